Background: an optimization exercise with open tools, aiming at small area. Do not read the settings as production practice.
RTL that was checked went through simulation tests only; none was proved equivalent to the original.
Runs are listed by start time; runs that overlapped did not see each other's results, and the first one shown may already differ from the original design.
Some runs may be left out. An edit can pass the tests and still lose a function that they never use.
Function not checked in runs 3 to 6 and 9: the RTL went through the layout flow alone.
The flow treats the clock pin as an ideal source, which a real chip does not have.
Power and IR drop assume default switching activity.

==> flow/design.v <==
module bcd_to_led7seg(
    input       [3:0] bcd,           
    output reg  [7:0] led7seg_ca     
    );
    always @(bcd) begin
        case (bcd)
            4'd0:   led7seg_ca = 8'b11000000;
            4'd1:   led7seg_ca = 8'b11111001;
            4'd2:   led7seg_ca = 8'b10100100;
            4'd3:   led7seg_ca = 8'b10110000;
            4'd4:   led7seg_ca = 8'b10011001;
            4'd5:   led7seg_ca = 8'b10010010;
            4'd6:   led7seg_ca = 8'b10000010;
            4'd7:   led7seg_ca = 8'b11111000;
            4'd8:   led7seg_ca = 8'b10000000;
            4'd9:   led7seg_ca = 8'b10010000;
            default:led7seg_ca = 8'b11111111;
        endcase
    end 
endmodule
module clk_divider #(
    parameter   input_clk_freq  = 100_000_000,       
    parameter   output_clk_freq = 10                 
)(
    input       clk,
    input       rst_n,                               
    output      clk_10Hz,                            
    output      tick                                 
);
    reg         clk_10Hz_temp;
    integer     count;
    localparam  integer half_cycle = input_clk_freq / output_clk_freq / 2 - 1;
    always @(posedge clk) begin
        if (~rst_n) begin
            clk_10Hz_temp <= 0;
            count <= 0;
        end else if (count == half_cycle) begin
            clk_10Hz_temp <= ~clk_10Hz_temp;
            count <= 0;
        end else
            count <= count + 1;
    end
    assign clk_10Hz = clk_10Hz_temp;
    assign tick     = (count == half_cycle) && ~clk_10Hz_temp;
endmodule
module digits(
    input               clk,
    input               rst_n,         
    input               en,            
    output reg [3:0]    dig_0,
    output reg [3:0]    dig_1,
    output reg [3:0]    dig_2,
    output reg [3:0]    dig_3
);
    always @(posedge clk)
        if (~rst_n)
            dig_0 <= 0;
        else if (en) begin
            if (dig_0 == 9)
                dig_0 <= 0;
            else
                dig_0 <= dig_0 + 1;
        end
    always @(posedge clk)
        if (~rst_n)
            dig_1 <= 0;
        else if (en && dig_0 == 9) begin
            if (dig_1 == 9)
                dig_1 <= 0;
            else
                dig_1 <= dig_1 + 1;
        end
    always @(posedge clk)
        if (~rst_n)
            dig_2 <= 0;
        else if (en && dig_1 == 9 && dig_0 == 9) begin
            if (dig_2 == 9)
                dig_2 <= 0;
            else
                dig_2 <= dig_2 + 1;
        end
    always @(posedge clk)
        if (~rst_n)
            dig_3 <= 0;
        else if (en && dig_2 == 9 && dig_1 == 9 && dig_0 == 9) begin
            if (dig_3 == 9)
                dig_3 <= 0;
            else
                dig_3 <= dig_3 + 1;
        end
endmodule
module gen_eninput_pulse #(
    parameter   input_clk_freq  = 100_000_000,       
    parameter   output_clk_freq = 10,                
    parameter   en_on_count     = 1000,              
    parameter   en_off_count    = 1500               
)(
    input       clk,
    input       rst_n,                               
    input       clk_10Hz,                            
    output      en_input                             
);
    reg         en_input_r;
    integer     count;
    always @(posedge clk)
        if (~rst_n) begin
            count <= 0;
            en_input_r <= 0;
        end else if (clk_10Hz) begin
            count <= count + 1;
            if (count == en_on_count)
                en_input_r <= 1;
            else if (count == en_off_count)
                en_input_r <= 0;
        end else begin
            count <= 0;
            en_input_r <= 0;
        end
    assign en_input = en_input_r;
endmodule
module gen_pulse #(
    parameter   setup_time      = 200,       
    parameter   pulse_duration  = 200        
)(
    input wire  clk,                         
    input wire  rst_n,                       
    input wire  toggle,
    output wire pulse
);
    localparam  [1:0]   IDLE    = 2'b00,
                        LOW     = 2'b01,
                        HIGH    = 2'b10,
                        WAIT    = 2'b11;
    reg [1:0]   state;
    integer     count;
    reg         pulse_r;
    assign pulse = pulse_r;
    always @(posedge clk) begin
        if (~rst_n) begin
            state       <= IDLE;
            count       <= 0;
            pulse_r     <= 0;
        end else
        case (state)
            IDLE: begin                              
                if (toggle) begin
                    state       <= LOW;
                    pulse_r     <= 0;
                    count       <= 0;
                end
            end
            LOW: begin                               
                if (count == setup_time - 3) begin   
                    state       <= HIGH;
                    pulse_r     <= 1;
                    count       <= 0;
                end else begin
                    count       <= count + 1;
                end
            end
            HIGH: begin                              
                if (count == pulse_duration - 1) begin
                    state       <= WAIT;
                    pulse_r     <= 0;
                    count       <= 0;
                end else begin
                    count       <= count + 1;
                end
            end
            WAIT: begin                              
                if (~toggle) begin
                    state   <= IDLE;
                end
            end
        endcase
    end
endmodule
module hc595_driver #(
    parameter   N = 8,                       
    parameter   setup_time      = 200,       
    parameter   pulse_duration  = 200        
)(
    input wire  clk,                         
    input wire  rst_n,                       
    input wire  en_input,                    
    input wire  [N-1:0] data_in,             
    output wire RDY,                         
    output wire SRCLK,                       
    output wire RCLK,                        
    output wire SER                          
);
    localparam  [1:0]   IDLE    = 2'b00,     
                        SHIFT   = 2'b01,
                        LATCH   = 2'b10;
    localparam  [1:0]   PUSH    = 2'b00,     
                        TGL_ON  = 2'b01,
                        TGL_OFF = 2'b10,
                        CHECK   = 2'b11;
    reg [1:0]   state;
    reg [1:0]   sub_state;
    reg [4:0]   count;
    reg [N:0]   shift;
    reg         SRCLK_toggle_r;
    reg         RCLK_toggle_r;
    reg         RDY_r;
    wire        SRCLK_toggle;
    wire        RCLK_toggle;
    assign SRCLK_toggle = SRCLK_toggle_r;
    assign RCLK_toggle  = RCLK_toggle_r;
    assign RDY          = RDY_r;
    assign SER          = shift[N];
    gen_pulse #(.setup_time(setup_time), .pulse_duration(pulse_duration)) SRCLK_gen (
        .clk            (clk),
        .rst_n          (rst_n),
        .toggle         (SRCLK_toggle),
        .pulse          (SRCLK)
    );
    gen_pulse #(.setup_time(setup_time), .pulse_duration(pulse_duration)) RCLK_gen (
        .clk            (clk),
        .rst_n          (rst_n),
        .toggle         (RCLK_toggle),
        .pulse          (RCLK)
    );
    always @(posedge clk) begin
        if (~rst_n) begin
            state           <= IDLE;
            sub_state       <= PUSH;
            count           <= 0;
            shift           <= 0;
            SRCLK_toggle_r  <= 0;
            RCLK_toggle_r   <= 0;
            RDY_r           <= 1;
        end else
        case (state)
            IDLE: begin                                  
                if (en_input) begin
                    state           <= SHIFT;
                    sub_state       <= PUSH;
                    shift[N-1:0]    <= data_in;
                    count           <= 0;
                    RDY_r           <= 0;
                    SRCLK_toggle_r  <= 0;
                    RCLK_toggle_r   <= 0;
                end else begin
                    state           <= IDLE;
                    sub_state       <= PUSH;
                    count           <= 0;
                    RDY_r           <= 1;
                    SRCLK_toggle_r  <= 0;
                    RCLK_toggle_r   <= 0;
                end
            end
            SHIFT: begin                                 
                case (sub_state)
                    PUSH: begin                          
                        sub_state           <= TGL_ON;
                        shift               <= {shift[N-1:0], 1'b0};
                    end
                    TGL_ON: begin                        
                        sub_state           <= TGL_OFF;
                        SRCLK_toggle_r      <= 1;
                    end
                    TGL_OFF: begin                       
                        if (SRCLK == 1) begin
                            sub_state       <= CHECK;
                            SRCLK_toggle_r  <= 0;
                        end
                    end
                    CHECK: begin                         
                        if (SRCLK == 0) begin
                            if (count == N-1) begin
                                state       <= LATCH;
                                sub_state   <= TGL_ON;
                                count       <= 0;
                            end else begin
                                sub_state   <= PUSH;
                                count       <= count + 1;
                            end
                        end
                    end
                endcase
            end
            LATCH: begin                                 
                case (sub_state)
                    TGL_ON: begin                        
                        sub_state           <= TGL_OFF;
                        RCLK_toggle_r       <= 1;
                    end
                    TGL_OFF: begin                       
                        if (RCLK == 1) begin
                            sub_state       <= CHECK;
                            RCLK_toggle_r   <= 0;
                        end
                    end
                    CHECK: begin                         
                        if (RCLK == 0) begin
                            state           <= IDLE;
                            sub_state       <= PUSH;
                            RDY_r           <= 1;
                        end
                    end
                endcase
            end
            default: begin
                state           <= IDLE;
                sub_state       <= PUSH;
                RDY_r           <= 1;
            end
        endcase
    end
endmodule
module top #(
    parameter   input_clk_freq  = 100_000_000,       
    parameter   output_clk_freq = 100_000,           
    parameter   en_on_count     = 100,               
    parameter   en_off_count    = 150,               
    parameter   hc595_setup     = 8,                 
    parameter   hc595_pulse     = 8                  
)(
    input   clk,
    input   rst_n,                                   
    output  SRCLK,
    output  RCLK,
    output  SER
);
    wire        clk_10Hz;
    wire        tick_10Hz;
    wire        en_input;
    wire [3:0]  dig_0_bcd;
    wire [3:0]  dig_1_bcd;
    wire [3:0]  dig_2_bcd;
    wire [3:0]  dig_3_bcd;
    wire [7:0]  dig_0_7seg;
    wire [7:0]  dig_1_7seg;
    wire [7:0]  dig_2_7seg;
    wire [7:0]  dig_3_7seg;
    clk_divider #(
        .input_clk_freq (input_clk_freq),
        .output_clk_freq(output_clk_freq)
    ) clk_10Hz_gen(
        .clk        (clk),
        .rst_n      (rst_n),
        .clk_10Hz   (clk_10Hz),
        .tick       (tick_10Hz)
    );
    gen_eninput_pulse #(
        .input_clk_freq (input_clk_freq),
        .output_clk_freq(output_clk_freq),
        .en_on_count    (en_on_count),
        .en_off_count   (en_off_count)
    ) eninput_pulse_gen(
        .clk        (clk),
        .rst_n      (rst_n),
        .clk_10Hz   (clk_10Hz),
        .en_input   (en_input)
    );
    digits digs(
        .clk        (clk),
        .rst_n      (rst_n),
        .en         (tick_10Hz),
        .dig_0      (dig_0_bcd),
        .dig_1      (dig_1_bcd),
        .dig_2      (dig_2_bcd),
        .dig_3      (dig_3_bcd)
    );
    bcd_to_led7seg DIGIT_0(
        .bcd        (dig_0_bcd),
        .led7seg_ca (dig_0_7seg)
    );
    bcd_to_led7seg DIGIT_1(
        .bcd        (dig_1_bcd),
        .led7seg_ca (dig_1_7seg)
    );
    bcd_to_led7seg DIGIT_2(
        .bcd        (dig_2_bcd),
        .led7seg_ca (dig_2_7seg)
    );
    bcd_to_led7seg DIGIT_3(
        .bcd        (dig_3_bcd),
        .led7seg_ca (dig_3_7seg)
    );
    hc595_driver #(
        .N              (32),
        .setup_time     (hc595_setup),
        .pulse_duration (hc595_pulse)
    ) hc595_controller(
        .clk        (clk),
        .rst_n      (rst_n),
        .en_input   (en_input),
        .data_in    ({dig_0_7seg, dig_1_7seg, dig_2_7seg, dig_3_7seg}),
        .RDY        (),
        .SRCLK      (SRCLK),
        .RCLK       (RCLK),
        .SER        (SER)
    );
endmodule
==> flow/run.sh <==
#!/bin/bash
# synth_recipe.tcl (not shown) runs the flow's synth.tcl, then flattens the netlist and writes it again
# the make line also repeats each setting of config.mk as NAME=value (left out here)
make -C /OpenROAD-flow-scripts/flow DESIGN_CONFIG=/design/flow/config.mk WORK_HOME=/design/flow/orfs CLKGATE_MAP_FILE= SYNTH_SCRIPT=/design/flow/synth_recipe.tcl finish
==> flow/config.mk <==
export PLATFORM = sky130hd
export DESIGN_NAME = top
export DESIGN_NICKNAME = top
export VERILOG_FILES = /design/flow/design.v
export SDC_FILE = /design/flow/constraint.sdc
export NUM_CORES = 4
export LEC_CHECK = 0
export CAP_MARGIN = 20
export CORE_MARGIN = 2
export CORE_UTILIZATION = 40
export SLEW_MARGIN = 20
==> flow/constraint.sdc <==
create_clock -name core_clock -period 10.0 [get_ports {clk}]
set_input_delay 2.0000 -clock core_clock [delete_from_list [all_inputs] [get_ports {clk}]]
set_output_delay 2.0000 -clock core_clock [all_outputs]
set_load 0.01 [all_outputs]
==> flow_metrics.tcl, run 1 <==
set metrics [dict create \
    r2r-start "digs.dig_1[3]" \
    antennaDiodeCount 0 \
    worst_r2r_endpoint "DIGIT_2.led7seg_ca[3]" \
    cp.arrival_ns 4.21 \
    rsz0062_at_grt "false" \
    cp_slowest_cell "nor3_1" \
    layout_common_cells "224 x dfxtp_1, 210 x nor2_1, 123 x nand2_1" \
    cts_resized 0 \
    worst_pin_slew_ns 1.086 \
    ir_drop_uv 150.1 \
    root_buffer "clkbuf_16" \
    routed_wl_um 23680 \
    max_stage_delay_ns 0.79 \
    rrSetupSlack_ns 6.19 \
    yosysSeqAreaShare 0.3880 \
    crit_chain "nor2b_1, nand4_1, nor3_1, mux2i_1, nor2_1, inv_1, ha_1, nor3_1, a21oi_1, nand2b_1, o221ai_1, a21oi_1" \
    ys_async_sr_fraction 0 \
    grt_pass1_vias 8981 \
    synth_fp_nets 1439 \
    hold_buffers 0 \
    post_drt_wl_per_cell_um 13.32 \
    ys_types 73 \
    period_share 0.3810 \
    first_pass_iters 5 \
    gp_congestion 0.8315 \
    fmax_mhz 262.4 \
    grt_use_total 0.1592 \
    final_common_cell "dfxtp_1" \
    boundaryPins 5 \
    synth_top_area_cell "dfxtp_1" \
    static-leakage-power_nw 4.340 \
    overflow 0 \
    cp.required_ns 10.40 \
    cp_max_fo 16 \
    ys_ff_latch 224 \
    setup-tns-final_ns 0 \
    layout-drive-gt1-share 0.07251 \
    grt_pass1_wl_um 42210 \
    min_from "clk_10Hz_gen.count[0]" \
    start_util 0.4049 \
    holdPathEnd "clk_10Hz_gen.count[0]" \
    whs_path_depth 1 \
    startpoint "digs.dig_1[3]" \
    clock_latency_ns 0.53 \
    die_h_um 174.0 \
    fin_crit_ns 3.810 \
    power_per_cell_area_nw_per_um2 154.8 \
    route.vias.total 9410 \
    syn2layout_area_growth_pct 12.04 \
    portBuffers 4 \
    start_kind "register" \
    grt_max_degree 54 \
    numCtsBuffers 26 \
    synth_area_leaders "dfxtp_1 39%, nor2_1 6.9%, ha_1 5.2%" \
    min_path_type "reg2reg" \
    nNetsFinal 1423 \
    synth.top_cell.area_share 0.3880 \
    drc_errors 0 \
    yosysWarnings 6 \
    critical_path_class "reg2reg" \
    synthesis.area_um2 11560 \
    synth_cells 1389 \
    fp.coreArea_um2 28550 \
    clk_pin_slew_ns 0.06 \
    synth_ff_type "dfxtp_1" \
    synth_edf_count 0 \
    drtIter0Drc 587 \
    drv_cap 0 \
    dpl.hpwl_um 16030 \
    htreeDepth 1 \
    ant_nets 0 \
    max_slew_margin 0.2748 \
    rows 62 \
    fp.dieArea_um2 30270 \
    clk_path_buf_depth 3 \
    rr_worst_depth 12 \
    status "timing/DRC/antenna clean" \
    fin_skew_ns 0.009618 \
    vias_per_cell 5.295 \
    drv_slew 0 \
    fin_hold_ws_ns 0.4382 \
    setup_viol 0 \
    die_x_um 174.0 \
    avgSynthCellArea_um2 8.322 \
    hold_viol_final 0 \
    post_cts_buffers 0 \
    setup.worst_path.end_class "register" \
    cts.sinks 224 \
    antenna_found_initial 0 \
    cts_tree "yes" \
]
area by class of cell:
type	instances	area [um2]
Multi-Input combinational cell	1051	6681
Inverter	57	214.0
Clock buffer	29	703.2
Tap cell	384	480.5
Fill cell	2837	15600
Timing Repair Buffer	13	122.6
Clock inverter	19	264.0
Sequential cell	224	4484
where the power goes:
part	switching, W	total (W)	internal [W]	leakage (nW)
combinational	0.0000379	0.0000546	0.0000167	2.06
sequential	0.00000276	0.000898	0.000895	1.80
clock	0.000390	0.00105	0.000663	0.473
total	0.000430	0.00201	0.00157	4.34
layer usage:
metal / vias up / global-route usage / wire length (um)
li1: 4875 / - / -
met3: 30 / 0.02253 / 880
met5: - / 0 / 0
met1: 4376 / 0.2207 / 11920
met4: 0 / 0.04132 / 470
met2: 129 / 0.2603 / 10400
cell usage after synthesis, drive strengths merged, types with 9 or more instances:
cell type	n
a211oi	35
a21oi	60
a31oi	14
and3	16
and4	10
buf	14
clkbuf	43
dfxtp	224
ha	48
inv	56
mux2i	51
nand2	124
nand2b	13
nand3	73
nand4	31
nor2	211
nor2b	12
nor3	34
nor4	43
o21a	9
o21ai	46
or3	15
xnor2	46
xor2	59
worst max-delay path by stage:
stage	cells past startpoint	to	slack [ns]
3_5_place_dp	11	DIGIT_2.led7seg_ca[3]	5.74
4_1_cts	12	DIGIT_2.led7seg_ca[3]	6.25
6_report	12	DIGIT_2.led7seg_ca[3]	6.19
3_3_place_gp	11	DIGIT_2.led7seg_ca[0]	5.75
5_1_grt	12	DIGIT_2.led7seg_ca[0]	5.91
2_1_floorplan	9	DIGIT_0.led7seg_ca[5]	6.20
metrics by stage:
stage	utilization	std cells	cell area (um2)	setup WS, ns	power, W
after global routing	0.4536	1777	12950	5.910	0.002081
after CTS	0.4531	1777	12930	6.249	0.002035
final	0.4536	1777	12950	6.190	0.002005
after floorplan	-	1389	11560	6.199	0.0009574
after detailed placement	0.4192	1729	11970	5.738	0.0009704
after global placement	0.4183	1728	11940	5.748	0.0009705
sequential cells by signal, summed over array words and instances, names as in the netlist, 5 cells and up:
name                              count
hc595_controller.count                5
hc595_controller.SRCLK_gen.count     32
hc595_controller.shift               33
DIGIT_3.led7seg_ca                    7
hc595_controller.RCLK_gen.count      32
DIGIT_1.led7seg_ca                    7
DIGIT_0.led7seg_ca                    7
eninput_pulse_gen.count              32
clk_10Hz_gen.count                   32
DIGIT_2.led7seg_ca                    7
logic make-up after synthesis:
kind of cell	count (synthesis)	synth area share
buffers and inverters	114	0.03778
AND/OR/NAND/NOR	619	0.2667
AO/OA/AOI/OAI	226	0.1288
adder cells (fa/ha/maj)	48	0.05196
multiplexers	53	0.04720
flip-flops	224	0.3880
XOR/XNOR	105	0.07956
worst max-delay path, delay by kind of cell (launching register included):
| kind | cells | cell delay [ns] |
|---|---|---|
| and+or+nand+nor | 6 | 2.19 |
| muxes | 1 | 0.21 |
| AOI/OAI and AO/OA | 3 | 0.27 |
| buffers and inverters | 1 | 0.11 |
| DFF | 1 | 0.64 |
| adders and majority gates | 1 | 0.25 |
==> inputs of run 2 (changes only) <==
==> flow/design.v (replaced) <==
module top (
    input   clk,
    input   rst_n,
    output  SRCLK,
    output  RCLK,
    output  SER
);
    reg [4:0]  p;
    reg [5:0]  q;
    reg        first;
    reg [3:0]  r0, r1, r2, r3;
    reg        c;
    reg        ser_r;
    wire jump = (q == 6'd55) && (p == 5'd9);       
    wire wrap = (p == 5'd17) || jump;              
    always @(posedge clk) begin
        if (~rst_n) begin
            p     <= 5'd1;
            q     <= 6'd22;
            first <= 1'b1;
        end else begin
            p     <= wrap ? 5'd0 : p + 5'd1;
            if (wrap) q <= jump ? 6'd0 : q + 6'd1;
            if (jump) first <= 1'b0;
        end
    end
    wire [1:0] ph  = {p[1] ^ q[0], p[0]};          
    wire       h9  = r0[3] & r0[0];                
    reg [3:0] inc;
    always @(*)
        if (first)     inc = 4'd0;
        else if (!c)   inc = r0;
        else if (h9)   inc = 4'd0;
        else           inc = r0 + 4'd1;
    always @(posedge clk) begin
        r0 <= r1;
        r1 <= r2;
        r2 <= r3;
        r3 <= inc;
        c  <= jump | (c & h9 & (ph != 2'd3));
    end
    localparam [127:0] SEGBIT = 128'hffffffffffff09011f4149990d259f03;
    always @(posedge clk)
        if (ph == q[4:3]) ser_r <= SEGBIT[{r0, q[2:0]}];
    assign SER   = ser_r;
    assign SRCLK = ~first & ~q[5] & ~p[4] & p[3];
    assign RCLK  = ~first & (q == 6'd32) & (p >= 5'd7) & (p <= 5'd14);
endmodule
==> run 2 against run 1 <==
  * Still clean
  * Via count fell by 90%
  * Setup slack got worse by 0.47 ns
  * Worst hold slack got worse by 0.11 ns
  * Power fell by 90%
  * Register-to-register slack improved by 1.9 ns
  * Sequential share of layout area rose by 8.3 points
  * Synthesized cell count fell by 90%
  * Non-clock buffer count fell by 9
  * Core utilization rose by 1.2 points
  * Critical endpoint is now RCLK
  * Largest cell class unchanged
  * Largest power group is now sequential cells
==> flow_metrics.tcl, run 2 <==
set metrics [dict create \
    cts.sinks 30 \
    cp_slowest_cell "clkdlybuf4s50_1" \
    synth_fp_nets 143 \
    route.vias.total 916 \
    die_x_um 60.76 \
    cp_max_fo 8 \
    grt_pass1_vias 877 \
    post_cts_buffers 0 \
    synth.top_cell.area_share 0.4505 \
    fp.coreArea_um2 3053 \
    layout-drive-gt1-share 0.08571 \
    start_util 0.4221 \
    grt_max_degree 16 \
    rr_worst_depth 6 \
    cp.required_ns 8.00 \
    portBuffers 4 \
    rsz0062_at_grt "false" \
    numCtsBuffers 5 \
    setup-tns-final_ns 0 \
    min_path_type "reg2reg" \
    clk_path_buf_depth 2 \
    drc_errors 0 \
    fin_skew_ns 0.01034 \
    max_stage_delay_ns 0.55 \
    largest-register "q" \
    critical_path_class "reg2out" \
    largest_registers "q (6), p (5)" \
    ys_types 32 \
    status "timing/DRC/antenna clean" \
    largest_reg_flops 6 \
    rows 20 \
    fill_cells 307 \
    avgSynthCellArea_um2 9.763 \
    holdPathEnd "r0[3]" \
    setup.worst_path.end_class "output pin" \
    dpl.hpwl_um 1560 \
    cts_resized 0 \
    power_per_cell_area_nw_per_um2 146.7 \
    cp.arrival_ns 2.28 \
    r2r-start "q[0]" \
    dpl.cell_count 176 \
    post_drt_wl_per_cell_um 12.34 \
    worst_pin_slew_ns 0.5467 \
    fmax_mhz 233.6 \
    yosysSeqAreaShare 0.4738 \
    startpoint "p[0]" \
    synth.top_cells.by_count "29 x dfxtp_1, 15 x nor2_1, 9 x a21oi_1, 9 x ha_1, 9 x xor2_1" \
    synth.most_common_cell "dfxtp_1" \
    antenna_found_initial 0 \
    syn2layout_area_growth_pct 10.29 \
    drv_slew 0 \
    regArea_um2 610.6 \
    ys_ff_latch 30 \
    static-leakage-power_nw 0.5368 \
    synth_top_area_cell "dfxtp_1" \
    vias_per_cell 4.978 \
    fp.dieArea_um2 3692 \
    clock_latency_ns 0.33 \
    root_buffer "clkbuf_4" \
    synth_area_leaders "dfxtp_1 45%, ha_1 8.7%, xor2_1 6.1%" \
    cp_common_cell "a21oi_1" \
    cts_tree "yes" \
    die_h_um 60.76 \
    worst_r2r_endpoint "ser_r" \
    yosysWarnings 1 \
    antennaDiodeCount 0 \
    gp_congestion 0.7963 \
    fin_crit_ns 4.281 \
    crit_chain "ha_1, a21oi_1, or3b_2, a21oi_1, clkdlybuf4s50_1" \
    boundaryPins 5 \
    rrSetupSlack_ns 8.11 \
    ir_drop_uv 80.89 \
    ant_nets 0 \
    final_common_cell "dfxtp_1" \
    routed_wl_um 2270 \
    hold_viol_final 0 \
    multi_input_area_um2 629.4 \
    setup_viol 0 \
    start_kind "register" \
    period_share 0.4281 \
    synth_ff_type "dfxtp_1" \
    nNetsFinal 150 \
    whs_path_depth 0 \
    synthesis.area_um2 1289 \
    ys_async_sr_fraction 0 \
    final_cells 184 \
    hold_buffers 0 \
    grt_use_total 0.1479 \
    synth_edf_count 1 \
    drv_cap 0 \
    synth_cells 132 \
    max_slew_margin 0.6351 \
    clk_pin_slew_ns 0.10 \
    drtIter0Drc 38 \
    overflow 0 \
    min_from "r1[3]" \
    grt_pass1_wl_um 3822 \
    first_pass_iters 4 \
    htreeDepth 2 \
    layout_common_cells "29 x dfxtp_1, 15 x nor2_1, 9 x a21oi_1, 9 x xor2_1, 9 x ha_1" \
]
[run 2: changes by cell type in the layout (fill, tap and decap cells not counted), moves of 36 or more]
| cell | delta |
|---|---|
| dfxtp_1 | -195 |
| nor2_1 | -195 |
| nand2_1 | -115 |
| nand3_1 | -68 |
| a21oi_1 | -51 |
| xor2_1 | -50 |
| inv_1 | -49 |
| mux2i_1 | -49 |
| xnor2_1 | -43 |
| ha_1 | -38 |
| nor4_1 | -36 |
[run 2: power by group]
| part | total (W) | internal [W] | switching [W] |
|---|---|---|---|
| logic | 0.00000867 | 0.00000467 | 0.00000400 |
| clock network | 0.0000749 | 0.0000337 | 0.0000411 |
| registers | 0.000125 | 0.000122 | 0.00000318 |
[run 2: cell families after synthesis]
logic type / synth area share
buffers and inverters: 0.03786
AND/OR/NAND/NOR: 0.2019
XOR/XNOR: 0.08156
flip-flops: 0.4738
multiplexers: 0.01650
adder cells (fa/ha/maj): 0.08738
AO/OA/AOI/OAI: 0.1010
[run 2: per-stage QoR]
stage / total power (W) / hold slack, ns / setup slack (ns) / area [um2] / util
floorplan: 0.0001336 / 0.3096 / 6.634 / 1289 / -
global placement: 0.0001361 / 0.3106 / 6.144 / 1358 / 0.4447
detailed placement: 0.0001363 / 0.3121 / 6.099 / 1358 / 0.4447
CTS: 0.0002123 / 0.3316 / 5.689 / 1421 / 0.4656
global route: 0.0002202 / 0.3396 / 5.591 / 1421 / 0.4656
finish: 0.0002085 / 0.3293 / 5.719 / 1421 / 0.4656
[run 2: critical path: cells and delay by family (launching register included)]
family / cells / cell delay [ns]
fa+ha+maj: 1 / 0.26
simple gates: 1 / 0.45
compound gates: 2 / 0.22
flops: 1 / 0.49
buf+inv: 1 / 0.55
[run 2: metal layers]
layer | track usage | wire [um] | up-vias
met5 | 0 | 0 | -
met4 | 0.07453 | 41 | 0
met3 | 0.07676 | 96 | 4
met2 | 0.2243 | 1003 | 13
met1 | 0.1711 | 1129 | 419
li1 | - | - | 480
[run 2: area by class of cell]
cell class                      instances  share of cell area
Multi-Input combinational cell         92              0.4428
Sequential cell                        30              0.4296
Tap cell                               44             0.03873
Clock buffer                            6             0.03609
Timing Repair Buffer                    4             0.02817
Inverter                                6             0.01585
Clock inverter                          2            0.008803
[run 2: worst max-delay path by stage]
stage | slack (ns) | to | cells after the start
finish | 5.72 | RCLK | 5
detailed placement | 6.10 | RCLK | 5
CTS | 5.69 | RCLK | 5
global route | 5.59 | RCLK | 5
floorplan | 6.63 | RCLK | 4
global placement | 6.14 | RCLK | 5
==> inputs of run 3 (changes only) <==
--- a/flow/design.v
+++ b/flow/design.v
@@ -11,8 +11,9 @@
     reg [3:0]  r0, r1, r2, r3;
     reg        c;
     reg        ser_r;
-    wire jump = (q == 6'd55) && (p == 5'd9);       
-    wire wrap = (p == 5'd17) || jump;              
+    wire jump = q[5] & q[4] & q[2] & q[1] & q[0]   
+              & p[3] & ~p[2] & ~p[1] & p[0];
+    wire wrap = (p[4] & p[0]) | jump;              
     always @(posedge clk) begin
         if (~rst_n) begin
             p     <= 5'd1;
@@ -44,5 +45,5 @@
         if (ph == q[4:3]) ser_r <= SEGBIT[{r0, q[2:0]}];
     assign SER   = ser_r;
     assign SRCLK = ~first & ~q[5] & ~p[4] & p[3];
-    assign RCLK  = ~first & (q == 6'd32) & (p >= 5'd7) & (p <= 5'd14);
+    assign RCLK  = ~first & (q == 6'd32) & ~p[4] & (p[3] ^ (p[2] & p[1] & p[0]));
 endmodule
--- a/flow/config.mk
+++ b/flow/config.mk
@@ -5,7 +5,10 @@
 export SDC_FILE = /design/flow/constraint.sdc
 export NUM_CORES = 4
 export LEC_CHECK = 0
+export ABC_AREA = 1
 export CAP_MARGIN = 20
 export CORE_MARGIN = 2
 export CORE_UTILIZATION = 40
+export CTS_CLUSTER_DIAMETER = 500
+export CTS_CLUSTER_SIZE = 50
 export SLEW_MARGIN = 20
==> run 3 against run 2 <==
  * Count of clock-buffer cells in the layout shrank 1
  * Largest power group unchanged
  * Fmax grew 4.5%
  * Register-to-register slack improved by 0.25 ns
  * Setup slack improved by 0.19 ns
  * Design area grew 1.3%
  * Power increased by 7.6%
  * Global-route usage down 0.062 points
==> flow_metrics.tcl, run 3 <==
set metrics [dict create \
    synth.most_common_cell "nand2_1" \
    rows 20 \
    setup.worst_path.end_class "output pin" \
    die_x_um 60.54 \
    numCtsBuffers 5 \
    ys_types 22 \
    hold_buffers 0 \
    die_h_um 60.54 \
    startpoint "q[0]" \
    cts.sinks 30 \
    post_cts_buffers 0 \
    fin_skew_ns 0.01352 \
    nNetsFinal 175 \
    status "timing/DRC/antenna clean" \
    start_kind "register" \
    multi_input_area_um2 570.5 \
    grt_use_total 0.1473 \
    fin_crit_ns 4.096 \
    post_drt_wl_per_cell_um 10.92 \
    antennaDiodeCount 0 \
    root_buffer "clkbuf_4" \
    fmax_mhz 244.1 \
    ys_async_sr_fraction 0 \
    ir_drop_uv 84.30 \
    largest_reg_flops 6 \
    yosysWarnings 1 \
    overflow 0 \
    vias_per_cell 4.627 \
    synthesis.area_um2 1279 \
    ys_ff_latch 30 \
    antenna_found_initial 0 \
    largest_registers "q (6), p (5)" \
    routed_wl_um 2316 \
    dpl.hpwl_um 1689 \
    min_from "r3[3]" \
    fin_hold_ws_ns 0.3164 \
    fp.dieArea_um2 3665 \
    synth_top_area_cell "dfxtp_1" \
    r2r-start "q[0]" \
    htreeDepth 2 \
    layout-drive-gt1-share 0.08333 \
    rsz0062_at_grt "false" \
    start_util 0.4189 \
    drv_cap 0 \
    synth_edf_count 1 \
    cp_max_fo 6 \
    syn2layout_area_growth_pct 12.62 \
    drc_errors 0 \
    critical_path_class "reg2out" \
    boundaryPins 5 \
    synth.top_cell.area_share 0.4540 \
    max_slew_margin 0.7595 \
    grt_pass1_wl_um 3898 \
    fill_cells 314 \
    min_path_type "reg2reg" \
    setup-tns-final_ns 0 \
    layout_common_cells "32 x nand2_1, 29 x dfxtp_1, 23 x inv_1" \
    period_share 0.4096 \
    grt_pass1_vias 927 \
    fp.coreArea_um2 3053 \
    first_pass_iters 4 \
    cp.required_ns 8.00 \
    cp.arrival_ns 2.10 \
    avgSynthCellArea_um2 8.145 \
    cts_resized 0 \
    largest-register "q" \
    clk_pin_slew_ns 0.10 \
    synth_ff_type "dfxtp_1" \
    synth.top_cells.by_count "32 x nand2_1, 29 x dfxtp_1, 23 x inv_1" \
    cts_tree "yes" \
    route.vias.total 981 \
    yosysSeqAreaShare 0.4775 \
    regArea_um2 610.6 \
    setup_viol 0 \
    static-leakage-power_nw 0.6560 \
    grt_max_degree 11 \
    clk_path_buf_depth 2 \
    portBuffers 4 \
    power_per_cell_area_nw_per_um2 155.8 \
    drv_slew 0 \
    drtIter0Drc 52 \
    synth_area_leaders "dfxtp_1 45%, nand2_1 9.4%, inv_1 6.8%" \
    synth_fp_nets 165 \
    hold_viol_final 0 \
    final_common_cell "nand2_1" \
    synth_cells 157 \
    worst_pin_slew_ns 0.3569 \
    clock_latency_ns 0.32 \
    ant_nets 0 \
    gp_congestion 0.8874 \
]
run 3: cell count changes in the layout (fill, tap and decap cells not counted), sizes merged, moves of 3 or more:
cell and change:
inv +17, o211ai +4, o21ai -3, ha -3
a21oi -3, nand4b -4, nor2 +6, xor2 -3
nand3 +8, nand2 +26
run 3: path summary, 6_finish.rpt:
check / end / slack [ns] / cells past startpoint
hold reg to reg: r2[3] / 0.32 / 0
setup reg to reg: ser_r / 8.36 / 7
setup / recovery: RCLK / 5.90 / 7
hold / removal: r2[3] / 0.32 / 0
run 3: final cells by class:
type                       instances  share of cell area
sequential                        30              0.4240
multi-input combinational        103              0.3962
inverter                          23             0.05995
tap                               44             0.03823
clock inverter                     3             0.02780
timing repair buffer               4             0.02780
clock buffer                       5             0.02606
run 3: cell families (layout without fill, tap and decap cells):
group | after synthesis | after routing | synth area share
compound gates | 16 | 16 | 0.07730
fa+ha+maj | 6 | 6 | 0.05871
simple gates | 73 | 73 | 0.2554
xor+xnor | 8 | 8 | 0.05480
flops | 30 | 30 | 0.4775
buf+inv | 24 | 35 | 0.07632
run 3: where the power goes:
part / leakage, nW / total [W] / internal [W] / switching [W]
Sequential: 0.244 / 0.000124 / 0.000122 / 0.00000208
Clock: 0.0450 / 0.0000926 / 0.0000518 / 0.0000408
Combinational: 0.367 / 0.00000802 / 0.00000370 / 0.00000432
run 3: metrics by stage:
stage	cell area, um2	util	std cells	setup slack (ns)	power, W
5_1_grt	1440	0.4717	212	5.721	0.0002359
4_1_cts	1440	0.4717	212	5.927	0.0002277
3_5_place_dp	1363	0.4463	204	6.315	0.0001346
6_report	1440	0.4717	212	5.904	0.0002244
3_3_place_gp	1363	0.4463	204	6.364	0.0001346
2_1_floorplan	1279	-	157	6.895	0.0001322
run 3: worst max-delay path, cell delays in order (launching register included):
cell	delay, ns
dfxtp_1	0.39
inv_1	0.14
ha_1	0.15
inv_1	0.07
nor3_1	0.17
nand4_1	0.11
nor3_1	0.18
clkdlybuf4s50_1	0.57
run 3: metal layers:
layer  up-vias  track usage  wire length (um)
met5         -            0                 0
met4         0      0.07143                19
met3         2      0.05117                95
met2        21       0.2283              1051
met1       440       0.1835              1150
li1        518            -                 -
==> inputs of run 4 (changes only) <==
--- a/flow/config.mk
+++ b/flow/config.mk
@@ -5,7 +5,6 @@
 export SDC_FILE = /design/flow/constraint.sdc
 export NUM_CORES = 4
 export LEC_CHECK = 0
-export ABC_AREA = 1
 export CAP_MARGIN = 20
 export CORE_MARGIN = 2
 export CORE_UTILIZATION = 40
==> run 4 against run 3 <==
  * Highest routed layer unchanged
  * Fmax grew 0.58%
  * Still clean
  * Largest power group unchanged
  * Clock skew is 0.0069 ns lower
  * Final cell count down 14%
  * Synthesized cell count decreased by 17%
  * Worst hold slack gained 0.015 ns
  * First-iteration DRC count is 71% lower
  * Sequential share of layout area grew 0.98 points
  * Setup slack improved by 0.024 ns
  * Die area down 0.46%
  * Critical endpoint unchanged
==> flow_metrics.tcl, run 4 <==
set metrics [dict create \
    setup.worst_path.end_class "output pin" \
    static-leakage-power_nw 0.5622 \
    rows 20 \
    post_drt_wl_per_cell_um 11.77 \
    ant_nets 0 \
    root_buffer "clkbuf_4" \
    ys_async_sr_fraction 0 \
    largest-register "q" \
    synth_edf_count 1 \
    synth_area_leaders "dfxtp_1 46%, ha_1 5.9%, xor2_1 4.8%" \
    utilization 0.4649 \
    vias_per_cell 4.896 \
    synthesis.area_um2 1272 \
    rsz0062_at_grt "false" \
    ys_ff_latch 30 \
    period_share 0.4073 \
    syn2layout_area_growth_pct 10.62 \
    synth.most_common_cell "dfxtp_1" \
    antenna_found_initial 0 \
    fin_hold_ws_ns 0.3315 \
    critical_path_class "reg2out" \
    ir_drop_uv 73.89 \
    drv_slew 0 \
    start_kind "register" \
    drtIter0Drc 15 \
    cp.required_ns 8.00 \
    min_path_type "reg2reg" \
    yosysWarnings 1 \
    die_x_um 60.40 \
    grt_pass1_wl_um 3815 \
    clk_path_buf_depth 2 \
    layout_common_cells "29 x dfxtp_1, 12 x nand2_1, 8 x o21ai_0" \
    cts_tree "yes" \
    grt_pass1_vias 834 \
    yosysSeqAreaShare 0.4798 \
    cts.sinks 30 \
    cp_max_fo 11 \
    numCtsBuffers 5 \
    largest_reg_flops 6 \
    setup-tns-final_ns 0 \
    routed_wl_um 2143 \
    drc_errors 0 \
    fin_crit_ns 4.073 \
    layout-drive-gt1-share 0.07246 \
    fp.dieArea_um2 3648 \
    htreeDepth 2 \
    final_common_cell "dfxtp_1" \
    cts_resized 0 \
    fin_skew_ns 0.006577 \
    finish.instance_area_um2 1408 \
    clock_latency_ns 0.32 \
    boundaryPins 5 \
    synth_top_area_cell "dfxtp_1" \
    fmax_mhz 245.5 \
    nNetsFinal 145 \
    synth_ff_type "dfxtp_1" \
    synth.top_cells.by_count "29 x dfxtp_1, 12 x nand2_1, 8 x o21ai_0" \
    largest_registers "q (6), p (5)" \
    clk_pin_slew_ns 0.09 \
    hold_buffers 0 \
    drv_cap 0 \
    first_pass_iters 4 \
    ys_types 40 \
    setup_viol 0 \
    max_slew_margin 0.6857 \
    synth_fp_nets 139 \
    avgSynthCellArea_um2 9.714 \
    grt_use_total 0.1444 \
    portBuffers 4 \
    route.vias.total 891 \
    power_per_cell_area_nw_per_um2 150.8 \
    worst_pin_slew_ns 0.4708 \
    overflow 0 \
    grt_max_degree 16 \
    antennaDiodeCount 0 \
    die_h_um 60.40 \
    synth.top_cell.area_share 0.4562 \
    cp.arrival_ns 2.07 \
    dpl.hpwl_um 1471 \
    placed_area_um2 1338 \
    hold_viol_final 0 \
    synth_cells 131 \
    start_util 0.4202 \
    status "timing/DRC/antenna clean" \
    fp.coreArea_um2 3028 \
    post_cts_buffers 0 \
    gp_congestion 0.8173 \
]
==> run 4: cell types whose count changed after synthesis, moves of 3 or more <==
cell,previous run,this run
inv_1,23,4
mux2i_1,0,3
nand2_1,32,12
nand2b_1,0,4
nand3_1,10,5
nor2_1,19,7
nor2b_1,0,3
nor3_1,5,1
o211ai_1,4,0
o21ai_0,4,8
==> run 4: stage by stage <==
step | setup slack [ns] | total power [W] | std cells
2_1_floorplan | 6.696 | 0.0001312 | 131
3_3_place_gp | 6.284 | 0.0001336 | 174
3_5_place_dp | 6.265 | 0.0001335 | 174
4_1_cts | 5.908 | 0.0002152 | 182
5_1_grt | 5.810 | 0.0002225 | 182
6_report | 5.927 | 0.0002122 | 182
==> run 4: path summary, 6_finish.rpt <==
path	from	to	slack, ns	depth (start not counted)
worst min-delay path	r1[1]	r0[1]	0.33	0
worst max register to register	q[0]	ser_r	8.05	6
worst max-delay path	q[2]	RCLK	5.93	3
worst min register to register	r1[1]	r0[1]	0.33	0
==> run 4: layout make-up <==
cell class	instances	area, um2
Sequential cell	30	610.6
Timing Repair Buffer	4	40.04
Clock buffer	8	70.07
Fill cell	298	1620
Inverter	4	15.01
Tap cell	44	55.05
Multi-Input combinational cell	92	616.8
==> run 4: cell families (layout without fill, tap and decap cells) <==
logic type	count (synthesis)	in the layout	synth area share
AO/OA/AOI/OAI	23	23	0.1121
XOR/XNOR	9	9	0.06195
adder cells (fa/ha/maj)	6	6	0.05900
buffers and inverters	9	16	0.03539
flip-flops	30	30	0.4798
multiplexers	4	4	0.03245
AND/OR/NAND/NOR	50	50	0.2193
==> run 4: report_power, final <==
group,total [W],switching [W],internal (W)
Clock,0.0000814,0.0000384,0.0000430
Combinational,0.00000695,0.00000344,0.00000351
Sequential,0.000124,0.00000215,0.000122
==> run 4: critical path: stages (launching register included) <==
cell	delay, ns
dfxtp_1	0.41
or4_1	0.54
nor4_1	0.21
clkdlybuf4s50_1	0.59
==> run 4: metal layers <==
layer	share of wire	vias to the layer above	GRT usage
met2	0.42	21	0.1925
met3	0.048	2	0.05757
met4	0.0070	0	0.05714
met1	0.53	399	0.2072
met5	0	-	0
li1	-	469	-
==> inputs of run 5 (changes only) <==
--- a/flow/design.v
+++ b/flow/design.v
@@ -26,13 +26,14 @@
         end
     end
     wire [1:0] ph  = {p[1] ^ q[0], p[0]};          
-    wire       h9  = r0[3] & r0[0];                
-    reg [3:0] inc;
-    always @(*)
-        if (first)     inc = 4'd0;
-        else if (!c)   inc = r0;
-        else if (h9)   inc = 4'd0;
-        else           inc = r0 + 4'd1;
+    wire       h9  = (r0[0] & r0[3]);    
+    wire [3:0] nxt;                               
+    assign nxt[0] = (~r0[0]);
+    assign nxt[1] = (r0[0] & ~r0[1] & ~r0[3]) | (~r0[0] & r0[1]);
+    assign nxt[2] = (r0[0] & r0[1] & ~r0[2]) | (~r0[1] & r0[2]) | (~r0[0] & r0[2]);
+    assign nxt[3] = (~r0[0] & r0[3]) | (r0[0] & r0[1] & r0[2]);
+    wire [3:0] inc = first ? 4'd0 : (c ? nxt : r0);
+    wire       segbit = (~q[1] & ~q[2] & ~r0[1] & ~r0[2] & ~r0[3]) | (~q[0] & ~q[1] & r0[0] & ~r0[1] & ~r0[2] & ~r0[3]) | (q[0] & q[1] & r0[0] & ~r0[1] & ~r0[2] & ~r0[3]) | (~q[0] & ~q[2] & r0[1] & ~r0[2]) | (q[0] & ~q[1] & q[2] & ~r0[0] & r0[1] & ~r0[2]) | (~q[0] & ~q[1] & ~r0[0] & ~r0[1] & r0[2]) | (~q[0] & ~q[1] & ~q[2]) | (q[0] & q[1] & ~r0[0] & ~r0[1] & r0[2]) | (q[0] & q[1] & ~q[2] & r0[0]) | (~q[0] & q[1] & q[2] & r0[0] & ~r0[1] & r0[2]) | (~q[0] & q[1] & q[2] & ~r0[0] & r0[1] & r0[2]) | (~q[2] & r0[0] & r0[1] & r0[2]) | (~q[0] & ~q[1] & r0[0] & r0[1] & r0[2]) | (q[1] & ~q[2] & r0[0] & ~r0[2] & ~r0[3]);
     always @(posedge clk) begin
         r0 <= r1;
         r1 <= r2;
@@ -40,9 +41,8 @@
         r3 <= inc;
         c  <= jump | (c & h9 & (ph != 2'd3));
     end
-    localparam [127:0] SEGBIT = 128'hffffffffffff09011f4149990d259f03;
     always @(posedge clk)
-        if (ph == q[4:3]) ser_r <= SEGBIT[{r0, q[2:0]}];
+        if (ph == q[4:3]) ser_r <= segbit;
     assign SER   = ser_r;
     assign SRCLK = ~first & ~q[5] & ~p[4] & p[3];
     assign RCLK  = ~first & (q == 6'd32) & ~p[4] & (p[3] ^ (p[2] & p[1] & p[0]));
--- a/flow/config.mk
+++ b/flow/config.mk
@@ -8,6 +8,4 @@
 export CAP_MARGIN = 20
 export CORE_MARGIN = 2
 export CORE_UTILIZATION = 40
-export CTS_CLUSTER_DIAMETER = 500
-export CTS_CLUSTER_SIZE = 50
 export SLEW_MARGIN = 20
==> run 5 against run 4 <==
  * Via count fell by 2.8%
  * Routed wire length up 1.4%
  * Setup slack improved by 0.026 ns
  * Largest cell class is now sequential cells
==> flow_metrics.tcl, run 5 <==
set metrics [dict create \
    start_util 0.4133 \
    fp.coreArea_um2 3003 \
    grt_use_total 0.1425 \
    die_x_um 59.71 \
    p_total_w 0.0002111 \
    boundaryPins 5 \
    fp.dieArea_um2 3565 \
    wl_met3_um 71 \
    routed_wl_um 2174 \
    power_per_cell_area_nw_per_um2 155.9 \
    cp.arrival_ns 2.05 \
    portBuffers 4 \
    largest_registers "q (6), p (5)" \
    holdPathEnd "r1[3]" \
    start_kind "register" \
    overflow 0 \
    synth_area_leaders "dfxtp_1 47%, ha_1 6.0%, xor2_1 4.9%" \
    clock_latency_ns 0.32 \
    top_layer_used "met4" \
    yosysWarnings 1 \
    clk_path_buf_depth 2 \
    fill_cells 295 \
    layout_common_cells "29 x dfxtp_1, 10 x nor2_1, 8 x nand2_1" \
    drc_errors 0 \
    ys_types 34 \
    synth_edf_count 1 \
    drv_slew 0 \
    htreeDepth 2 \
    period_share 0.4047 \
    synth_fp_nets 134 \
    cp.required_ns 8.00 \
    avgSynthCellArea_um2 9.851 \
    critical_path_class "reg2out" \
    crit_cells 6 \
    rows 20 \
    ys_ff_latch 30 \
    post_drt_wl_per_cell_um 13.18 \
    root_buffer "clkbuf_4" \
    first_pass_iters 4 \
    setup_viol 0 \
    hold_buffers 0 \
    fin_skew_ns 0.004078 \
    finish.instance_area_um2 1354 \
    route.vias.total 866 \
    gp_congestion 0.7463 \
    r2r-start "q[0]" \
    antennaDiodeCount 0 \
    largest-register "q" \
    cts_resized 0 \
    min_from "r2[3]" \
    largest_reg_flops 6 \
    drv_cap 0 \
    ant_nets 0 \
    setup-tns-final_ns 0 \
    max_slew_margin 0.7139 \
    cp_slowest_cell "clkdlybuf4s50_1" \
    fin_hold_ws_ns 0.3340 \
    fin_crit_ns 4.047 \
    ir_drop_uv 80.61 \
    dpl.hpwl_um 1507 \
    synthesis.area_um2 1241 \
    drtIter0Drc 22 \
    worst_r2r_endpoint "ser_r" \
    syn2layout_area_growth_pct 9.073 \
    vias_per_cell 5.248 \
    antenna_found_initial 0 \
    synth_cells 126 \
    rsz0062_at_grt "false" \
    grt_pass1_wl_um 3712 \
    placed_area_um2 1290 \
    wl_met1_um 1087 \
    nNetsFinal 139 \
    cts_tree "yes" \
    cp.buffers_inverters 2 \
    whs_path_depth 0 \
    grt_max_degree 13 \
    rrSetupSlack_ns 8.20 \
    wl_met2_um 994 \
    min_path_type "reg2reg" \
    rr_worst_depth 6 \
    hold_viol_final 0 \
    cp_max_fo 6 \
    max_stage_delay_ns 0.54 \
    post_cts_buffers 0 \
    layout-drive-gt1-share 0.1061 \
    fmax_mhz 247.1 \
    numCtsBuffers 5 \
    synth.top_cell.area_share 0.4677 \
    final_common_cell "dfxtp_1" \
    status "timing/DRC/antenna clean" \
    ys_async_sr_fraction 0 \
    die_h_um 59.71 \
    regArea_um2 610.6 \
    cp_top_family "buffers and inverters" \
    synth_ff_type "dfxtp_1" \
    static-leakage-power_nw 0.5318 \
    setup.worst_path.end_class "output pin" \
    synth_top_area_cell "dfxtp_1" \
    worst_pin_slew_ns 0.4273 \
    clk_pin_slew_ns 0.10 \
    utilization 0.4508 \
    multi_input_area_um2 571.8 \
    grt_pass1_vias 812 \
    synth.top_cells.by_count "29 x dfxtp_1, 10 x nor2_1, 8 x nand2_1" \
    crit_chain "inv_1, ha_1, nor2b_1, nand3_1, nor2_1, clkdlybuf4s50_1" \
    yosysSeqAreaShare 0.4919 \
    synth.most_common_cell "dfxtp_1" \
    cts.sinks 30 \
]
-- run 5: changes by cell type in the layout (fill, tap and decap cells not counted), sizes merged, moves of 3 or more --
| cell | before | now |
|---|---|---|
| nand2 | 12 | 8 |
| nand3 | 5 | 8 |
| nand2b | 4 | 0 |
| inv | 4 | 7 |
| nor2 | 7 | 10 |
-- run 5: how the worst max path moves through the flow --
stage               from  endpoint  slack, ns
global placement    q[0]      RCLK       6.39
floorplan           q[0]      RCLK       6.94
detailed placement  q[0]      RCLK       6.34
finish              q[0]      RCLK       5.95
global route        q[0]      RCLK       5.78
CTS                 q[0]      RCLK       5.96
-- run 5: per-stage QoR --
step,instances,worst slack [ns]
6_report,165,5.953
5_1_grt,165,5.783
4_1_cts,165,5.960
3_5_place_dp,157,6.339
3_3_place_gp,157,6.387
2_1_floorplan,126,6.943
-- run 5: kinds of logic (layout without fill, tap and decap cells) --
group,count (synthesis),count (layout),share of synthesized area
xor+xnor,11,11,0.07762
fa+ha+maj,6,6,0.06048
flops,30,30,0.4919
compound gates,20,20,0.1008
mux,1,1,0.008065
buf+inv,13,19,0.04738
simple gates,45,45,0.2137
-- run 5: final cells by class --
| type | instances | area share |
|---|---|---|
| Multi-Input combinational cell | 83 | 0.4224 |
| Timing Repair Buffer | 4 | 0.02957 |
| Tap cell | 33 | 0.03050 |
| Sequential cell | 30 | 0.4510 |
| Inverter | 7 | 0.01941 |
| Clock buffer | 6 | 0.03789 |
| Clock inverter | 2 | 0.009242 |
-- run 5: per-layer routing --
layer  track usage  vias to the layer above
li1              -                      444
met1        0.1889                      409
met2        0.2081                       11
met3       0.05195                        2
met4       0.06032                        0
met5             0                        -
-- run 5: report_power, final --
part / internal [W] / switching (W) / leakage, nW / total [W]
registers: 0.000123 / 0.00000386 / 0.244 / 0.000126
logic: 0.00000492 / 0.00000452 / 0.253 / 0.00000944
clock network: 0.0000338 / 0.0000414 / 0.0343 / 0.0000752
total: 0.000161 / 0.0000498 / 0.532 / 0.000211
==> inputs of run 6 (changes only) <==
==> flow/design.v (replaced) <==
module top (
    input   clk,
    input   rst_n,
    output  SRCLK,
    output  RCLK,
    output  SER
);
    reg [4:0]  p;
    reg [5:0]  q;
    reg        first;
    reg [3:0]  r0, r1, r2, r3;
    reg        c;
    reg        ser_r;
    wire jump = q[5] & q[4] & q[2] & q[1] & q[0]   
              & p[3] & ~p[2] & ~p[1] & p[0];
    wire wrap = (p[4] & p[0]) | jump;              
    always @(posedge clk) begin
        if (~rst_n) begin
            p     <= 5'd1;
            q     <= 6'd22;
            first <= 1'b1;
        end else begin
            p     <= wrap ? 5'd0 : p + 5'd1;
            if (wrap) q <= jump ? 6'd0 : q + 6'd1;
            if (jump) first <= 1'b0;
        end
    end
    wire [1:0] ph  = {p[1] ^ q[0], p[0]};          
    wire       h9  = (r0[0] & ~r0[1] & r0[2]);    
    wire [3:0] nxt;                               
    assign nxt[0] = (r0[0] & r0[2]) | (~r0[1] & r0[3]) | (r0[0] & r0[1]);
    assign nxt[1] = (~r0[1]);
    assign nxt[2] = (~r0[1] & r0[2]) | (~r0[0] & ~r0[3]) | (r0[2] & r0[3]);
    assign nxt[3] = (r0[0] & ~r0[1] & ~r0[2] & ~r0[3]) | (r0[1] & r0[2] & ~r0[3]) | (~r0[0] & r0[2]);
    wire [3:0] inc = first ? 4'd7 : (c ? nxt : r0);
    wire       segbit = (~q[0] & ~q[1] & ~q[2]) | (q[0] & q[1] & ~q[2] & ~r0[1]) | (~q[1] & ~q[2] & r0[0] & r0[1] & r0[2] & ~r0[3]) | (~q[2] & ~r0[1] & r0[3]) | (q[0] & q[1] & ~r0[2] & r0[3]) | (~q[0] & ~q[1] & ~r0[2] & r0[3]) | (~q[0] & ~q[2] & r0[0] & ~r0[2]) | (~q[0] & q[1] & q[2] & ~r0[0] & ~r0[3]) | (~q[0] & ~q[1] & ~r0[0] & r0[3]) | (q[0] & ~q[1] & q[2] & r0[0] & r0[1] & ~r0[2]);
    always @(posedge clk) begin
        r0 <= r1;
        r1 <= r2;
        r2 <= r3;
        r3 <= inc;
        c  <= jump | (c & h9 & (ph != 2'd3));
    end
    always @(posedge clk)
        if (ph == q[4:3]) ser_r <= segbit;
    assign SER   = ser_r;
    assign SRCLK = ~first & ~q[5] & ~p[4] & p[3];
    assign RCLK  = ~first & (q == 6'd32) & ~p[4] & (p[3] ^ (p[2] & p[1] & p[0]));
endmodule
==> flow/flow/run.sh (new file) <==
#!/bin/bash
# Own layout flow: the standard ORFS flow (standard.sh) with three changes:
#  - synthesis maps logic with an area-oriented ABC script and without the
#    adder extraction step (registers and their names are unchanged);
#  - port buffers use the smallest buffer cell;
#  - the clock tree is one clkbuf_16 that drives every register (pre_cts.tcl).
# Runs in the standard flow's work folder; each tool's output is kept in orfs/logs and
# the make output in flow_make.log.
set -euo pipefail
W=$(pwd)
bash standard.sh \
  SYNTH_SCRIPT="$W/flow/synth.tcl" \
  MY_ABC_SCRIPT="$W/flow/area.abc" \
  ADDER_MAP_FILE= \
  BUFFER_PORTS_ARGS="-buffer_cell sky130_fd_sc_hd__buf_1" \
  PRE_CTS_TCL="$W/flow/pre_cts.tcl" \
  finish 2>&1 | tee "$W/flow_make.log"
==> flow/flow/area.abc (new file) <==
strash
&get -n
&fraig -x
&put
scorr
dc2
dretime
strash
&get -n
&dch -f
&nf
&put
==> flow/flow/pre_cts.tcl (new file) <==
# Clock tree: a single clkbuf_16, placed at the centroid of the registers,
# drives every register; clock_tree_synthesis then finds no net to buffer.
set block [ord::get_db_block]
set sx 0.0; set sy 0.0; set n 0
foreach inst [$block getInsts] {
  if {![string match "*__*df*" [[$inst getMaster] getName]]} continue
  set bb [$inst getBBox]
  set sx [expr {$sx + ([$bb xMin] + [$bb xMax]) / 2.0}]
  set sy [expr {$sy + ([$bb yMin] + [$bb yMax]) / 2.0}]
  incr n
}
set dbu [[ord::get_db_tech] getDbUnitsPerMicron]
set cx [expr {$sx / $n / $dbu}]
set cy [expr {$sy / $n / $dbu}]
set clk_port [lindex [get_property [lindex [all_clocks] 0] sources] 0]
set clk_net [get_nets -of_objects $clk_port]
puts "pre_cts: clkbuf_16 for [get_full_name $clk_net] at $cx $cy ($n registers)"
insert_buffer -net $clk_net -buffer_cell sky130_fd_sc_hd__clkbuf_16 \
  -location [list $cx $cy] -buffer_name clkbuf_root -net_name clknet_root
==> flow/flow/synth.tcl (new file) <==
# The standard flow's synthesis script (synth_recipe.tcl) with ABC's mapping script
# replaced by flow/area.abc
proc abc {args} {
  set i [lsearch -exact $args -script]
  if {$i >= 0} {
    set args [lreplace $args $i [expr {$i + 1}] -script $::env(MY_ABC_SCRIPT)]
  }
  yosys abc {*}$args
}
source [file join [file dirname [info script]] .. synth_recipe.tcl]
==> flow/standard.sh (new file) <==
#!/bin/bash
# synth_recipe.tcl (not shown) runs the flow's synth.tcl, then flattens the netlist and writes it again
# the make line also repeats each setting of config.mk as NAME=value (left out here)
make -C /OpenROAD-flow-scripts/flow DESIGN_CONFIG=/design/flow/config.mk WORK_HOME=/design/flow/orfs CLKGATE_MAP_FILE= SYNTH_SCRIPT=/design/flow/synth_recipe.tcl "${@:-finish}"
removed: flow/run.sh
==> run 6 against run 5 <==
  * Synthesized cell count down 11%
  * Synthesized area fell by 13%
  * The flow now stops in 4_1_cts
==> flow_metrics.tcl, run 6 <==
set metrics [dict create \
    boundaryPins 5 \
    die_x_um 56.08 \
    synth_cells 112 \
    synth_area_leaders "dfxtp_1 54%, nor2_1 4.5%, nand2_1 4.2%" \
    gp_congestion 0.7956 \
    ys_ff_latch 30 \
    portBuffers 4 \
    firstError "[ERROR STA-2204] get_property NULL is not an object." \
    dpl.hpwl_um 1348 \
    synth_edf_count 1 \
    yosysWarnings 1 \
    synth.top_cell.area_share 0.5352 \
    yosysSeqAreaShare 0.5629 \
    start_util 0.4301 \
    ys_async_sr_fraction 0 \
    synth.top_cells.by_count "29 x dfxtp_1, 13 x nor2_1, 12 x nand2_1" \
    synth_fp_nets 114 \
    dp_slack_ns 6.856 \
    haltStage "4_1_cts" \
    synth.most_common_cell "dfxtp_1" \
    rows 18 \
    avgSynthCellArea_um2 9.686 \
    ys_types 30 \
    dpl.cell_count 146 \
    synthesis.area_um2 1085 \
    die_h_um 56.08 \
    status "did not finish" \
    synth_ff_type "dfxtp_1" \
    synth_top_area_cell "dfxtp_1" \
]
==> run 6: cell types whose count changed after synthesis, sizes merged, moves of 3 or more <==
cell | before | now
inv | 7 | 0
buf | 3 | 0
nor2 | 10 | 13
clkbuf | 3 | 0
ha | 6 | 0
nand2 | 8 | 12
nand3 | 8 | 4
xor2 | 7 | 4
clkinv | 0 | 3
o31ai | 0 | 3
==> run 6: logic make-up after synthesis <==
| kind of cell | count (synthesis) | synth area share |
|---|---|---|
| compound gates | 32 | 0.1949 |
| flops | 30 | 0.5629 |
| buf+inv | 3 | 0.01038 |
| xor+xnor | 7 | 0.05652 |
| simple gates | 40 | 0.1753 |
==> run 6: worst max path at each step <==
stage | end | depth (start not counted) | slack (ns)
3_5_place_dp | RCLK | 4 | 6.86
3_3_place_gp | RCLK | 4 | 6.90
2_1_floorplan | RCLK | 3 | 7.05
==> run 6: power groups by stage <==
stage | sequential, W | clock, W | combinational (W)
2_1_floorplan | 0.000126 | 0 | 0.00000414
3_3_place_gp | 0.000126 | 0 | 0.00000539
3_5_place_dp | 0.000126 | 0 | 0.00000540
==> run 6: metrics by stage <==
stage / utilization / total power (W) / cell area [um2]
detailed placement: 0.4509 / 0.0001316 / 1137
global placement: 0.4509 / 0.0001316 / 1137
floorplan: - / 0.0001301 / 1085
==> inputs of run 7 (changes only) <==
==> flow/design.v (replaced) <==
module top (
    input   clk,
    input   rst_n,
    output  SRCLK,
    output  RCLK,
    output  SER
);
    reg [4:0]  p;
    reg [5:0]  q;
    reg [3:0]  r0, r1, r2, r3;
    reg        x;                                  
    reg        ser_r;
    wire jump = q[5] & q[4] & q[2] & q[1] & q[0]   
              & p[3] & ~p[2] & p[1] & ~p[0];
    wire q31  = ~q[5] & q[4] & q[3] & q[2] & q[1] & q[0];
    wire wrap = (p[4] & (p[0] | q31)) | jump;      
    always @(posedge clk) begin
        if (~rst_n) begin
            p     <= 5'd1;
            q     <= 6'd22;
        end else begin
            p     <= wrap ? 5'd0 : p + 5'd1;
            if (wrap) q <= jump ? 6'd0 : q + 6'd1;
        end
    end
    wire [1:0] ph  = {p[1] ^ q[0], p[0]};          
    wire       pre = q[5] | q[4];                  
    wire       first = x & pre;
    wire       c = x;
    wire       h9  = (r0[1] & ~r0[2] & ~r0[3]);    
    wire [3:0] nxt;                               
    assign nxt[0] = (r0[2]) | (r0[0] & r0[3]);
    assign nxt[1] = (~r0[1] & ~r0[2]) | (r0[0] & r0[1] & r0[2]) | (~r0[0] & ~r0[1]);
    assign nxt[2] = (r0[0] & r0[3]) | (r0[0] & r0[1] & ~r0[2]) | (~r0[0] & ~r0[2] & ~r0[3]);
    assign nxt[3] = (r0[0] & ~r0[2] & ~r0[3]) | (~r0[0] & r0[2]);
    wire [3:0] inc = first ? 4'd12 : (c ? nxt : r0);
    wire       segbit = (~q[0] & ~q[1] & ~q[2]) | (q[0] & q[1] & ~q[2] & ~r0[2]) | (~q[2] & r0[0] & r0[3]) | (q[0] & q[1] & r0[1] & r0[3]) | (~q[0] & ~q[1] & ~r0[2] & r0[3]) | (~q[0] & ~q[2] & r0[0] & ~r0[1]) | (~q[0] & q[1] & q[2] & ~r0[0] & ~r0[3]) | (~q[1] & ~q[2] & ~r0[1] & r0[3]) | (q[0] & ~q[1] & q[2] & r0[0] & ~r0[1] & r0[2]);
    always @(posedge clk) begin
        r0 <= r1;
        r1 <= r2;
        r2 <= r3;
        r3 <= inc;
        x  <= ~rst_n | jump | (x & (pre | (h9 & (ph != 2'd3))));
    end
    always @(posedge clk)
        if (ph == q[4:3]) ser_r <= segbit;
    assign SER   = ser_r;
    assign SRCLK = ~first & ~q[5] & ~p[4] & p[3];
    assign RCLK  = ~first & (q == 6'd32) & ~p[4] & p[3];
endmodule
==> flow/flow/run.sh (replaced) <==
#!/bin/bash
# Own layout flow: the standard ORFS flow (standard.sh) with these changes:
#  - synthesis maps the logic with several area-oriented ABC scripts
#    (flow/*.abc) and keeps the smallest result, without the adder
#    extraction step (registers and their names are unchanged);
#  - port buffers use the smallest buffer cell;
#  - the clock tree is one buf_12 at the registers' centroid that drives every
#    register (flow/pre_cts.tcl); clock_tree_synthesis is limited to the clock
#    port's net, which then has that single sink, so it adds nothing.
# Runs in the standard flow's work folder; each tool's output is kept in orfs/logs and
# the make output in flow_make.log.
set -euo pipefail
W=$(pwd)
F="$W/flow"
bash standard.sh \
  SYNTH_SCRIPT="$F/synth.tcl" \
  MY_ABC_SCRIPTS="$F/area.abc $F/nf_r.abc $F/nf_rp.abc $F/amap.abc $F/dch_amap.abc $F/rw_amap.abc" \
  ADDER_MAP_FILE= \
  BUFFER_PORTS_ARGS="-buffer_cell sky130_fd_sc_hd__buf_1" \
  PRE_CTS_TCL="$F/pre_cts.tcl" \
  CTS_ARGS="-sink_clustering_enable -repair_clock_nets -clk_nets clk" \
  finish 2>&1 | tee "$W/flow_make.log"
==> flow/flow/amap.abc (new file) <==
strash
&get -n
&fraig -x
&put
scorr
dc2
dretime
strash
dch -f
amap -m
==> flow/flow/dch_amap.abc (new file) <==
strash
&get -n
&fraig -x
&put
scorr
dc2
dretime
strash
dc2
dch -f
dc2
dch -f
amap
==> flow/flow/nf_r.abc (new file) <==
strash
&get -n
&fraig -x
&put
scorr
dc2
dretime
strash
&get -n
&dch -f
&nf -R 1000
&put
==> flow/flow/nf_rp.abc (new file) <==
strash
&get -n
&fraig -x
&put
scorr
dc2
dretime
strash
&get -n
&dch -f
&nf -R 1000 -p
&put
==> flow/flow/pre_cts.tcl (replaced) <==
# Clock tree: a single buf_12, placed at the centroid of the registers,
# drives every register; clock_tree_synthesis (limited to the clock port's net by
# CTS_ARGS) then finds only that one sink and adds nothing.
set block [ord::get_db_block]
set sx 0.0; set sy 0.0; set n 0
foreach inst [$block getInsts] {
  if {![string match "*__*df*" [[$inst getMaster] getName]]} continue
  set bb [$inst getBBox]
  set sx [expr {$sx + ([$bb xMin] + [$bb xMax]) / 2.0}]
  set sy [expr {$sy + ([$bb yMin] + [$bb yMax]) / 2.0}]
  incr n
}
set dbu [[ord::get_db_tech] getDbUnitsPerMicron]
set cx [expr {$sx / $n / $dbu}]
set cy [expr {$sy / $n / $dbu}]
set clk_net [get_nets [[[$block findBTerm clk] getNet] getName]]
puts "pre_cts: buf_12 for [get_full_name $clk_net] at $cx $cy ($n registers)"
insert_buffer -net $clk_net -buffer_cell sky130_fd_sc_hd__buf_12 \
  -location [list $cx $cy] -buffer_name clkbuf_root -net_name clknet_root
==> flow/flow/rw_amap.abc (new file) <==
strash
&get -n
&fraig -x
&put
scorr
dc2
dretime
strash
ifraig
dc2
rewrite -z
refactor -z
balance
dch -f
amap
==> flow/flow/synth.tcl (replaced) <==
# The standard flow's synthesis script (synth_recipe.tcl), with ABC run once for each
# mapping script in flow/*.abc (MY_ABC_SCRIPTS); the mapping with the
# smallest cell area is kept. Only the combinational logic differs between
# them: registers are mapped before ABC runs and keep their names.
proc abc {args} {
  set i [lsearch -exact $args -script]
  yosys design -save my_pre_abc
  set best -1
  set report [file join $::env(OBJECTS_DIR) my_abc_area.txt]
  foreach script [split $::env(MY_ABC_SCRIPTS)] {
    if {$script eq ""} continue
    yosys design -load my_pre_abc
    yosys abc {*}[lreplace $args $i [expr {$i + 1}] -script $script]
    yosys tee -q -o $report stat {*}$::lib_args
    set fh [open $report]
    set text [read $fh]
    close $fh
    if {![regexp {Chip area for module [^:]*:\s*([0-9.eE+-]+)} $text -> area]} {
      error "no area for $script"
    }
    puts "my_abc: $script area $area"
    if {$best < 0 || $area < $best} {
      set best $area
      yosys design -save my_best_abc
    }
  }
  yosys design -load my_best_abc
  puts "my_abc: kept area $best"
}
source [file join [file dirname [info script]] .. synth_recipe.tcl]
--- a/flow/config.mk
+++ b/flow/config.mk
@@ -6,6 +6,6 @@
 export NUM_CORES = 4
 export LEC_CHECK = 0
 export CAP_MARGIN = 20
-export CORE_MARGIN = 2
-export CORE_UTILIZATION = 40
+export CORE_AREA = 10 10 90 90
+export DIE_AREA = 0 0 100 100
 export SLEW_MARGIN = 20
==> run 7 against run 6 <==
  * Now clean on timing, DRC and antenna
  * Synthesized area is 6.1% lower
  * Synthesized cell count is 2.7% lower
==> flow_metrics.tcl, run 7 <==
set metrics [dict create \
    status "timing/DRC/antenna clean" \
    crit_cells 4 \
    setup-tns-final_ns 0 \
    cp.arrival_ns 1.40 \
    sequentialPowerShare 0.718 \
    cp.required_ns 8.00 \
    synth_top_area_cell "dfxtp_1" \
    cts_resized 0 \
    dpl.cell_count 190 \
    synth_edf_count 1 \
    die_x_um 100 \
    synth-simple-area-share 0.2211 \
    dp_slack_ns 6.808 \
    static-leakage-power_nw 0.3814 \
    cp_top_family "simple AND/OR/NAND/NOR gates" \
    grt_max_degree 30 \
    rsz0062_at_grt "false" \
    synth_fp_nets 111 \
    ys_async_sr_fraction 0 \
    synth.top_cell.area_share 0.5504 \
    fin_crit_ns 3.404 \
    clkPwrFrac 0.255 \
    fp.coreArea_um2 6277 \
    syn2layout_area_growth_pct 12.90 \
    synth_area_leaders "dfxtp_1 55%, nor2_1 5.9%, o21ai_0 4.4%" \
    overflow 0 \
    clock_latency_ns 0.13 \
    worst_pin_slew_ns 0.6107 \
    start_util 0.1622 \
    synth_cells 109 \
    largest_reg_flops 6 \
    rr_worst_depth 5 \
    setup.worst_path.end_class "output pin" \
    start_kind "register" \
    vias_per_cell 4.005 \
    critical_path_class "reg2out" \
    layout_common_cells "28 x dfxtp_1, 16 x nor2_1, 11 x nand2_1" \
    routed_wl_um 1813 \
    synth.most_common_cell "dfxtp_1" \
    clk_pin_slew_ns 0.10 \
    yosysWarnings 1 \
    synth-xor-area-share 0.05160 \
    synth_top_family_by_area "simple AND/OR/NAND/NOR gates" \
    drtIter0Drc 24 \
    gp_congestion 0.8452 \
    largest_registers "q (6), p (5)" \
    post_cts_buffers 0 \
    crit_chain "nor3_1, nand4_1, nor4_1, buf_1" \
    max_stage_delay_ns 0.44 \
    layout-drive-gt1-share 0.008772 \
    cp.buffers_inverters 1 \
    avgSynthCellArea_um2 9.344 \
    drv_slew 0 \
    drc_errors 0 \
    largest-register "q" \
    fmax_mhz 293.8 \
    grt_use_total 0.03596 \
    grt_pass1_vias 751 \
    boundaryPins 5 \
    p_sw_w 0.00003096 \
    synth_compound_area_frac 0.1400 \
    period_share 0.3404 \
    min_path_type "reg2reg" \
    switching_share 0.1856 \
    nNetsFinal 118 \
    fp.dieArea_um2 10000 \
    ys_types 25 \
    antenna_found_initial 0 \
    hold_viol_final 0 \
    cp_max_fo 13 \
    synthesis.area_um2 1018 \
    setup_viol 0 \
    synth_ff_type "dfxtp_1" \
    synth.top_cells.by_count "28 x dfxtp_1, 16 x nor2_1, 11 x nand2_1" \
    antennaDiodeCount 0 \
    first_pass_iters 4 \
    fin_skew_ns 0.002703 \
    final_cells 191 \
    final_common_cell "dfxtp_1" \
    max_slew_margin 0.5886 \
    portBuffers 4 \
    p_int_w 0.0001359 \
    whs_path_depth 0 \
    yosysSeqAreaShare 0.5799 \
    power_per_cell_area_nw_per_um2 145.1 \
    rows 29 \
    combPwrFrac 0.027 \
    p_total_w 0.0001668 \
    dpl.hpwl_um 1297 \
    ir_drop_uv 120.8 \
    die_h_um 100 \
    hold_buffers 0 \
    synthMuxAreaShare 0 \
    synth-adder-area-share 0 \
    route.vias.total 765 \
    drv_cap 0 \
    setup_slack_ns 6.596 \
    grt_pass1_wl_um 3298 \
    ys_ff_latch 29 \
    post_drt_wl_per_cell_um 9.492 \
    ant_nets 0 \
    cp_slowest_cell "dfxtp_1" \
]
[run 7: cell families (layout without fill, tap and decap cells)]
group                  count (synthesis)  count (layout)
flip-flops                            29              29
buffers and inverters                  2               7
XOR/XNOR                               6               6
AND/OR/NAND/NOR                       48              48
AO/OA/AOI/OAI                         24              24
[run 7: final timing paths]
| path | slack [ns] | startpoint | endpoint |
|---|---|---|---|
| worst max-delay path | 6.60 | q[0] | RCLK |
| worst min register to register | 0.34 | r2[3] | r1[3] |
| worst min-delay path | 0.34 | r2[3] | r1[3] |
| worst max register to register | 8.14 | q[0] | q[2] |
[run 7: power by group through the flow]
stage / logic [W] / registers [W] / clock network [W]
floorplan: 0.00000338 / 0.000122 / 0
global placement: 0.00000446 / 0.000122 / 0
detailed placement: 0.00000459 / 0.000122 / 0
CTS: 0.00000457 / 0.000122 / 0.0000339
global route: 0.00000546 / 0.000120 / 0.0000473
finish: 0.00000452 / 0.000120 / 0.0000425
[run 7: per-layer routing]
metal  track usage  routed length (um)  vias up
met5             0                   0        -
met4      0.002174                   0        0
met3      0.003434                  39        0
met2       0.05824                 776        8
met1       0.05236                 998      354
li1              -                   -      403
[run 7: cell type report, without the clock buffers]
type | count | area, um2
Inverter | 2 | 7.507
Sequential cell | 29 | 590.6
Timing Repair Buffer | 4 | 15.01
Multi-Input combinational cell | 78 | 420.4
Tap cell | 77 | 96.34
Fill cell | 694 | 5127
[run 7: worst reg2reg max path: stages, from the launching register on]
cell	delay, ns
dfxtp_1	0.57
nand3_1	0.16
or4_1	0.59
a21oi_1	0.24
xnor2_1	0.14
nand2_1	0.06
[run 7: through the flow]
| stage | instance area [um2] | hold slack, ns | util |
|---|---|---|---|
| final | 1150 | 0.3360 | 0.1832 |
| after floorplan | 1018 | 0.3096 | - |
| after CTS | 1150 | 0.3121 | 0.1832 |
| after global placement | 1130 | 0.3105 | 0.1800 |
| after global routing | 1150 | 0.3466 | 0.1832 |
| after detailed placement | 1130 | 0.3121 | 0.1800 |
==> inputs of run 8 (changes only) <==
--- a/flow/design.v
+++ b/flow/design.v
@@ -12,15 +12,24 @@
     reg        ser_r;
     wire jump = q[5] & q[4] & q[2] & q[1] & q[0]   
               & p[3] & ~p[2] & p[1] & ~p[0];
-    wire q31  = ~q[5] & q[4] & q[3] & q[2] & q[1] & q[0];
+    wire q31  = q[4] & q[3] & q[2] & q[1] & q[0];
     wire wrap = (p[4] & (p[0] | q31)) | jump;      
     always @(posedge clk) begin
         if (~rst_n) begin
             p     <= 5'd1;
             q     <= 6'd22;
         end else begin
-            p     <= wrap ? 5'd0 : p + 5'd1;
-            if (wrap) q <= jump ? 6'd0 : q + 6'd1;
+            p[0]  <= ~wrap & ~p[0];
+            p[1]  <= ~wrap & (p[1] ^ p[0]);
+            p[2]  <= ~wrap & (p[2] ^ (p[1] & p[0]));
+            p[3]  <= ~wrap & (p[3] ^ (p[2] & p[1] & p[0]));
+            p[4]  <= ~wrap & (p[4] | (p[3] & p[2] & p[1] & p[0]));
+            q[0]  <= ~jump & (q[0] ^ wrap);
+            q[1]  <= ~jump & (q[1] ^ (wrap & q[0]));
+            q[2]  <= ~jump & (q[2] ^ (wrap & q[1] & q[0]));
+            q[3]  <= ~jump & (q[3] ^ (wrap & q[2] & q[1] & q[0]));
+            q[4]  <= ~jump & (q[4] ^ (wrap & q[3] & q[2] & q[1] & q[0]));
+            q[5]  <= ~jump & (q[5] | (wrap & q[4] & q[3] & q[2] & q[1] & q[0]));
         end
     end
     wire [1:0] ph  = {p[1] ^ q[0], p[0]};          
@@ -40,7 +49,7 @@
         r1 <= r2;
         r2 <= r3;
         r3 <= inc;
-        x  <= ~rst_n | jump | (x & (pre | (h9 & (ph != 2'd3))));
+        x  <= ~rst_n | jump | (x & (pre | (h9 & ~(p[1] & p[0]))));   
     end
     always @(posedge clk)
         if (ph == q[4:3]) ser_r <= segbit;
==> run 8 against run 7 <==
  * Worst hold slack worse by 0.00076 ns
  * Fmax is 1.3% lower
  * Routed wire length is 5.5% higher
  * Power is 0.71% lower
  * Critical path type unchanged
  * Highest routed layer is now met4
  * Global-route usage hardly changed
  * Critical path depth is 1 higher
  * Synthesized area is 0.49% higher
  * Register-to-register slack worse by 0.96 ns
  * Still clean
  * Via count is 5.6% higher
  * Flip-flop and latch count stayed put
  * First-iteration DRC count is 29% lower
==> flow_metrics.tcl, run 8 <==
set metrics [dict create \
    status "timing/DRC/antenna clean" \
    rows 29 \
    yosysSeqAreaShare 0.5770 \
    synthMuxAreaShare 0 \
    routed_wl_um 1912 \
    holdPathEnd "r0[0]" \
    synth_edf_count 1 \
    portBuffers 4 \
    p_total_w 0.0001656 \
    largest_registers "q (6), p (5)" \
    synth_top_area_cell "dfxtp_1" \
    drtIter0Drc 17 \
    final_common_cell "dfxtp_1" \
    ir_drop_uv 122.6 \
    drc_errors 0 \
    power_per_cell_area_nw_per_um2 143.4 \
    fin_crit_ns 3.448 \
    static-leakage-power_nw 0.3598 \
    fmax_mhz 290.0 \
    clock_latency_ns 0.14 \
    largest-register "q" \
    overflow 0 \
    post_cts_buffers 0 \
    cp.required_ns 8.00 \
    clk_pin_slew_ns 0.10 \
    first_pass_iters 4 \
    synth_compound_area_frac 0.1724 \
    worst_r2r_endpoint "q[4]" \
    placed_area_um2 1135 \
    synth-xor-area-share 0 \
    antennaDiodeCount 0 \
    synthesis.area_um2 1023 \
    synth.most_common_cell "dfxtp_1" \
    hold_viol_final 0 \
    grt_pass1_wl_um 3201 \
    synth_fp_nets 117 \
    cp.arrival_ns 1.45 \
    yosysWarnings 1 \
    period_share 0.3448 \
    layout_common_cells "28 x dfxtp_1, 17 x clkinv_1, 16 x nor2_1" \
    setup-tns-final_ns 0 \
    grt_pass1_vias 754 \
    boundaryPins 5 \
    ant_nets 0 \
    synth_top_family_by_area "simple AND/OR/NAND/NOR gates" \
    drv_slew 0 \
    die_x_um 100 \
    min_path_type "reg2reg" \
    vias_per_cell 4.102 \
    hold_buffers 0 \
    fp.coreArea_um2 6277 \
    r2r-start "q[4]" \
    setup.worst_path.end_class "output pin" \
    finish.instance_area_um2 1155 \
    min_from "r1[0]" \
    rr_worst_depth 10 \
    antenna_found_initial 0 \
    fin_skew_ns 0.003095 \
    post_drt_wl_per_cell_um 9.706 \
    layout-drive-gt1-share 0.008333 \
    rsz0062_at_grt "false" \
    startpoint "q[1]" \
    worst_pin_slew_ns 0.7704 \
    start_util 0.1630 \
    whs_path_depth 0 \
    synth_area_leaders "dfxtp_1 55%, clkinv_1 6.2%, nor2_1 5.9%" \
    synth.top_cells.by_count "28 x dfxtp_1, 17 x clkinv_1, 16 x nor2_1" \
    synth-simple-area-share 0.1883 \
    gp_congestion 0.8338 \
    route.vias.total 808 \
    ys_async_sr_fraction 0 \
    ys_ff_latch 29 \
    dpl.hpwl_um 1534 \
    fp.dieArea_um2 10000 \
    grt_max_degree 30 \
    setup_viol 0 \
    grt_use_total 0.03607 \
    drv_cap 0 \
    ys_types 22 \
    synth_ff_type "dfxtp_1" \
    synth-adder-area-share 0 \
    critical_path_class "reg2out" \
    max_slew_margin 0.4810 \
    avgSynthCellArea_um2 8.900 \
    start_kind "register" \
    synth_cells 115 \
    largest_reg_flops 6 \
    rrSetupSlack_ns 7.18 \
    cts_resized 0 \
    nNetsFinal 124 \
    cp_max_fo 9 \
    syn2layout_area_growth_pct 12.84 \
    synth.top_cell.area_share 0.5477 \
    die_h_um 100 \
]
[run 8: worst max-delay path: stages, from the launching register on]
cell	delay, ns
dfxtp_1	0.40
or2_0	0.25
nor2_1	0.15
nand4_1	0.11
nor4_1	0.20
buf_1	0.19
[run 8: cells by family (layout without fill, tap and decap cells)]
family	Yosys count	in the layout
DFF	29	29
and+or+nand+nor	41	41
buffers and inverters	17	22
AOI/OAI and AO/OA	28	28
[run 8: cell type report, without the clock buffers]
cell class                      count  area [um2]
Timing Repair Buffer                4       15.01
Fill cell                         701        5122
Tap cell                           77       96.34
Inverter                           17       63.81
Sequential cell                    29       590.6
Multi-Input combinational cell     69       369.1
[run 8: how the worst max path moves through the flow]
stage / depth (start not counted) / end
after global routing: 5 / RCLK
after detailed placement: 5 / RCLK
after floorplan: 4 / RCLK
after global placement: 5 / RCLK
after CTS: 5 / RCLK
final: 5 / RCLK
[run 8: per-stage QoR]
stage,utilization,setup WS [ns],std cells,hold slack (ns)
after global placement,0.1808,6.770,196,0.3104
after floorplan,-,6.857,115,0.3096
after global routing,0.1840,6.455,197,0.3463
final,0.1840,6.552,197,0.3353
after CTS,0.1840,6.724,197,0.3121
after detailed placement,0.1808,6.729,196,0.3121
[run 8: routing by layer]
metal | track usage | vias to the layer above | share of wire
met4 | 0.005435 | 0 | 0.011
met5 | 0 | - | 0
met1 | 0.04821 | 378 | 0.51
met3 | 0.002747 | 2 | 0.022
li1 | - | 420 | -
met2 | 0.06272 | 8 | 0.46
[run 8: power by group]
group | internal, W | switching (W)
Clock | 0.0000163 | 0.0000262
Combinational | 0.00000153 | 0.00000317
Sequential | 0.000117 | 0.000000974
==> inputs of run 9 (changes only) <==
==> flow/design.v (replaced) <==
module top (
    input   clk,
    input   rst_n,
    output  SRCLK,
    output  RCLK,
    output  SER
);
    reg [4:0]  p;
    reg [5:0]  q;
    reg [3:0]  r0, r1, r2, r3;
    reg        x;                                  
    reg        ser_r;
    wire q0s  = ~q[5] & ~q[4] & ~q[3];             
    wire jump = q0s & p[3] & p[2] & p[1] & p[0];   
    wire q63  = q[5] & q[4] & q[3] & q[2] & q[1] & q[0];
    wire wrap = p[4] & (p[0] | q63);               
    wire [5:0] e;                                  
    assign e[0] = wrap;
    assign e[1] = e[0] & q[0];
    assign e[2] = e[1] & q[1];
    assign e[3] = e[2] & q[2];
    assign e[4] = e[3] & q[3];
    assign e[5] = e[4] & q[4];
    wire start = e[5] & ~q[5];                     
    always @(posedge clk) begin
        if (~rst_n) begin
            p     <= 5'd1;
            q     <= 6'd54;
        end else begin
            p[0]  <= jump | (~wrap & ~p[0]);
            p[1]  <= ~jump & ~wrap & (p[1] ^ p[0]);
            p[2]  <= jump | (~wrap & (p[2] ^ (p[1] & p[0])));
            p[3]  <= ~jump & ~wrap & (p[3] ^ (p[2] & p[1] & p[0]));
            p[4]  <= ~jump & ~wrap & (p[4] | (p[3] & p[2] & p[1] & p[0]));
            q[0]  <= jump | (q[0] ^ e[0]);
            q[1]  <= ~jump & (q[1] ^ e[1]);
            q[2]  <= ~jump & (q[2] ^ e[2]);
            q[3]  <= jump | (q[3] ^ e[3]);
            q[4]  <= ~jump & (q[4] ^ e[4]);
            q[5]  <= ~jump & (q[5] ^ e[5]);
        end
    end
    wire [1:0] ph  = {p[1] ^ q[0], p[0]};          
    wire       pre = q[4] | ~q[5];                 
    wire       first = x & pre;
    wire       c = x;
    wire       h9  = (r0[0] & r0[3]);    
    wire [3:0] nxt;                               
    assign nxt[0] = (~r0[0]);
    assign nxt[1] = (r0[0] & ~r0[1] & ~r0[3]) | (~r0[0] & r0[1]);
    assign nxt[2] = (r0[0] & r0[1] & ~r0[2]) | (~r0[1] & r0[2]) | (~r0[0] & r0[2]);
    assign nxt[3] = (~r0[0] & r0[3]) | (r0[0] & r0[1] & r0[2]);
    wire [3:0] inc = first ? 4'd0 : (c ? nxt : r0);
    wire       segbit = (~q[1] & ~q[2] & ~r0[1] & ~r0[2] & ~r0[3]) | (~q[0] & ~q[1] & r0[0] & ~r0[1] & ~r0[2] & ~r0[3]) | (q[0] & q[1] & r0[0] & ~r0[1] & ~r0[2] & ~r0[3]) | (~q[0] & ~q[2] & r0[1] & ~r0[2]) | (q[0] & ~q[1] & q[2] & ~r0[0] & r0[1] & ~r0[2]) | (~q[0] & ~q[1] & ~r0[0] & ~r0[1] & r0[2]) | (~q[0] & ~q[1] & ~q[2]) | (q[0] & q[1] & ~r0[0] & ~r0[1] & r0[2]) | (q[0] & q[1] & ~q[2] & r0[0]) | (~q[0] & q[1] & q[2] & r0[0] & ~r0[1] & r0[2]) | (~q[0] & q[1] & q[2] & ~r0[0] & r0[1] & r0[2]) | (~q[2] & r0[0] & r0[1] & r0[2]) | (~q[0] & ~q[1] & r0[0] & r0[1] & r0[2]) | (q[1] & ~q[2] & r0[0] & ~r0[2] & ~r0[3]);
    always @(posedge clk) begin
        r0 <= r1;
        r1 <= r2;
        r2 <= r3;
        r3 <= inc;
        x  <= ~rst_n | start | (x & (pre | (h9 & ~(p[1] & p[0]))));   
    end
    always @(posedge clk)
        if (ph == q[4:3]) ser_r <= segbit;
    assign SER   = ser_r;
    assign SRCLK = ~first & q[5] & ~p[4] & p[3];
    assign RCLK  = ~x & q0s & ~p[4] & p[3];
endmodule
==> run 9 against run 8 <==
  * Still clean
  * Routed wire length decreased by 5.9%
  * Design area up 0.43%
  * Synthesized area is 0.49% higher
  * Core utilization increased by 0.080 points
  * Die area did not move
  * Final cell count grew 2.5%
  * Combinational power rose by 3%
  * First-iteration DRC count is 53% higher
  * Setup slack gained 0.22 ns
  * Fmax grew 6.9%
  * Sequential power about the same
  * Critical path type unchanged
  * Critical endpoint is now SRCLK
  * Largest power group unchanged
==> flow_metrics.tcl, run 9 <==
set metrics [dict create \
    dpl.hpwl_um 1435 \
    clk_pin_slew_ns 0.10 \
    grt_use_total 0.03481 \
    clock_latency_ns 0.14 \
    fin_hold_ws_ns 0.3374 \
    largest_registers "q (6), p (5)" \
    route.vias.total 774 \
    post_cts_buffers 0 \
    switching_share 0.1873 \
    synth_ff_type "dfxtp_1" \
    worst_pin_slew_ns 0.4778 \
    largest-register "q" \
    multi_input_area_um2 374.1 \
    min_path_type "reg2reg" \
    synth_edf_count 1 \
    setup-tns-final_ns 0 \
    gp_congestion 0.7637 \
    fp.coreArea_um2 6277 \
    vias_per_cell 3.832 \
    cp.arrival_ns 1.23 \
    die_h_um 100 \
    drtIter0Drc 26 \
    ant_nets 0 \
    p_total_w 0.0001665 \
    overflow 0 \
    max_slew_margin 0.6781 \
    ys_ff_latch 29 \
    power_per_cell_area_nw_per_um2 143.6 \
    drv_cap 0 \
    avgSynthCellArea_um2 8.571 \
    fp.dieArea_um2 10000 \
    setup.worst_path.end_class "output pin" \
    largest_reg_flops 6 \
    grt_max_degree 30 \
    ys_async_sr_fraction 0 \
    combPwrFrac 0.029 \
    ys_types 20 \
    dp_slack_ns 6.948 \
    cts_resized 0 \
    ir_drop_uv 82.51 \
    start_util 0.1638 \
    hold_viol_final 0 \
    fill_cells 697 \
    antennaDiodeCount 0 \
    cp.required_ns 8.00 \
    drv_slew 0 \
    clkPwrFrac 0.262 \
    portBuffers 4 \
    yosysWarnings 1 \
    fmax_mhz 310.0 \
    routed_wl_um 1800 \
    hold_buffers 0 \
    fin_skew_ns 0.003962 \
    synth.top_cell.area_share 0.5450 \
    synthesis.area_um2 1028 \
    grt_pass1_wl_um 3139 \
    sequentialPowerShare 0.709 \
    grt_pass1_vias 718 \
    syn2layout_area_growth_pct 12.77 \
    setup_viol 0 \
    fin_crit_ns 3.226 \
    regArea_um2 590.6 \
    die_x_um 100 \
    period_share 0.3226 \
    yosysSeqAreaShare 0.5742 \
    setup_slack_ns 6.774 \
    first_pass_iters 4 \
    static-leakage-power_nw 0.3769 \
    post_drt_wl_per_cell_um 8.911 \
    synth.most_common_cell "dfxtp_1" \
    antenna_found_initial 0 \
    synth_top_area_cell "dfxtp_1" \
    final_common_cell "dfxtp_1" \
    rsz0062_at_grt "false" \
    p_sw_w 0.00003119 \
    cp_max_fo 7 \
    drc_errors 0 \
    start_kind "register" \
    boundaryPins 5 \
    critical_path_class "reg2out" \
    synth.top_cells.by_count "28 x dfxtp_1, 19 x nor2_1, 17 x clkinv_1" \
    p_int_w 0.0001353 \
    layout-drive-gt1-share 0.008000 \
    nNetsFinal 129 \
    status "timing/DRC/antenna clean" \
    synth_fp_nets 122 \
    layout_common_cells "28 x dfxtp_1, 19 x nor2_1, 17 x clkinv_1" \
    synth_cells 120 \
    rows 29 \
    synth_area_leaders "dfxtp_1 55%, nor2_1 6.9%, clkinv_1 6.2%" \
]
==> run 9: changes by cell type in the layout (fill, tap and decap cells not counted), moves of 2 or more <==
cell	change
a2111oi_0	-2
a21oi_1	+6
nand2_1	+2
nand3_1	+2
nor2_1	+3
nor3_1	-2
nor4_1	-3
o211ai_1	+2
o22ai_1	+2
or4_1	-2
==> run 9: logic make-up after synthesis <==
logic type	synth area share
AND/OR/NAND/NOR	0.1740
flip-flops	0.5742
AO/OA/AOI/OAI	0.1898
buffers and inverters	0.06204
==> run 9: worst max-delay path, cell delays in order, from the launching register on <==
cell,delay (ns)
dfxtp_1,0.35
clkinv_1,0.16
a21oi_1,0.35
nor4_1,0.08
buf_1,0.14
==> run 9: power groups by stage <==
stage / logic, W / registers, W / clock network, W
detailed placement: 0.00000493 / 0.000121 / 0
floorplan: 0.00000350 / 0.000121 / 0
finish: 0.00000483 / 0.000118 / 0.0000436
global route: 0.00000546 / 0.000118 / 0.0000495
CTS: 0.00000495 / 0.000121 / 0.0000339
global placement: 0.00000482 / 0.000121 / 0
==> run 9: routing by layer <==
metal	routed length (um)	up-vias	share of wire	GRT usage
li1	-	423	-	-
met1	930	343	0.52	0.04825
met2	778	6	0.43	0.05724
met3	73	2	0.041	0.005495
met4	17	0	0.0094	0.003261
met5	0	-	0	0
==> run 9: cell type report, without the clock buffers <==
cell class | count | share of cell area
well taps | 77 | 0.08306
flip-flops and latches | 29 | 0.5092
repair buffers | 4 | 0.01295
multi-input cells | 74 | 0.3225
inverters | 17 | 0.05502
==> run 9: final timing paths <==
| kind | startpoint | end | slack, ns | cells after the start |
|---|---|---|---|---|
| setup / recovery | q[4] | SRCLK | 6.77 | 4 |
| hold / removal | r1[3] | r0[3] | 0.34 | 0 |
| setup reg to reg | q[4] | q[4] | 7.79 | 10 |
| hold reg to reg | r1[3] | r0[3] | 0.34 | 0 |
==> run 9: metrics by stage <==
stage / std cells / cell area (um2) / utilization
after floorplan: 120 / 1028 / -
after global placement: 201 / 1140 / 0.1816
after detailed placement: 201 / 1140 / 0.1816
after CTS: 202 / 1160 / 0.1848
after global routing: 202 / 1160 / 0.1848
final: 202 / 1160 / 0.1848
==> inputs of run 10 (changes only) <==
==> flow/design.v: back to that of run 8 <==
--- a/flow/flow/run.sh
+++ b/flow/flow/run.sh
@@ -1,7 +1,7 @@
 #!/bin/bash
 # Own layout flow: the standard ORFS flow (standard.sh) with these changes:
 #  - synthesis maps the logic with several area-oriented ABC scripts
-#    (flow/*.abc) and keeps the smallest result, without the adder
+#    (flow/abc_scripts.txt) and keeps the smallest result, without the adder
 #    extraction step (registers and their names are unchanged);
 #  - port buffers use the smallest buffer cell;
 #  - the clock tree is one buf_12 at the registers' centroid that drives every
@@ -14,7 +14,7 @@
 F="$W/flow"
 bash standard.sh \
   SYNTH_SCRIPT="$F/synth.tcl" \
-  MY_ABC_SCRIPTS="$F/area.abc $F/nf_r.abc $F/nf_rp.abc $F/amap.abc $F/dch_amap.abc $F/rw_amap.abc" \
+  MY_ABC_SCRIPTS="$F/abc_scripts.txt" \
   ADDER_MAP_FILE= \
   BUFFER_PORTS_ARGS="-buffer_cell sky130_fd_sc_hd__buf_1" \
   PRE_CTS_TCL="$F/pre_cts.tcl" \
==> flow/flow/abc_scripts.txt (new file) <==
strash
&get -n
&fraig -x
&put
scorr
dc2
dretime
strash
&get -n
&dch -f
&nf
&put
----
strash
&get -n
&fraig -x
&put
scorr
dc2
dretime
strash
&get -n
&dch -f
&nf -R 1000
&put
----
strash
&get -n
&fraig -x
&put
scorr
dc2
dretime
strash
&get -n
&dch -f
&nf -R 1000 -p
&put
----
strash
&get -n
&fraig -x
&put
scorr
dc2
dretime
strash
dch -f
amap -m
----
strash
&get -n
&fraig -x
&put
scorr
dc2
dretime
strash
dc2
dch -f
dc2
dch -f
amap
----
strash
&get -n
&fraig -x
&put
scorr
dc2
dretime
strash
ifraig
dc2
rewrite -z
refactor -z
balance
dch -f
amap
----
strash
&get -n
&fraig -x
&put
scorr
dc2
dretime
strash
dch -f
amap
----
strash
&get -n
&fraig -x
&put
scorr
dc2
dretime
strash
dch -f
map -a
----
strash
&get -n
&fraig -x
&put
scorr
dc2
dretime
strash
&get -n
&dch
&nf -R 1000
&put
----
strash
&get -n
&fraig -x
&put
scorr
dc2
dretime
strash
dc2
&get -n
&dch -f
&nf -R 1000
&put
----
strash
&get -n
&fraig -x
&put
scorr
dc2
dretime
strash
dc2
&get -n
&dch -f
&nf -R 1000 -p
&put
----
strash
&get -n
&fraig -x
&put
scorr
dc2
dretime
strash
dc2
dch -f
amap
----
strash
&get -n
&fraig -x
&put
scorr
dc2
dretime
strash
dc2
dch -f
map -a
----
strash
&get -n
&fraig -x
&put
scorr
dc2
dretime
strash
dc2
&get -n
&dch
&nf -R 1000
&put
----
strash
&get -n
&fraig -x
&put
scorr
dc2
dretime
strash
dc2
dc2
&get -n
&dch -f
&nf -R 1000
&put
----
strash
&get -n
&fraig -x
&put
scorr
dc2
dretime
strash
dc2
dc2
&get -n
&dch -f
&nf -R 1000 -p
&put
----
strash
&get -n
&fraig -x
&put
scorr
dc2
dretime
strash
dc2
dc2
dch -f
amap
----
strash
&get -n
&fraig -x
&put
scorr
dc2
dretime
strash
dc2
dc2
dch -f
map -a
----
strash
&get -n
&fraig -x
&put
scorr
dc2
dretime
strash
dc2
dc2
&get -n
&dch
&nf -R 1000
&put
----
strash
&get -n
&fraig -x
&put
scorr
dc2
dretime
strash
&get -n
&syn2
&put
&get -n
&dch -f
&nf -R 1000
&put
----
strash
&get -n
&fraig -x
&put
scorr
dc2
dretime
strash
&get -n
&syn2
&put
&get -n
&dch -f
&nf -R 1000 -p
&put
----
strash
&get -n
&fraig -x
&put
scorr
dc2
dretime
strash
&get -n
&syn2
&put
dch -f
amap
----
strash
&get -n
&fraig -x
&put
scorr
dc2
dretime
strash
&get -n
&syn2
&put
dch -f
map -a
----
strash
&get -n
&fraig -x
&put
scorr
dc2
dretime
strash
&get -n
&syn2
&put
&get -n
&dch
&nf -R 1000
&put
----
strash
&get -n
&fraig -x
&put
scorr
dc2
dretime
strash
&get -n
&dc2
&put
&get -n
&dch -f
&nf -R 1000
&put
----
strash
&get -n
&fraig -x
&put
scorr
dc2
dretime
strash
&get -n
&dc2
&put
&get -n
&dch -f
&nf -R 1000 -p
&put
----
strash
&get -n
&fraig -x
&put
scorr
dc2
dretime
strash
&get -n
&dc2
&put
dch -f
amap
----
strash
&get -n
&fraig -x
&put
scorr
dc2
dretime
strash
&get -n
&dc2
&put
dch -f
map -a
----
strash
&get -n
&fraig -x
&put
scorr
dc2
dretime
strash
&get -n
&dc2
&put
&get -n
&dch
&nf -R 1000
&put
----
strash
&get -n
&fraig -x
&put
scorr
dc2
dretime
strash
&get -n
&syn3
&put
&get -n
&dch -f
&nf -R 1000
&put
----
strash
&get -n
&fraig -x
&put
scorr
dc2
dretime
strash
&get -n
&syn3
&put
&get -n
&dch -f
&nf -R 1000 -p
&put
----
strash
&get -n
&fraig -x
&put
scorr
dc2
dretime
strash
&get -n
&syn3
&put
dch -f
amap
----
strash
&get -n
&fraig -x
&put
scorr
dc2
dretime
strash
&get -n
&syn3
&put
dch -f
map -a
----
strash
&get -n
&fraig -x
&put
scorr
dc2
dretime
strash
&get -n
&syn3
&put
&get -n
&dch
&nf -R 1000
&put
----
strash
&get -n
&fraig -x
&put
scorr
dc2
dretime
strash
rewrite
refactor
balance
&get -n
&dch -f
&nf -R 1000
&put
----
strash
&get -n
&fraig -x
&put
scorr
dc2
dretime
strash
rewrite
refactor
balance
&get -n
&dch -f
&nf -R 1000 -p
&put
----
strash
&get -n
&fraig -x
&put
scorr
dc2
dretime
strash
rewrite
refactor
balance
dch -f
amap
----
strash
&get -n
&fraig -x
&put
scorr
dc2
dretime
strash
rewrite
refactor
balance
dch -f
map -a
----
strash
&get -n
&fraig -x
&put
scorr
dc2
dretime
strash
rewrite
refactor
balance
&get -n
&dch
&nf -R 1000
&put
----
strash
&get -n
&fraig -x
&put
scorr
dc2
dretime
strash
&get -n
&b
&put
&get -n
&dch -f
&nf -R 1000
&put
----
strash
&get -n
&fraig -x
&put
scorr
dc2
dretime
strash
&get -n
&b
&put
&get -n
&dch -f
&nf -R 1000 -p
&put
----
strash
&get -n
&fraig -x
&put
scorr
dc2
dretime
strash
&get -n
&b
&put
dch -f
amap
----
strash
&get -n
&fraig -x
&put
scorr
dc2
dretime
strash
&get -n
&b
&put
dch -f
map -a
----
strash
&get -n
&fraig -x
&put
scorr
dc2
dretime
strash
&get -n
&b
&put
&get -n
&dch
&nf -R 1000
&put
----
strash
&get -n
&fraig -x
&put
scorr
dc2
dretime
strash
&get -n
&syn2
&dc2
&put
&get -n
&dch -f
&nf -R 1000
&put
----
strash
&get -n
&fraig -x
&put
scorr
dc2
dretime
strash
&get -n
&syn2
&dc2
&put
&get -n
&dch -f
&nf -R 1000 -p
&put
----
strash
&get -n
&fraig -x
&put
scorr
dc2
dretime
strash
&get -n
&syn2
&dc2
&put
dch -f
amap
----
strash
&get -n
&fraig -x
&put
scorr
dc2
dretime
strash
&get -n
&syn2
&dc2
&put
dch -f
map -a
----
strash
&get -n
&fraig -x
&put
scorr
dc2
dretime
strash
&get -n
&syn2
&dc2
&put
&get -n
&dch
&nf -R 1000
&put
==> flow/flow/synth.tcl (replaced) <==
# The standard flow's synthesis script (synth_recipe.tcl), with ABC run once for each
# mapping script in flow/abc_scripts.txt (scripts separated by "----" lines,
# file named by MY_ABC_SCRIPTS); the mapping with the smallest cell area is
# kept. Only the combinational logic differs between them: registers are
# mapped before ABC runs and keep their names.
proc abc {args} {
  set i [lsearch -exact $args -script]
  set fh [open $::env(MY_ABC_SCRIPTS)]
  set all [read $fh]
  close $fh
  set scripts {}
  set cur {}
  foreach line [split $all "\n"] {
    if {[string trim $line] eq "----"} {
      lappend scripts $cur
      set cur {}
    } elseif {[string trim $line] ne ""} {
      append cur $line "\n"
    }
  }
  if {$cur ne ""} { lappend scripts $cur }
  yosys design -save my_pre_abc
  set best -1
  set report [file join $::env(OBJECTS_DIR) my_abc_area.txt]
  set n 0
  foreach text $scripts {
    incr n
    set script [file join $::env(OBJECTS_DIR) my_abc_$n.script]
    set fh [open $script w]
    puts -nonewline $fh $text
    close $fh
    yosys design -load my_pre_abc
    yosys abc {*}[lreplace $args $i [expr {$i + 1}] -script $script]
    yosys tee -q -o $report stat {*}$::lib_args
    set fh [open $report]
    set stat [read $fh]
    close $fh
    if {![regexp {Chip area for module [^:]*:\s*([0-9.eE+-]+)} $stat -> area]} {
      error "no area for ABC script $n"
    }
    puts "my_abc: script $n area $area"
    if {$best < 0 || $area < $best} {
      set best $area
      set kept $n
      yosys design -save my_best_abc
    }
  }
  yosys design -load my_best_abc
  puts "my_abc: kept script $kept, area $best"
}
source [file join [file dirname [info script]] .. synth_recipe.tcl]
removed: flow/flow/amap.abc
removed: flow/flow/area.abc
removed: flow/flow/dch_amap.abc
removed: flow/flow/nf_r.abc
removed: flow/flow/nf_rp.abc
removed: flow/flow/rw_amap.abc
==> run 10 against run 9 <==
  * Register-to-register slack improved by 0.02 ns
  * Worst hold slack got worse by 0.0024 ns
  * Critical path depth unchanged
  * Final cell count decreased by 6.9%
  * First-iteration DRC count increased by 3.8%
  * Flip-flop and latch count unchanged
  * Highest routed layer unchanged
  * Core utilization decreased by 0.34 points
  * Design area decreased by 1.8%
  * Sequential power about the same
  * Still clean on timing, DRC and antenna
==> flow_metrics.tcl, run 10 <==
set metrics [dict create \
    status "timing/DRC/antenna clean" \
    die_h_um 100 \
    setup.worst_path.end_class "output pin" \
    largest_registers "q (6), p (5)" \
    grt_pass1_vias 658 \
    syn2layout_area_growth_pct 13.04 \
    vias_per_cell 4.080 \
    layout_common_cells "28 x dfxtp_1, 15 x a21oi_1, 14 x o21ai_0" \
    period_share 0.3283 \
    ys_types 25 \
    static-leakage-power_nw 0.3723 \
    synth_fp_nets 108 \
    largest_reg_flops 6 \
    rows 29 \
    antennaDiodeCount 0 \
    setup-tns-final_ns 0 \
    grt_use_total 0.03314 \
    layout-drive-gt1-share 0.009009 \
    cts_resized 0 \
    boundaryPins 5 \
    grt_pass1_wl_um 2967 \
    portBuffers 4 \
    hold_viol_final 0 \
    dpl.hpwl_um 1309 \
    start_util 0.1605 \
    setup_slack_ns 6.717 \
    dp_slack_ns 6.883 \
    yosysWarnings 1 \
    power_per_cell_area_nw_per_um2 145.6 \
    post_cts_buffers 0 \
    overflow 0 \
    critical_path_class "reg2out" \
    avgSynthCellArea_um2 9.502 \
    max_slew_margin 0.7140 \
    final_cells 188 \
    synthesis.area_um2 1007 \
    synth.top_cells.by_count "28 x dfxtp_1, 15 x a21oi_1, 14 x o21ai_0" \
    die_x_um 100 \
    synth_edf_count 1 \
    rrSetupSlack_ns 7.81 \
    clk_pin_slew_ns 0.10 \
    setup_viol 0 \
    drc_errors 0 \
    gp_congestion 0.7551 \
    yosysSeqAreaShare 0.5863 \
    drv_cap 0 \
    hold_buffers 0 \
    ir_drop_uv 70.38 \
    ys_async_sr_fraction 0 \
    synth_top_area_cell "dfxtp_1" \
    fp.coreArea_um2 6277 \
    largest-register "q" \
    fp.dieArea_um2 10000 \
    synth_area_leaders "dfxtp_1 56%, a21oi_1 7.5%, o21ai_0 7.0%" \
    fin_crit_ns 3.283 \
    nNetsFinal 115 \
    first_pass_iters 4 \
    drv_slew 0 \
    cp.required_ns 8.00 \
    synth.top_cell.area_share 0.5565 \
    drtIter0Drc 27 \
    synth_ff_type "dfxtp_1" \
    clock_latency_ns 0.14 \
    start_kind "register" \
    min_path_type "reg2reg" \
    antenna_found_initial 0 \
    route.vias.total 767 \
    final_common_cell "dfxtp_1" \
    synth_cells 106 \
    ys_ff_latch 29 \
    worst_pin_slew_ns 0.4284 \
    grt_max_degree 30 \
    ant_nets 0 \
    fill_cells 693 \
    dpl.cell_count 187 \
    cp_max_fo 8 \
    synth.most_common_cell "dfxtp_1" \
    post_drt_wl_per_cell_um 9.303 \
    routed_wl_um 1749 \
    fin_skew_ns 0.005551 \
    fmax_mhz 304.6 \
    cp.arrival_ns 1.28 \
    rsz0062_at_grt "false" \
]
run 10: path summary, 6_finish.rpt:
path	startpoint	to	cells after the start
max	q[4]	RCLK	4
min	r3[2]	r2[2]	0
max reg2reg	p[0]	q[4]	7
min reg2reg	r3[2]	r2[2]	0
run 10: metrics by stage:
| stage | util | hold WS [ns] | power (W) | area [um2] |
|---|---|---|---|---|
| finish | 0.1814 | 0.3351 | 0.0001658 | 1139 |
| global route | 0.1814 | 0.3460 | 0.0001721 | 1139 |
| CTS | 0.1814 | 0.3138 | 0.0001598 | 1139 |
| detailed placement | 0.1782 | 0.3138 | 0.0001259 | 1119 |
| global placement | 0.1782 | 0.3097 | 0.0001259 | 1119 |
| floorplan | - | 0.3096 | 0.0001244 | 1007 |
run 10: final cells by class, without the clock buffers:
class	instances	area [um2]	share of cell area
Sequential cell	29	590.6	0.5187
Timing Repair Buffer	4	15.01	0.01319
Tap cell	77	96.34	0.08462
Inverter	2	7.507	0.006593
Multi-Input combinational cell	75	409.1	0.3593
run 10: power breakdown:
group / switching, W / internal (W)
clock network: 0.0000263 / 0.0000163
registers: 0.00000169 / 0.000117
logic: 0.00000225 / 0.00000188
total: 0.0000303 / 0.000136
run 10: critical path, stage by stage (launching register included):
cell	delay (ns)
dfxtp_1	0.38
o21ai_0	0.31
nand2_1	0.11
nor3_1	0.17
buf_1	0.17
run 10: cells by family after synthesis:
family | count (synthesis) | synth area share
XOR/XNOR | 3 | 0.02609
buffers and inverters | 2 | 0.007456
AO/OA/AOI/OAI | 36 | 0.2025
AND/OR/NAND/NOR | 36 | 0.1777
flip-flops | 29 | 0.5863
run 10: per-layer routing:
layer | track usage | vias to the layer above | share of wire
li1 | - | 391 | -
met1 | 0.04556 | 359 | 0.51
met2 | 0.05575 | 15 | 0.44
met3 | 0.004121 | 2 | 0.043
met4 | 0.003261 | 0 | 0.0080
met5 | 0 | - | 0
==> inputs of run 11 (changes only) <==
--- a/flow/design.v
+++ b/flow/design.v
@@ -11,9 +11,8 @@
     reg        x;                                  
     reg        ser_r;
     wire jump = q[5] & q[4] & q[2] & q[1] & q[0]   
-              & p[3] & ~p[2] & p[1] & ~p[0];
-    wire q31  = q[4] & q[3] & q[2] & q[1] & q[0];
-    wire wrap = (p[4] & (p[0] | q31)) | jump;      
+              & p[3] & ~p[2] & ~p[1] & p[0];
+    wire wrap = (p[4] & p[0]) | jump;              
     always @(posedge clk) begin
         if (~rst_n) begin
             p     <= 5'd1;
@@ -54,6 +53,6 @@
     always @(posedge clk)
         if (ph == q[4:3]) ser_r <= segbit;
     assign SER   = ser_r;
-    assign SRCLK = ~first & ~q[5] & ~p[4] & p[3];
-    assign RCLK  = ~first & (q == 6'd32) & ~p[4] & p[3];
+    assign SRCLK = ~(x & q[4]) & ~q[5] & ~p[4] & p[3];
+    assign RCLK  = ~x & (q == 6'd32) & ~p[4] & (p[3] ^ (p[2] & p[1] & p[0]));
 endmodule
==> run 11 against run 10 <==
  * Core utilization shrank 0.12 points
  * Synthesized area shrank 0.75%
  * Via count shrank 5.2%
  * Critical path type unchanged
  * Design area shrank 0.66%
  * Still clean on timing, DRC and antenna
  * Combinational power shrank 8.7%
  * First-iteration DRC count shrank 7.4%
  * Flip-flop and latch count is the same
  * Critical path depth is the same
==> flow_metrics.tcl, run 11 <==
set metrics [dict create \
    synth_area_leaders "dfxtp_1 56%, a21oi_1 6.5%, nor2_1 4.9%" \
    whs_path_depth 0 \
    fmax_mhz 306.7 \
    yosysSeqAreaShare 0.5907 \
    synthesis.area_um2 999.7 \
    gp_congestion 0.7630 \
    worst_r2r_endpoint "q[4]" \
    layout-drive-gt1-share 0.009009 \
    final_common_cell "dfxtp_1" \
    critPathCapture "RCLK" \
    fin_crit_ns 3.261 \
    clk_pin_slew_ns 0.10 \
    die_h_um 100 \
    fin_skew_ns 0.002674 \
    hold_viol_final 0 \
    die_x_um 100 \
    min_path_type "reg2reg" \
    antenna_found_initial 0 \
    setup_slack_ns 6.739 \
    boundaryPins 5 \
    r2r-start "q[0]" \
    drtIter0Drc 25 \
    start_util 0.1593 \
    nNetsFinal 115 \
    grt_pass1_vias 635 \
    synth_ff_type "dfxtp_1" \
    drv_cap 0 \
    synth_top_area_cell "dfxtp_1" \
    layout_common_cells "28 x dfxtp_1, 13 x nor2_1, 13 x a21oi_1" \
    overflow 0 \
    fp.dieArea_um2 10000 \
    cts_resized 0 \
    critical_path_class "reg2out" \
    synth.most_common_cell "dfxtp_1" \
    rr_worst_depth 8 \
    portBuffers 4 \
    avgSynthCellArea_um2 9.431 \
    ys_ff_latch 29 \
    largest_reg_flops 6 \
    grt_pass1_wl_um 2973 \
    synth.top_cell.area_share 0.5607 \
    max_slew_margin 0.6449 \
    cp.required_ns 8.00 \
    period_share 0.3261 \
    grt_use_total 0.03284 \
    dp_slack_ns 6.892 \
    drc_errors 0 \
    ys_async_sr_fraction 0 \
    synth.top_cells.by_count "28 x dfxtp_1, 13 x a21oi_1, 13 x nor2_1" \
    post_drt_wl_per_cell_um 9.016 \
    vias_per_cell 3.867 \
    route.vias.total 727 \
    rows 29 \
    largest_registers "q (6), p (5)" \
    fp.coreArea_um2 6277 \
    dpl.hpwl_um 1277 \
    setup_viol 0 \
    post_cts_buffers 0 \
    yosysWarnings 1 \
    setup.worst_path.end_class "output pin" \
    synth_edf_count 1 \
    rsz0062_at_grt "false" \
    syn2layout_area_growth_pct 13.14 \
    rrSetupSlack_ns 7.83 \
    synth_fp_nets 108 \
    grt_max_degree 30 \
    worst_pin_slew_ns 0.5278 \
    cp.arrival_ns 1.26 \
    routed_wl_um 1695 \
    power_per_cell_area_nw_per_um2 146.0 \
    largest-register "q" \
    static-leakage-power_nw 0.3803 \
    startpoint "p[0]" \
    ys_types 20 \
    drv_slew 0 \
    fill_cells 699 \
    status "timing/DRC/antenna clean" \
    ir_drop_uv 84.27 \
    ant_nets 0 \
    synth_cells 106 \
    start_kind "register" \
    first_pass_iters 4 \
    hold_buffers 0 \
    cp_max_fo 9 \
    antennaDiodeCount 0 \
    clock_latency_ns 0.13 \
    setup-tns-final_ns 0 \
]
run 11: power by group:
part / leakage [nW] / switching (W) / internal [W]
Clock: 0.00940 / 0.0000261 / 0.0000163
Sequential: 0.236 / 0.00000166 / 0.000117
Combinational: 0.135 / 0.00000208 / 0.00000168
run 11: cell type report, without the clock buffers:
cell class / instances / area, um2 / area share
repair buffers: 4 / 15.01 / 0.01327
multi-input cells: 75 / 401.6 / 0.3551
inverters: 2 / 7.507 / 0.006637
flip-flops and latches: 29 / 590.6 / 0.5221
well taps: 77 / 96.34 / 0.08518
run 11: worst min path at each step:
stage / startpoint / endpoint / slack (ns)
global placement: r3[0] / r2[0] / 0.31
finish: r3[3] / r2[3] / 0.34
floorplan: r1[0] / r0[0] / 0.31
global route: r1[0] / r0[0] / 0.34
detailed placement: r3[0] / r2[0] / 0.31
CTS: r3[0] / r2[0] / 0.31
run 11: metal layers:
| metal | global-route usage | wire length [um] | vias to the layer above |
|---|---|---|---|
| met5 | 0 | 0 | - |
| met4 | 0.002174 | 12 | 0 |
| met3 | 0.005495 | 74 | 2 |
| met1 | 0.04710 | 864 | 329 |
| li1 | - | - | 388 |
| met2 | 0.05226 | 744 | 8 |
run 11: cells by family after synthesis:
kind of cell / synth area share
buffers and inverters: 0.007512
AOI/OAI and AO/OA: 0.1577
and+or+nand+nor: 0.2003
xor gates and xnor gates: 0.04380
DFF: 0.5907
run 11: through the flow:
step | std cells | total power, W | hold WS (ns) | cell area, um2 | util
2_1_floorplan | 106 | 0.0001241 | 0.3096 | 999.7 | -
3_3_place_gp | 187 | 0.0001257 | 0.3113 | 1111 | 0.1770
3_5_place_dp | 187 | 0.0001256 | 0.3121 | 1111 | 0.1770
4_1_cts | 188 | 0.0001595 | 0.3121 | 1131 | 0.1802
5_1_grt | 188 | 0.0001717 | 0.3437 | 1131 | 0.1802
6_report | 188 | 0.0001652 | 0.3359 | 1131 | 0.1802
run 11: critical path, stage by stage, from the launching register on:
cell and delay [ns]:
dfxtp_1 0.49, and3_1 0.26, xnor2_1 0.10, nor2_1 0.11, buf_1 0.17
==> inputs of run 12 (changes only) <==
==> flow/flow/pre_cts.tcl (replaced) <==
set block [ord::get_db_block]
set sx 0.0; set sy 0.0; set n 0
foreach inst [$block getInsts] {
  if {![string match "*__*df*" [[$inst getMaster] getName]]} continue
  set bb [$inst getBBox]
  set sx [expr {$sx + ([$bb xMin] + [$bb xMax]) / 2.0}]
  set sy [expr {$sy + ([$bb yMin] + [$bb yMax]) / 2.0}]
  incr n
}
set dbu [[ord::get_db_tech] getDbUnitsPerMicron]
set cx [expr {$sx / $n / $dbu}]
set cy [expr {$sy / $n / $dbu}]
set clk_net [get_nets [[[$block findBTerm clk] getNet] getName]]
set cells {sky130_fd_sc_hd__buf_8 sky130_fd_sc_hd__buf_12 sky130_fd_sc_hd__clkbuf_16}
insert_buffer -net $clk_net -buffer_cell [lindex $cells 0] \
  -location [list $cx $cy] -buffer_name clkbuf_root -net_name clknet_root
set buf [get_cells clkbuf_root*]
set_propagated_clock [all_clocks]
foreach cell $cells {
  replace_cell $buf $cell
  estimate_parasitics -placement
  set slew 0.0
  foreach pin [get_pins -of_objects [get_nets clknet_root*]] {
    if {[get_property $pin direction] ne "input"} continue
    set s [get_property $pin slew_max]
    if {$s > $slew} { set slew $s }
  }
  puts "pre_cts: $cell at $cx $cy for $n registers, clock pin slew [format %.1f [expr {$slew * 1000}]] ps"
  if {$slew < 0.120} break
}
unset_propagated_clock [all_clocks]
==> run 12 against run 11 <==
  * Still clean
  * Clock skew unchanged
  * Via count unchanged
  * Fmax unchanged
  * Flip-flop and latch count is the same
  * Combinational power about the same
==> flow_metrics.tcl, run 12 <==
set metrics [dict create \
    grt_max_degree 30 \
    layout_common_cells "28 x dfxtp_1, 13 x nor2_1, 13 x a21oi_1" \
    min_path_type "reg2reg" \
    routed_wl_um 1695 \
    nNetsFinal 115 \
    largest-register "q" \
    cts_resized 0 \
    syn2layout_area_growth_pct 13.14 \
    setup_slack_ns 6.739 \
    rows 29 \
    synth_top_area_cell "dfxtp_1" \
    cp.arrival_ns 1.26 \
    synth.most_common_cell "dfxtp_1" \
    final_common_cell "dfxtp_1" \
    drv_slew 0 \
    route.vias.total 727 \
    static-leakage-power_nw 0.3803 \
    boundaryPins 5 \
    setup_viol 0 \
    rrSetupSlack_ns 7.83 \
    dp_slack_ns 6.892 \
    avgSynthCellArea_um2 9.431 \
    ir_drop_uv 84.27 \
    start_kind "register" \
    synth_ff_type "dfxtp_1" \
    fp.dieArea_um2 10000 \
    fmax_mhz 306.7 \
    grt_pass1_wl_um 2973 \
    overflow 0 \
    largest_registers "q (6), p (5)" \
    hold_viol_final 0 \
    ys_types 20 \
    die_h_um 100 \
    period_share 0.3261 \
    holdPathEnd "r2[3]" \
    drtIter0Drc 25 \
    r2r-start "q[0]" \
    cp_max_fo 9 \
    gp_congestion 0.7630 \
    antennaDiodeCount 0 \
    rsz0062_at_grt "false" \
    fp.coreArea_um2 6277 \
    die_x_um 100 \
    synthesis.area_um2 999.7 \
    ys_ff_latch 29 \
    setup.worst_path.end_class "output pin" \
    vias_per_cell 3.867 \
    setup-tns-final_ns 0 \
    hold_buffers 0 \
    portBuffers 4 \
    worst_pin_slew_ns 0.5278 \
    max_slew_margin 0.6449 \
    dpl.hpwl_um 1277 \
    post_drt_wl_per_cell_um 9.016 \
    yosysSeqAreaShare 0.5907 \
    start_util 0.1593 \
    drc_errors 0 \
    yosysWarnings 1 \
    rr_worst_depth 8 \
    ant_nets 0 \
    final_cells 188 \
    whs_path_depth 0 \
    status "timing/DRC/antenna clean" \
    synth_fp_nets 108 \
    synth_cells 106 \
    synth.top_cell.area_share 0.5607 \
    synth_edf_count 1 \
    first_pass_iters 4 \
    drv_cap 0 \
    power_per_cell_area_nw_per_um2 146.0 \
    ys_async_sr_fraction 0 \
    post_cts_buffers 0 \
    clk_pin_slew_ns 0.10 \
    fin_skew_ns 0.002674 \
    antenna_found_initial 0 \
    grt_use_total 0.03284 \
    layout-drive-gt1-share 0.009009 \
    largest_reg_flops 6 \
    clock_latency_ns 0.13 \
    cp.required_ns 8.00 \
    utilization 0.1802 \
    p_total_w 0.0001652 \
    worst_r2r_endpoint "q[4]" \
    dpl.cell_count 187 \
    critical_path_class "reg2out" \
    fin_crit_ns 3.261 \
    synth_area_leaders "dfxtp_1 56%, a21oi_1 6.5%, nor2_1 4.9%" \
    grt_pass1_vias 635 \
    synth.top_cells.by_count "28 x dfxtp_1, 13 x a21oi_1, 13 x nor2_1" \
    min_from "r3[3]" \
]
## run 12: cell counts in the layout (fill, tap and decap cells not counted)
No cell type changed its count.
## run 12: stage by stage
stage	cell area (um2)	hold WS [ns]
6_report	1131	0.3359
5_1_grt	1131	0.3437
4_1_cts	1131	0.3121
3_5_place_dp	1111	0.3121
3_3_place_gp	1111	0.3113
2_1_floorplan	999.7	0.3096
## run 12: cell families (layout without fill, tap and decap cells)
logic type,Yosys count,count (layout),share of synthesized area
AO/OA/AOI/OAI,28,28,0.1577
XOR/XNOR,5,5,0.04380
buffers and inverters,2,7,0.007512
flip-flops,29,29,0.5907
AND/OR/NAND/NOR,42,42,0.2003
## run 12: power breakdown
part / leakage (nW) / internal [W] / switching, W
clock network: 0.00940 / 0.0000163 / 0.0000261
registers: 0.236 / 0.000117 / 0.00000166
logic: 0.135 / 0.00000168 / 0.00000208
## run 12: how the worst max path moves through the flow
stage                     start    end  slack (ns)
final                      p[0]   RCLK        6.74
after global routing       p[0]   RCLK        6.61
after CTS                  p[0]   RCLK        6.89
after detailed placement   p[0]   RCLK        6.89
after global placement     p[0]   RCLK        6.92
after floorplan            p[3]  SRCLK        6.92
## run 12: metal layers
metal | GRT usage | share of wire
met5 | 0 | 0
met1 | 0.04710 | 0.51
met2 | 0.05226 | 0.44
met3 | 0.005495 | 0.044
met4 | 0.002174 | 0.0071
## run 12: layout make-up, without the clock buffers
| class | count | area (um2) |
|---|---|---|
| well taps | 77 | 96.34 |
| flip-flops and latches | 29 | 590.6 |
| repair buffers | 4 | 15.01 |
| fillers | 699 | 5146 |
| inverters | 2 | 7.507 |
| multi-input cells | 75 | 401.6 |
## run 12: worst max-delay path, stage by stage (launching register included)
cell and delay [ns]:
dfxtp_1 0.49, and3_1 0.26, xnor2_1 0.10, nor2_1 0.11, buf_1 0.17
==> inputs of run 13 (changes only) <==
--- a/flow/config.mk
+++ b/flow/config.mk
@@ -8,4 +8,5 @@
 export CAP_MARGIN = 20
 export CORE_AREA = 10 10 90 90
 export DIE_AREA = 0 0 100 100
+export PLACE_DENSITY = 0.9
 export SLEW_MARGIN = 20
==> run 13 against run 12 <==
  * Still clean
  * Critical path depth is the same
  * Combinational power up 2%
  * Flip-flop and latch count stayed put
  * Sequential share of layout area is the same
  * Synthesized area is the same
==> flow_metrics.tcl, run 13 <==
set metrics [dict create \
    ant_nets 0 \
    fp.dieArea_um2 10000 \
    fill_cells 692 \
    fp.coreArea_um2 6277 \
    min_path_type "reg2reg" \
    gp_congestion 0.8658 \
    synth_ff_type "dfxtp_1" \
    max_stage_delay_ns 0.51 \
    crit_chain "and3_1, xnor2_1, nor2_1, buf_1" \
    synth_area_leaders "dfxtp_1 56%, a21oi_1 6.5%, nor2_1 4.9%" \
    die_x_um 100 \
    grt_max_degree 30 \
    dpl.cell_count 187 \
    routed_wl_um 1734 \
    post_drt_wl_per_cell_um 9.223 \
    portBuffers 4 \
    grt_use_total 0.03466 \
    period_share 0.3317 \
    largest-register "q" \
    grt_pass1_vias 689 \
    hold_viol_final 0 \
    rows 29 \
    synthesis.area_um2 999.7 \
    synth.top_cell.area_share 0.5607 \
    overflow 0 \
    cp.required_ns 8.00 \
    drc_errors 0 \
    start_kind "register" \
    fin_crit_ns 3.317 \
    antenna_found_initial 0 \
    start_util 0.1593 \
    synth.top_cells.by_count "28 x dfxtp_1, 13 x a21oi_1, 13 x nor2_1" \
    use_met2 0.06222 \
    fmax_mhz 301.5 \
    die_h_um 100 \
    layout_common_cells "28 x dfxtp_1, 13 x nor2_1, 13 x a21oi_1" \
    drv_cap 0 \
    max_slew_margin 0.6328 \
    hold_buffers 0 \
    nNetsFinal 115 \
    status "timing/DRC/antenna clean" \
    post_cts_buffers 0 \
    final_cells 188 \
    fin_skew_ns 0.008078 \
    met3_usage 0.002747 \
    critical_path_class "reg2out" \
    dp_slack_ns 6.822 \
    static-leakage-power_nw 0.3803 \
    cts_resized 0 \
    syn2layout_area_growth_pct 13.14 \
    first_pass_iters 4 \
    final_common_cell "dfxtp_1" \
    cp_max_fo 9 \
    drv_slew 0 \
    antennaDiodeCount 0 \
    route.vias.total 754 \
    setup_viol 0 \
    cp_top_family "flip-flops" \
    cp.buffers_inverters 1 \
    cp_slowest_cell "dfxtp_1" \
    ys_types 20 \
    fin_hold_ws_ns 0.3374 \
    ir_drop_uv 122.3 \
    rsz0062_at_grt "false" \
    synth_top_area_cell "dfxtp_1" \
    multi_input_area_um2 401.6 \
    grt_pass1_wl_um 3111 \
    setup-tns-final_ns 0 \
    clk_pin_slew_ns 0.11 \
    cp.arrival_ns 1.32 \
    worst_pin_slew_ns 0.5457 \
    clock_latency_ns 0.14 \
    synth_cells 106 \
    drtIter0Drc 30 \
    setup.worst_path.end_class "output pin" \
    ys_async_sr_fraction 0 \
    boundaryPins 5 \
    top_usage_layer "met2" \
    yosysWarnings 1 \
    ys_ff_latch 29 \
    dpl.hpwl_um 1332 \
    avgSynthCellArea_um2 9.431 \
    synth_fp_nets 108 \
    use_met1 0.04620 \
    synth_edf_count 1 \
    vias_per_cell 4.011 \
    largest_registers "q (6), p (5)" \
    power_per_cell_area_nw_per_um2 147.4 \
    setup_slack_ns 6.683 \
    yosysSeqAreaShare 0.5907 \
    largest_reg_flops 6 \
    layout-drive-gt1-share 0.009009 \
    synth.most_common_cell "dfxtp_1" \
    regArea_um2 590.6 \
]
-- run 13: area by class of cell, without the clock buffers --
| class | instances | area share |
|---|---|---|
| tap | 77 | 0.08518 |
| inverter | 2 | 0.006637 |
| timing repair buffer | 4 | 0.01327 |
| sequential | 29 | 0.5221 |
| multi-input combinational | 75 | 0.3551 |
-- run 13: where the power goes --
part,internal [W],leakage (nW),switching [W]
clock,0.0000163,0.00940,0.0000273
sequential,0.000117,0.236,0.00000189
combinational,0.00000167,0.135,0.00000216
-- run 13: metrics by stage --
step	utilization	cell area, um2	power [W]
3_3_place_gp	0.1770	1111	0.0001254
2_1_floorplan	-	999.7	0.0001241
6_report	0.1802	1131	0.0001667
4_1_cts	0.1802	1131	0.0001596
5_1_grt	0.1802	1131	0.0001726
3_5_place_dp	0.1770	1111	0.0001257
-- run 13: worst paths after layout --
kind         slack, ns   from  depth (start not counted)  endpoint
max               6.68   p[0]                          4      RCLK
min               0.34  r3[2]                          0     r2[2]
max reg2reg       7.79   q[0]                          8      q[4]
min reg2reg       0.34  r3[2]                          0     r2[2]
-- run 13: routing by layer --
layer  share of wire  vias to the layer above  wire length, um
li1                -                      388                -
met1            0.48                      344              829
met2            0.47                       22              812
met3           0.054                        0               93
met4               0                        0                0
met5               0                        -                0
-- run 13: logic make-up (layout without fill, tap and decap cells) --
| logic type | after synthesis | after routing | synth area share |
|---|---|---|---|
| simple gates | 42 | 42 | 0.2003 |
| flops | 29 | 29 | 0.5907 |
| compound gates | 28 | 28 | 0.1577 |
| xor+xnor | 5 | 5 | 0.04380 |
| buf+inv | 2 | 7 | 0.007512 |
==> inputs of run 14 (changes only) <==
--- a/flow/design.v
+++ b/flow/design.v
@@ -1,4 +1,11 @@
-module top (
+module top #(
+    parameter   input_clk_freq  = 100_000_000,       
+    parameter   output_clk_freq = 100_000,           
+    parameter   en_on_count     = 100,               
+    parameter   en_off_count    = 150,               
+    parameter   hc595_setup     = 8,                 
+    parameter   hc595_pulse     = 8                  
+)(
     input   clk,
     input   rst_n,
     output  SRCLK,
==> flow/flow/pre_cts.tcl (replaced) <==
# Clock tree: a single buf_12, placed at the centroid of the registers,
# drives every register; clock_tree_synthesis (limited to the clock port's net by
# CTS_ARGS) then finds only that one sink and adds nothing.
set block [ord::get_db_block]
set sx 0.0; set sy 0.0; set n 0
foreach inst [$block getInsts] {
  if {![string match "*__*df*" [[$inst getMaster] getName]]} continue
  set bb [$inst getBBox]
  set sx [expr {$sx + ([$bb xMin] + [$bb xMax]) / 2.0}]
  set sy [expr {$sy + ([$bb yMin] + [$bb yMax]) / 2.0}]
  incr n
}
set dbu [[ord::get_db_tech] getDbUnitsPerMicron]
set cx [expr {$sx / $n / $dbu}]
set cy [expr {$sy / $n / $dbu}]
set clk_net [get_nets [[[$block findBTerm clk] getNet] getName]]
puts "pre_cts: buf_12 for [get_full_name $clk_net] at $cx $cy ($n registers)"
insert_buffer -net $clk_net -buffer_cell sky130_fd_sc_hd__buf_12 \
  -location [list $cx $cy] -buffer_name clkbuf_root -net_name clknet_root
--- a/flow/config.mk
+++ b/flow/config.mk
@@ -8,5 +8,4 @@
 export CAP_MARGIN = 20
 export CORE_AREA = 10 10 90 90
 export DIE_AREA = 0 0 100 100
-export PLACE_DENSITY = 0.9
 export SLEW_MARGIN = 20
==> run 14 against run 13 <==
  * Synthesized area did not move
  * Fmax rose by 1.7%
  * First-iteration DRC count fell by 17%
  * Critical endpoint unchanged
  * Die area did not move
  * Largest cell class unchanged
  * Global-route usage fell by 0.18 points
  * Combinational power fell by 2%
  * Flip-flop and latch count did not move
  * Clock power fell by 3%
  * Critical path depth did not move
  * Core utilization did not move
==> flow_metrics.tcl, run 14 <==
set metrics [dict create \
    setup_viol 0 \
    fp.dieArea_um2 10000 \
    worst_pin_slew_ns 0.5278 \
    die_x_um 100 \
    synth.top_cells.by_count "28 x dfxtp_1, 13 x a21oi_1, 13 x nor2_1" \
    antennaDiodeCount 0 \
    critical_path_class "reg2out" \
    setup-tns-final_ns 0 \
    syn2layout_area_growth_pct 13.14 \
    setup.worst_path.end_class "output pin" \
    synth_fp_nets 108 \
    drv_cap 0 \
    fin_skew_ns 0.002674 \
    drv_slew 0 \
    ys_ff_latch 29 \
    ys_async_sr_fraction 0 \
    max_slew_margin 0.6449 \
    status "timing/DRC/antenna clean" \
    ys_types 20 \
    synthesis.area_um2 999.7 \
    cp_max_fo 9 \
    rsz0062_at_grt "false" \
    synth_area_leaders "dfxtp_1 56%, a21oi_1 6.5%, nor2_1 4.9%" \
    largest_registers "q (6), p (5)" \
    grt_use_total 0.03284 \
    avgSynthCellArea_um2 9.431 \
    synth_edf_count 1 \
    grt_pass1_wl_um 2973 \
    drc_errors 0 \
    dpl.hpwl_um 1277 \
    vias_per_cell 3.867 \
    post_drt_wl_per_cell_um 9.016 \
    synth_cells 106 \
    yosysWarnings 1 \
    first_pass_iters 4 \
    power_per_cell_area_nw_per_um2 146.0 \
    layout_common_cells "28 x dfxtp_1, 13 x nor2_1, 13 x a21oi_1" \
    synth.most_common_cell "dfxtp_1" \
    r2r-start "q[0]" \
    final_common_cell "dfxtp_1" \
    grt_pass1_vias 635 \
    fin_hold_ws_ns 0.3359 \
    startpoint "p[0]" \
    fp.coreArea_um2 6277 \
    fin_crit_ns 3.261 \
    period_share 0.3261 \
    synth_top_area_cell "dfxtp_1" \
    routed_wl_um 1695 \
    min_path_type "reg2reg" \
    yosysSeqAreaShare 0.5907 \
    fill_cells 699 \
    largest_reg_flops 6 \
    portBuffers 4 \
    grt_max_degree 30 \
    antenna_found_initial 0 \
    start_util 0.1593 \
    start_kind "register" \
    nNetsFinal 115 \
    synth_ff_type "dfxtp_1" \
    clk_pin_slew_ns 0.10 \
    drtIter0Drc 25 \
    gp_congestion 0.7630 \
    cts_resized 0 \
    cp.required_ns 8.00 \
    ant_nets 0 \
    hold_buffers 0 \
    overflow 0 \
    post_cts_buffers 0 \
    rows 29 \
    clock_latency_ns 0.13 \
    route.vias.total 727 \
    largest-register "q" \
    fmax_mhz 306.7 \
    synth.top_cell.area_share 0.5607 \
    cp.arrival_ns 1.26 \
    hold_viol_final 0 \
    boundaryPins 5 \
    ir_drop_uv 84.27 \
    layout-drive-gt1-share 0.009009 \
    static-leakage-power_nw 0.3803 \
    die_h_um 100 \
    min_from "r3[3]" \
]
==> run 14: worst max-delay path: stages (launching register included) <==
cell	delay, ns
dfxtp_1	0.49
and3_1	0.26
xnor2_1	0.10
nor2_1	0.11
buf_1	0.17
==> run 14: kinds of logic after synthesis <==
logic type | Yosys count | share of synthesized area
DFF | 29 | 0.5907
AOI/OAI and AO/OA | 28 | 0.1577
buffers and inverters | 2 | 0.007512
xor gates and xnor gates | 5 | 0.04380
and+or+nand+nor | 42 | 0.2003
==> run 14: worst paths after layout <==
kind / to / slack, ns / depth (start not counted)
max reg2reg: q[4] / 7.83 / 8
min: r2[3] / 0.34 / 0
max: RCLK / 6.74 / 4
min reg2reg: r2[3] / 0.34 / 0
==> run 14: metal layers <==
metal,global-route usage,up-vias,part of all wire
met5,0,-,0
met4,0.002174,0,0.0071
met3,0.005495,2,0.044
met2,0.05226,8,0.44
met1,0.04710,329,0.51
li1,-,388,-
==> run 14: final cells by class, without the clock buffers <==
cell class | count | area [um2] | area share
repair buffers | 4 | 15.01 | 0.01327
multi-input cells | 75 | 401.6 | 0.3551
well taps | 77 | 96.34 | 0.08518
flip-flops and latches | 29 | 590.6 | 0.5221
inverters | 2 | 7.507 | 0.006637
==> run 14: stage by stage <==
stage	area (um2)	power, W	worst slack (ns)	util	instances
floorplan	999.7	0.0001241	6.924	-	106
finish	1131	0.0001652	6.739	0.1802	188
global route	1131	0.0001717	6.609	0.1802	188
detailed placement	1111	0.0001256	6.892	0.1770	187
CTS	1131	0.0001595	6.894	0.1802	188
global placement	1111	0.0001257	6.921	0.1770	187
==> run 14: where the power goes <==
part / switching, W / leakage [nW] / internal (W)
combinational: 0.00000208 / 0.135 / 0.00000168
clock: 0.0000261 / 0.00940 / 0.0000163
sequential: 0.00000166 / 0.236 / 0.000117
total: 0.0000298 / 0.380 / 0.000135

==> port drivers added, routing unchanged <==
How much do the figures lean on ideal ports? The routed layouts below were timed once more, with nothing changed but the port constraints. Step 1 assumes that a clkbuf_16 drives the clock port and a buf_2 every other input. Step 2 times the ports against the registers' clock, not the clock port: input delays grow and output delays shrink by t, the midpoint of the rising clock arrivals with the driver on. a / b / c = no drivers / after step 1 / after step 2; a / b = the first two.
run | t, ns | setup WS [ns] | worst setup path after step 2 | worst data-port slew with drivers (ns)
run 1 | 0.571 | 6.190 / 6.190 / 5.726 | input to register | 0.03
run 2 | 0.346 | 5.719 / 5.696 / 6.042 | register to output | 0.03
run 3 | 0.336 | 5.904 / 5.881 / 6.217 | register to output | 0.03
run 4 | 0.334 | 5.927 / 5.907 / 6.241 | register to output | 0.03
run 5 | 0.337 | 5.953 / 5.935 / 6.272 | register to output | 0.03
run 7 | 0.160 | 6.596 / 6.569 / 6.728 | register to output | 0.04
run 8 | 0.161 | 6.552 / 6.524 / 6.685 | register to output | 0.04
run 9 | 0.166 | 6.774 / 6.744 / 6.910 | register to output | 0.03
run 10 | 0.164 | 6.717 / 6.686 / 6.850 | register to output | 0.04
run 11 | 0.163 | 6.739 / 6.709 / 6.872 | register to output | 0.04
run 12 | 0.163 | 6.739 / 6.709 / 6.872 | register to output | 0.04
run 13 | 0.163 | 6.683 / 6.656 / 6.819 | register to output | 0.04
run 14 | 0.163 | 6.739 / 6.709 / 6.872 | register to output | 0.04
After both steps setup and hold are still met in every run listed. For run 1, which loses most, drivers alone change the setup slack by 0.000 ns; drivers and shift together by -0.464 ns.
